This design comes from an exercise in tuning for small area on the open sky130 flow, not from production work.
In this exercise RTL edits were held to simulation tests only and were not proved equivalent to the original.
Order is by start time. A run may have started before the one above it ended, and the first run may already hold edits.
Not every run is shown, and edits may drop behaviour that the tests do not exercise.
Power is estimated from default activity; no workload was simulated.

==> design/flow/design.v <==
module address_mem_encoder  #(  
        parameter int unsigned output_width = 5,
        parameter int unsigned input_width  = 32
    )(   
        input   logic                       clock, reset, we, clear,
        input   logic [input_width-1:0]     addr_in,
        output  logic [output_width-1:0]    addr_out,
        output  logic                       not_selected, address_conflict, free_space
    );
    logic                          init, end_init;
    logic [output_width-1:0]       pos, start_ptr, end_ptr;
    logic [output_width-1:0]       pos_vector[2**output_width-1:0];
    logic [output_width:0]         pos_start_ptr, pos_end_ptr;
    wire  [2**output_width-1:0]    sel_vector;
    wire  [2**output_width-2:0]    conflict_vector, sel;
    logic [2**output_width-1:0]    used_vector;
    wire  [2**output_width-1:0]    addr_out_comb[2**output_width-1:0];
    logic [input_width-1:0]        task_lookup_reg[2**output_width-1:0];
    assign start_ptr    = pos_start_ptr[output_width-1:0];
    assign end_ptr      = pos_end_ptr[output_width-1:0];
    assign pos          = pos_vector[start_ptr];
    assign end_init     = &end_ptr;
    always_ff @(posedge clock) 
        if (reset) begin
            used_vector                 <= 1'd0;
            init                        <= 1'd1;
            pos_start_ptr               <= {output_width{1'd0}};
            pos_end_ptr                 <= {output_width{1'd0}};
        end
        else if (we & free_space & ~init) begin
            used_vector[pos]            <= 1'd1;
            task_lookup_reg[pos]        <= addr_in;
            pos_start_ptr               <= pos_start_ptr + 1'd1; 
        end
        else if (clear & ~init & ~not_selected & ~address_conflict) begin
            used_vector[addr_out]       <= 1'd0;
            task_lookup_reg[addr_out]   <= {input_width{1'd0}};
            pos_vector[end_ptr]         <= addr_out;
            pos_end_ptr                 <= pos_end_ptr + 1'd1;
        end
        else if (init) begin
            init                        <= ~end_init;
            pos_vector[end_ptr]         <= pos_end_ptr[output_width-1:0];
            pos_end_ptr                 <= pos_end_ptr + 1'd1;
            task_lookup_reg[end_ptr]    <= {input_width{1'd0}};
        end
            assign sel_vector[0]    = used_vector[0] & (addr_in == task_lookup_reg[0]);
            assign addr_out_comb[0] = {output_width{1'd0}};
            genvar i;
            generate
            for(i=0; i < 2**output_width-1; i=i+1)
                begin
                    assign sel[i]               = used_vector[i+1] && (addr_in == task_lookup_reg[i+1]);
                    assign sel_vector[i+1]      = sel[i] | sel_vector[i];
                    assign addr_out_comb[i+1]   = addr_out_comb[i] | (sel[i] ? i+1 : {output_width{1'd0}});
                    assign conflict_vector[i]   = sel_vector[i] & sel[i];
                end
            endgenerate
    assign addr_out             = addr_out_comb[2**output_width-1];
    assign not_selected         = ~|sel_vector;
    assign address_conflict     = |conflict_vector;
    assign free_space           = ~&used_vector;
endmodule 
==> design/flow/run.sh <==
#!/bin/bash
# synth_recipe.tcl (not shown) runs the flow's synth.tcl, then flattens the netlist and writes it again
# the make line also repeats each setting of config.mk as NAME=value (left out here)
make -C /OpenROAD-flow-scripts/flow DESIGN_CONFIG=/design/flow/config.mk WORK_HOME=/design/flow/orfs CLKGATE_MAP_FILE= SYNTH_SCRIPT=/design/flow/synth_recipe.tcl finish
==> design/flow/config.mk <==
export PLATFORM = sky130hd
export DESIGN_NAME = address_mem_encoder
export DESIGN_NICKNAME = address_mem_encoder
export VERILOG_FILES = /design/flow/design.v
export SDC_FILE = /design/flow/constraint.sdc
export NUM_CORES = 4
export LEC_CHECK = 0
export CAP_MARGIN = 20
export CORE_MARGIN = 2
export CORE_UTILIZATION = 45
export PLACE_DENSITY = 0.6
export SETUP_SLACK_MARGIN = 0.15
export SLEW_MARGIN = 20
==> design/flow/constraint.sdc <==
create_clock -name core_clock -period 5.5 [get_ports {clock}]
set_input_delay 1.1000 -clock core_clock [delete_from_list [all_inputs] [get_ports {clock}]]
set_output_delay 1.1000 -clock core_clock [all_outputs]
set_load 0.01 [all_outputs]
==> results of run 1 <==
==> worst max path at each step <==
stage                start                       to  slack, ns  cells past startpoint
2_1_floorplan   addr_in[9]   task_lookup_reg[17][0]      -0.08                     16
3_3_place_gp   addr_in[18]  task_lookup_reg[26][17]      -0.47                     21
3_5_place_dp   addr_in[18]  task_lookup_reg[26][17]      -0.46                     21
4_1_cts         addr_in[3]         address_conflict      -0.08                     15
5_1_grt         addr_in[2]         address_conflict       0.09                     16
6_report        addr_in[7]              addr_out[4]       0.15                     13
==> final cells by class <==
type / count / area share, %
inverters: 26 / 0.147
clock inverters: 74 / 1.00
clock buffers: 167 / 5.45
multi-input cells: 1915 / 24.8
repair buffers: 608 / 10.6
flip-flops and latches: 1232 / 55.1
well taps: 1536 / 2.90
diodes: 1 / 0.00378
==> timing repair <==
item,CTS,global route
gates resized for setup,35,16
setup endpoints to repair,7,5
buffers inserted,18,8
pin swaps,12,11
==> Yosys cell counts, types with 9 or more instances <==
cell type | n | area, sq um
nand3_1 | 64 | 320
nand2_1 | 47 | 176
a211oi_1 | 15 | 113
o21bai_1 | 12 | 90.1
xor2_1 | 935 | 8190
nor2_1 | 56 | 210
nor2b_1 | 39 | 244
buf_4 | 69 | 518
buf_6 | 34 | 383
nor3_1 | 58 | 290
edfxtp_1 | 1184 | 35600
or3_1 | 22 | 138
xnor2_1 | 98 | 858
inv_1 | 26 | 97.6
buf_1 | 10 | 37.5
nand4_1 | 69 | 432
mux4_2 | 50 | 1130
dfxtp_1 | 48 | 961
ha_1 | 12 | 150
nor4_1 | 235 | 1470
buf_2 | 31 | 155
a31oi_1 | 12 | 75.1
or2_2 | 9 | 56.3
and3_1 | 40 | 250
a21oi_1 | 35 | 175
clkbuf_1 | 22 | 82.6
==> metal layers <==
| layer | wire length [microns] | vias up | part of all wire (%) |
|---|---|---|---|
| li1 | - | 13600 | - |
| met1 | 72400 | 16800 | 40 |
| met2 | 85300 | 1890 | 47 |
| met3 | 17400 | 289 | 9.7 |
| met4 | 5650 | 2 | 3.1 |
| met5 | 15 | - | 0.0083 |
==> where the power goes <==
group	internal, mW	switching [mW]	leakage, nW
Sequential	10.4	0.0338	11.2
Combinational	0.665	1.14	10.2
Clock	5.13	3.70	2.08
==> per-stage QoR <==
stage          std cells  setup TNS [ns]  instance area, sq um  hold slack (ns)  setup slack, ns
6_report            5559               0                 66300            0.547            0.153
5_1_grt             5558               0                 66300            0.572           0.0927
4_1_cts             5550         -0.0777                 66100            0.558          -0.0777
3_5_place_dp        5291         -578.07                 61500            0.553           -0.457
3_3_place_gp        5291         -552.35                 61500            0.527           -0.468
2_1_floorplan       3342          -21.90                 54100            0.485          -0.0819
==> kinds of logic after synthesis <==
logic type	share of synthesized area (%)
fa+ha+maj	0.304
mux	2.31
flops	68.7
simple gates	7.52
buf+inv	2.51
xor+xnor	17.0
compound gates	1.63
==> critical path, cell delays in order <==
cell	delay, ns
buf_2	0.15
buf_4	0.20
buf_12	0.17
xor2_1	0.31
nor4_1	0.09
buf_4	0.14
nand4_1	0.14
or4_4	0.21
buf_4	0.13
nand4_1	0.13
nor4_2	0.59
inv_1	0.25
clkdlybuf4s50_1	0.58
==> reports/metrics.csv, run 1 <==
metric,value,unit
status,no timing/DRC/antenna violations,
YS warnings,1,
Hold Path Depth,2,
FP Rows,126,
"most common cell after layout, fill and taps aside",edfxtp_1,
chip height,348,microns
grt total ovfl,0,
total power,21.0,mW
Worst R2R Start,task_lookup_reg[7][23],
clock sink count,1232,
met2 usage,47.8,%
hold_sp,pos_start_ptr[4],
H-tree Lvls,4,
syn nets,3390,
WL final,181000,microns
Max IR drop VDD,314,uV
GPL Wtd Cong,0.940,
total CTS buffers,134,
initial DRC count,4686,
Worst Path Max Fanout,9,
clk latency of the worst-skew pair,0.75,ns
TritonRoute pass-1 iters,6,
via count,32600,
"Setup violations, final",0,
Rel. slew slack,44.8,%
Post-Syn Instances,3342,
Async SR Flop Fraction,0,%
first-pass GRT wire length,251000,microns
DIE WIDTH,348,microns
"EDFF count, synth",1184,
GR Util All Layers,29.9,%
Slew @ Worst Pin,0.826,ns
CTS tree,yes,
dpl hpwl,120000,microns
Worst-path clk slew,0.06,ns
GR peak layer,met2,
CP Capture Type,primary output,
worst reg2reg path depth,19,
initial antenna violation count,18,
die area,0.121,sq mm
Core ar.,0.118,sq mm
final core occ,56.4,%
"commonest cells after routing, fill and taps aside","edfxtp_1 (1,184), xor2_1 (933), buf_4 (366)",
vias per cell,5.86,
average instance area after synthesis,15.9,sq um
ys flop type,edfxtp_1,
register area,0.0365,sq mm
Critical Path RT,4.40,ns
leakage,23.5,nW
DRC,0,
Max Slew Vio Count,0,
R2R setup slack,0.71,ns
grt met1 use,41.9,%
MaxCap Viol Count,0,
cts hold-fix bufs,0,
CP arrival,4.25,ns
number of global-route vias before repair,32200,
min cycle time layout,5.35,ns
fmax,187,MHz
post-synthesis sequential area ratio,68.7,%
reg2reg end,task_lookup_reg[19][27],
Final period util,97.2,%
P&R area growth vs syn,24.7,%
Clock Path Buffers,3,
Final Hold Viols,0,
WS Path Type,in2out,
multi-input logic area,0.0164,sq mm
Initial Utilization,45.2,%
PD cells,318,mW/mm^2
max reg flops,1024,
clk root buf,clkbuf_16,
Mapped Area,0.0531,sq mm
met3 usage,4.79,%
Nets,3965,
largest net degree at the start of global routing,41,
Yosys reg bits,1232,
Netlist cell types,73,
worst min-delay path category,reg2reg,
clock skew,0.0279,ns
RSZ-0062 raised after global routing,yes,
# IOs,44,
I/O Buffers,43,
Routed WL per cell,32.5,microns
CP startpoint kind,input pin,
share of cells above drive strength 1,25.0,%
ANT nets after route,0,
fillcell total,9139,
==> inputs of run 2 (changes only) <==
==> design/flow/design.v (replaced) <==
module address_mem_encoder  #(
        parameter int unsigned output_width = 5,
        parameter int unsigned input_width  = 32
    )(
        input   logic                       clock, reset, we, clear,
        input   logic [input_width-1:0]     addr_in,
        output  logic [output_width-1:0]    addr_out,
        output  logic                       not_selected, address_conflict, free_space
    );
    localparam int unsigned N = 2**output_width;
    logic                       init;
    logic [output_width-1:0]    start_ptr, end_ptr;
    logic [N-1:0]               used;
    logic [output_width-1:0]    seq [N-1:0];
    logic [input_width-1:0]     data[N-1:0];
    logic [N-1:0]               sel, head, wsel, csel;
    logic                       do_write, do_clear;
    genvar i;
    generate
        for (i = 0; i < N; i = i + 1) begin : g_cmp
            assign sel[i]  = used[i] & (addr_in == data[i]);
            assign head[i] = ~used[i] & (seq[i] == start_ptr);
        end
    endgenerate
    logic [N-1:0] any_l [output_width:0];
    logic [N-1:0] mul_l [output_width:0];
    assign any_l[0] = sel;
    assign mul_l[0] = '0;
    genvar l, k;
    generate
        for (l = 0; l < output_width; l = l + 1) begin : g_lvl
            for (k = 0; k < (N >> (l+1)); k = k + 1) begin : g_node
                assign any_l[l+1][k] = any_l[l][2*k] | any_l[l][2*k+1];
                assign mul_l[l+1][k] = mul_l[l][2*k] | mul_l[l][2*k+1] |
                                       (any_l[l][2*k] & any_l[l][2*k+1]);
            end
            for (k = (N >> (l+1)); k < N; k = k + 1) begin : g_pad
                assign any_l[l+1][k] = 1'b0;
                assign mul_l[l+1][k] = 1'b0;
            end
        end
    endgenerate
    always_comb begin
        addr_out = '0;
        for (int j = 0; j < N; j = j + 1)
            if (sel[j]) addr_out = addr_out | j[output_width-1:0];
    end
    assign not_selected     = ~any_l[output_width][0];
    assign address_conflict = mul_l[output_width][0];
    assign free_space       = ~&used;
    assign do_write = we & ~init & free_space;
    assign do_clear = clear & ~init & ~do_write & ~not_selected & ~address_conflict;
    assign wsel     = head & {N{we & ~init}};
    assign csel     = sel  & {N{do_clear}};
    always_ff @(posedge clock)
        if (reset) begin
            init      <= 1'b1;
            start_ptr <= '0;
            end_ptr   <= '0;
        end else begin
            if (init) begin
                init    <= ~&end_ptr;
                end_ptr <= end_ptr + 1'b1;
            end else if (do_clear)
                end_ptr <= end_ptr + 1'b1;
            if (do_write)
                start_ptr <= start_ptr + 1'b1;
        end
    always_ff @(posedge clock)
        used <= reset ? '0 : ((used | wsel) & ~csel);
    logic [output_width-1:0] seq_d;
    logic [N-1:0]            seq_keep, seq_load;
    assign seq_keep = ~used & {N{~reset}};
    assign seq_load = csel | {N{reset}};
    generate
        for (i = 0; i < N; i = i + 1) begin : g_seq
            logic [output_width-1:0] ld;
            assign ld = reset ? i[output_width-1:0] : end_ptr;
            always_ff @(posedge clock)
                seq[i] <= (seq[i] & {output_width{seq_keep[i]}}) |
                          (ld     & {output_width{seq_load[i]}});
        end
    endgenerate
    generate
        for (i = 0; i < N; i = i + 1) begin : g_data
            always_ff @(posedge clock)
                data[i] <= (data[i] & {input_width{used[i]}}) |
                           (addr_in & {input_width{wsel[i]}});
        end
    endgenerate
endmodule
==> reports/metrics.csv, run 2 <==
metric,value,unit
clock sink count,1227,
Nets,5084,
H-tree Lvls,4,
"commonest cells after routing, fill and taps aside","dfxtp_1 (1,222), a22o_1 (1,020), xnor2_1 (947)",
Async SR Flop Fraction,0,%
ys flop type,dfxtp_1,
number of diodes,0,
CP bufs+invs,7,
die area,0.120,sq mm
Worst Path Max Fanout,26,
TritonRoute pass-1 iters,6,
top-count cell post-synth,dfxtp_1,
"EDFF count, synth",0,
Worst path max stage delay,0.58,ns
ANT nets after route,0,
Final period util,96.3,%
Final WS setup,0.203,ns
dpl hpwl,106000,microns
total CTS buffers,133,
placed inst area,0.0564,sq mm
register area,0.0246,sq mm
status,no timing/DRC/antenna violations,
PD cells,315,mW/mm^2
clk root buf,clkbuf_16,
leakage,21.6,nW
Crit path top cell by count,buf_4,
fillcell total,10300,
initial antenna violation count,0,
Area contributors post-synth,"dfxtp_1 (47%), a22o_1 (17%), xnor2_1 (16%)",
Netlist cell types,49,
Core ar.,0.116,sq mm
Mapped Area,0.0528,sq mm
GPL Wtd Cong,0.848,
DRC,0,
"Setup violations, final",0,
P&R area growth vs syn,15.6,%
average instance area after synthesis,10.6,sq um
I/O Buffers,43,
Critical Path Slowest Stage Cell,clkdlybuf4s50_1,
Synth top area share,46.5,%
clk latency of the worst-skew pair,0.76,ns
Routed WL per cell,24.7,microns
largest area contributor in the netlist,dfxtp_1,
DIE WIDTH,346,microns
chip height,346,microns
Max Slew Vio Count,0,
fmax,189,MHz
Crit path max-delay family,buffers and inverters,
WS Path Type,in2out,
cts hold-fix bufs,0,
Clock Path Buffers,3,
YS warnings,5,
via count,39100,
"most common cell after layout, fill and taps aside",dfxtp_1,
CTS tree,yes,
Max IR drop VDD,289,uV
GR Util All Layers,26.9,%
setup_tns,0,ns
vias per cell,5.87,
CP startpoint kind,input pin,
cells along the critical path,buf_4 -> buf_12 -> xor2_1 -> nor2_1 -> nand4_1 -> buf_4 -> nand4_1 -> buf_4 -> buf_4 -> or4_4 -> buf_4 -> nor2_1 -> clkdlybuf4s50_1,
worst min-delay path category,reg2reg,
WL final,165000,microns
post-synthesis sequential area ratio,46.5,%
largest net degree at the start of global routing,116,
post-route cell area,0.0610,sq mm
Critical Path RT,4.40,ns
Final Hold Viols,0,
# IOs,44,
Initial Utilization,45.4,%
FP Rows,125,
CP arrival,4.20,ns
initial DRC count,3328,
Yosys reg bits,1227,
total power,19.2,mW
Post-synth top cells,"dfxtp_1 (1,227), a22o_1 (1,020), xnor2_1 (947)",
MaxCap Viol Count,0,
CP Capture Type,primary output,
max reg flops,1024,
Post-Syn Instances,5002,
RSZ-0062 raised after global routing,no,
clock skew,0.0303,ns
multi-input logic area,0.0256,sq mm
share of cells above drive strength 1,14.0,%
grt total ovfl,0,
number of global-route vias before repair,37600,
first-pass GRT wire length,248000,microns
syn nets,5041,
Rel. slew slack,33.5,%
min cycle time layout,5.30,ns
Slew @ Worst Pin,0.990,ns
Worst-path clk slew,0.05,ns
"worst slack, placed",-0.229,ns
==> run 2: cell count changes after synthesis, moves of 51 or more <==
cell,delta
edfxtp_1,-1184
dfxtp_1,+1179
a22o_1,+1020
xnor2_1,+849
xor2_1,-708
clkbuf_1,+350
nand4_1,+183
nor4_1,-128
o21ai_0,+83
nor2_1,+78
a21oi_1,+51
==> run 2: final timing paths <==
path                            startpoint           end  slack, ns  depth (start not counted)
worst max register to register    used[11]    seq[14][0]       1.60                         11
worst min-delay path            seq[12][4]    seq[12][4]       0.49                          2
worst max-delay path            addr_in[3]  not_selected       0.20                         13
worst min register to register  seq[12][4]    seq[12][4]       0.49                          2
==> run 2: metal layers <==
metal | wire length (microns) | GRT usage (%) | vias to the layer above
met5 | 0 | 0 | -
met4 | 5280 | 9.18 | 0
met3 | 8410 | 3.50 | 295
met2 | 77100 | 44.0 | 1094
met1 | 74200 | 36.6 | 19600
li1 | - | - | 18100
==> run 2: cell type report <==
cell class	instances	share of cell area, %
clock buffer	195	6.43
sequential	1227	40.3
clock inverter	43	0.883
inverter	50	0.307
tap	1524	3.12
multi-input combinational	3203	41.9
timing repair buffer	430	7.07
==> run 2: kinds of logic after synthesis <==
family	after synthesis	synth area share, %
flip-flops	1227	46.5
multiplexers	3	0.0569
adder cells (fa/ha/maj)	3	0.0711
XOR/XNOR	1177	19.6
AO/OA/AOI/OAI	1302	20.3
AND/OR/NAND/NOR	718	7.93
buffers and inverters	572	5.53
==> run 2: repair_timing <==
action                     CTS  global route
setup endpoints to repair    4             2
buffers inserted             2             5
pin swaps                    1             5
resized for setup            5            14
==> run 2: worst reg2reg max path, delay by kind of cell, from the launching register on <==
family | cells | cell delay, ns
buffers and inverters | 3 | 0.90
DFF | 1 | 0.32
AOI/OAI and AO/OA | 2 | 0.34
and+or+nand+nor | 6 | 2.28
==> run 2: stage by stage <==
step	hold slack [ns]	std cells	util [%]
final	0.486	6672	52.5
after global routing	0.501	6672	52.5
after floorplan	0.452	5002	-
after detailed placement	0.470	6427	48.5
after CTS	0.481	6667	52.4
after global placement	0.465	6427	48.5
==> run 2: where the power goes <==
| part | total (mW) | leakage, nW | internal, mW | switching (mW) |
|---|---|---|---|---|
| sequential | 8.89 | 9.88 | 8.89 | 0.00178 |
| clock | 9.18 | 2.21 | 5.43 | 3.75 |
| combinational | 1.14 | 9.55 | 0.441 | 0.699 |
==> inputs of run 3 (changes only) <==
==> design/flow/config.mk (replaced) <==
export PLATFORM = sky130hd
export DESIGN_NAME = address_mem_encoder
export DESIGN_NICKNAME = address_mem_encoder
export VERILOG_FILES = /design/flow/design.v
export SDC_FILE = /design/flow/constraint.sdc
export NUM_CORES = 4
export LEC_CHECK = 0
export CAP_MARGIN = 0
export CORE_MARGIN = 2
export CORE_UTILIZATION = 65
export CTS_BUF_LIST = sky130_fd_sc_hd__clkbuf_4
export PLACE_DENSITY = 0.8
export SETUP_SLACK_MARGIN = 0.05
export SLEW_MARGIN = 0
==> reports/metrics.csv, run 3 <==
metric,value,unit
"EDFF count, synth",0,
vias per cell,6.40,
initial DRC count,4365,
R2R setup slack,0.95,ns
"commonest cells after routing, fill and taps aside","dfxtp_1 (1,214), a22o_1 (1,020), xnor2_1 (947)",
clk root buf,clkbuf_4,
chip height,289,microns
Routed WL per cell,24.0,microns
dpl hpwl,96300,microns
Critical Path RT,4.40,ns
DIE WIDTH,289,microns
total CTS buffers,324,
Max IR drop VDD,201,uV
final std cells w/o fill,6406,
status,no timing/DRC/antenna violations,
max reg flops,1024,
"Setup violations, final",0,
MaxCap Viol Count,0,
I/O Buffers,43,
DRC,0,
part of the power in combinational logic,6.1,%
GPL Wtd Cong,0.903,
ANT nets after route,0,
share of cells above drive strength 1,17.1,%
clk latency of the worst-skew pair,1.25,ns
Final Hold Viols,0,
first-pass GRT wire length,237000,microns
Reg power frac,50.8,%
TritonRoute pass-1 iters,5,
PD cells,298,mW/mm^2
sw power,4.29,mW
Netlist cell types,49,
Async SR Flop Fraction,0,%
average instance area after synthesis,10.6,sq um
Area contributors post-synth,"dfxtp_1 (47%), a22o_1 (17%), xnor2_1 (16%)",
placed inst area,0.0548,sq mm
Nets,5185,
post-route cell area,0.0587,sq mm
largest area contributor in the netlist,dfxtp_1,
min cycle time layout,5.44,ns
YS warnings,5,
Core ar.,0.0804,sq mm
leakage,21.1,nW
grt total ovfl,0,
initial antenna violation count,2,
largest net degree at the start of global routing,130,
Worst-path clk slew,0.06,ns
WL final,153000,microns
Initial Utilization,65.6,%
clock sink count,1227,
Rel. slew slack,27.2,%
via count,41000,
top-count cell post-synth,dfxtp_1,
# IOs,44,
fillcell total,5618,
number of global-route vias before repair,40000,
clock share of power,43.2,%
ys flop type,dfxtp_1,
Synth top area share,46.5,%
FP Rows,104,
placed cells,5879,
CTS tree,yes,
"most common cell after layout, fill and taps aside",dfxtp_1,
total power,17.5,mW
post-synthesis sequential area ratio,46.5,%
Worst Path Max Fanout,4,
fmax,184,MHz
Post-synth top cells,"dfxtp_1 (1,227), a22o_1 (1,020), xnor2_1 (947)",
Post-Syn Instances,5002,
GR Util All Layers,36.5,%
RSZ-0062 raised after global routing,yes,
WS Path Type,reg2out,
H-tree Lvls,5,
worst min-delay path category,in2reg,
Slew @ Worst Pin,1.08,ns
syn nets,5041,
Mapped Area,0.0528,sq mm
Yosys reg bits,1227,
Clock Path Buffers,4,
P_int,13.2,mW
clock skew,0.123,ns
CP startpoint kind,flip-flop,
CP Capture Type,primary output,
Final period util,98.8,%
CP arrival,4.34,ns
Max Slew Vio Count,0,
die area,0.0835,sq mm
Net Sw Frac,24.5,%
P&R area growth vs syn,11.2,%
==> run 3: cell counts after synthesis <==
Identical to the previous run, type by type.
==> run 3: worst paths after layout <==
check | from | end | cells past startpoint
max | data[18][2] | address_conflict | 11
min reg2reg | seq[18][0] | seq[18][0] | 2
min | addr_in[17] | data[23][17] | 2
max reg2reg | used[12] | seq[6][4] | 9
==> run 3: power by group through the flow <==
stage          clock (mW)  combinational [mW]  sequential (mW)
2_1_floorplan           0               0.674             9.09
3_3_place_gp            0                1.02             9.09
3_5_place_dp            0                1.03             9.09
4_1_cts              7.64                1.04             8.88
5_1_grt              8.12                1.10             8.88
6_report             7.55                1.06             8.88
==> run 3: routing by layer <==
metal	vias to the layer above	global-route usage, %	wire, microns
met5	-	0	0
met4	0	21.6	9160
met3	457	6.72	12400
met2	1919	57.5	70100
met1	20200	46.9	61800
li1	18400	-	-
==> run 3: per-stage QoR <==
stage	setup TNS, ns	util (%)	setup slack [ns]	hold slack [ns]
detailed placement	-0.0175	68.2	-0.0175	0.468
global route	-0.0233	73.0	-0.0233	0.194
floorplan	0	-	1.31	0.452
global placement	0	68.2	0.00770	0.464
finish	0	73.0	0.0645	0.256
CTS	0	72.9	0.0636	0.172
==> run 3: area by class of cell <==
cell class                      count  area (sq um)  share of cell area [%]
Antenna cell                        8          20.0                  0.0341
Clock buffer                      470          3530                    6.01
Clock inverter                     48           228                   0.388
Inverter                           50           188                   0.320
Multi-Input combinational cell   3203         25600                    43.5
Sequential cell                  1227         24600                    41.9
Tap cell                         1060          1330                    2.26
Timing Repair Buffer              340          3260                    5.56
==> run 3: timing repair <==
action                                  CTS  global route
hold buffers                              0             0
pin swaps                                 3             2
buffers inserted                          0             1
resized for setup                        15             9
endpoints found under the setup margin    4             1
==> run 3: cell families (layout without fill, tap and decap cells) <==
family,Yosys count,count (layout),synth area share [%]
mux,3,3,0.0569
fa+ha+maj,3,3,0.0711
compound gates,1302,1302,20.3
xor+xnor,1177,1177,19.6
flops,1227,1227,46.5
simple gates,718,718,7.93
buf+inv,572,908,5.53
other cells,0,8,0
==> run 3: critical path, stage by stage, from the launching register on <==
cell and delay (ns):
dfxtp_4 0.39, xor2_1 0.16, nor4_2 0.32, buf_4 0.17, nand4_1 0.32, or4_4 0.60
a22oi_1 0.23, nor4_1 0.10, o2111ai_1 0.15, nor2_2 0.12, nand2_1 0.07, clkdlybuf4s50_1 0.53
==> inputs of run 4 (changes only) <==
--- a/design/flow/config.mk
+++ b/design/flow/config.mk
@@ -7,8 +7,8 @@
 export LEC_CHECK = 0
 export CAP_MARGIN = 0
 export CORE_MARGIN = 2
-export CORE_UTILIZATION = 65
+export CORE_UTILIZATION = 45
 export CTS_BUF_LIST = sky130_fd_sc_hd__clkbuf_4
-export PLACE_DENSITY = 0.8
+export PLACE_DENSITY = 0.6
 export SETUP_SLACK_MARGIN = 0.05
 export SLEW_MARGIN = 0
==> reports/metrics.csv, run 4 <==
metric,value,unit
wire length on met2,78300,microns
PD cells,298,mW/mm^2
CP arrival,4.29,ns
P&R area growth vs syn,14.6,%
Post-synth top cells,"dfxtp_1 (1,227), a22o_1 (1,020), xnor2_1 (947)",
die area,0.120,sq mm
leakage,21.8,nW
"commonest cells after routing, fill and taps aside","dfxtp_1 (1,222), a22o_1 (1,020), xnor2_1 (947)",
post-route cell area,0.0605,sq mm
CP Capture Type,primary output,
worst reg2reg path depth,11,
total CTS buffers,340,
Nets,5285,
number of global-route vias before repair,39300,
WS Path Type,in2out,
Slew @ Worst Pin,0.990,ns
initial DRC count,3196,
CP startpoint kind,input pin,
Crit path max-delay family,buffers and inverters,
Area contributors post-synth,"dfxtp_1 (47%), a22o_1 (17%), xnor2_1 (16%)",
syn nets,5041,
multi-input logic area,0.0255,sq mm
share of cells above drive strength 1,18.5,%
ys flop type,dfxtp_1,
Critical Path Slowest Stage Cell,clkdlybuf4s50_1,
I/O Buffers,43,
largest area contributor in the netlist,dfxtp_1,
cells along the critical path,buf_4 -> buf_12 -> xnor2_1 -> nand4_1 -> nor4_1 -> nand4_1 -> buf_4 -> nand4_1 -> buf_4 -> or4_4 -> buf_4 -> nor2_1 -> clkdlybuf4s50_1,
Mapped Area,0.0528,sq mm
final core occ,52.1,%
Yosys reg bits,1227,
GPL Wtd Cong,0.848,
clock skew,0.0697,ns
chip height,346,microns
Initial Utilization,45.4,%
setup_tns,0,ns
Critical Path RT,4.40,ns
top-count cell post-synth,dfxtp_1,
average instance area after synthesis,10.6,sq um
Crit path top cell by count,buf_4,
Final WS setup,0.113,ns
Hold Path Depth,2,
post-synthesis sequential area ratio,46.5,%
dpl hpwl,106000,microns
placed inst area,0.0564,sq mm
CP bufs+invs,6,
fillcell total,10700,
clk latency of the worst-skew pair,1.22,ns
hold_sp,addr_in[14],
DRC,0,
R2R setup slack,1.61,ns
Final period util,98.0,%
Worst Path Max Fanout,17,
initial antenna violation count,2,
"Setup violations, final",0,
Clock Path Buffers,4,
Max Slew Vio Count,0,
Final Hold Viols,0,
WL final,167000,microns
clk root buf,clkbuf_4,
max reg flops,1024,
"worst slack, placed",-0.229,ns
Rel. slew slack,33.5,%
register area,0.0246,sq mm
total power,18.0,mW
min cycle time layout,5.39,ns
vias per cell,5.79,
DIE WIDTH,346,microns
reg2reg end,seq[30][0],
FP Rows,125,
Synth top area share,46.5,%
fmax,186,MHz
M1 WL,73900,microns
MaxCap Viol Count,0,
Post-Syn Instances,5002,
"most common cell after layout, fill and taps aside",dfxtp_1,
worst min-delay path category,in2reg,
GR Util All Layers,27.2,%
CTS tree,yes,
met3 wire len,9200,microns
Max IR drop VDD,253,uV
status,no timing/DRC/antenna violations,
Hold Path End,data[19][14],
ANT nets after route,0,
Async SR Flop Fraction,0,%
first-pass GRT wire length,251000,microns
grt total ovfl,0,
largest net degree at the start of global routing,116,
Worst-path clk slew,0.06,ns
TritonRoute pass-1 iters,5,
Core ar.,0.116,sq mm
Worst R2R Start,used[11],
Routed WL per cell,23.9,microns
RSZ-0062 raised after global routing,no,
via count,40500,
YS warnings,5,
top sig layer,met4,
H-tree Lvls,5,
"EDFF count, synth",0,
# IOs,44,
Worst path max stage delay,0.58,ns
Netlist cell types,49,
clock sink count,1227,
==> run 4: cells by family after synthesis <==
logic type,after synthesis,synth area share (%)
fa+ha+maj,3,0.0711
xor+xnor,1177,19.6
buf+inv,572,5.53
simple gates,718,7.93
flops,1227,46.5
compound gates,1302,20.3
mux,3,0.0569
==> run 4: through the flow <==
step / hold slack (ns) / instances
6_report: 0.186 / 6993
5_1_grt: 0.132 / 6993
4_1_cts: 0.0626 / 6987
3_5_place_dp: 0.470 / 6427
3_3_place_gp: 0.465 / 6427
2_1_floorplan: 0.452 / 5002
==> run 4: how the worst max path moves through the flow <==
stage	start	to	slack, ns	cells past startpoint
global route	addr_in[26]	not_selected	0.06	13
detailed placement	addr_in[6]	address_conflict	-0.23	12
floorplan	addr_in[23]	address_conflict	1.31	12
CTS	addr_in[29]	not_selected	0.05	12
finish	addr_in[26]	not_selected	0.11	13
global placement	addr_in[6]	address_conflict	-0.23	12
==> run 4: layout make-up <==
class | count | share of cell area (%)
antenna | 6 | 0.0248
clock buffer | 497 | 6.17
clock inverter | 62 | 0.484
inverter | 50 | 0.310
multi-input combinational | 3203 | 42.2
sequential | 1227 | 40.6
tap | 1524 | 3.15
timing repair buffer | 424 | 7.03
==> run 4: routing by layer <==
metal,vias up,global-route usage [%]
met1,20100,36.0
li1,18700,-
met4,0,11.1
met2,1344,44.3
met5,-,0
met3,318,4.18
==> run 4: where the power goes <==
part	switching [mW]	internal [mW]
clock network	3.79	4.19
logic	0.699	0.440
registers	0.00175	8.88
==> run 4: timing repair <==
action                                  4_1_cts  5_1_grt
buffers inserted                              1        0
gates resized for setup                       6        2
hold endpoints to repair                      0        0
endpoints found under the setup margin        4        1
hold buffers                                  0        0
pin swaps                                     4        0
==> run 4: worst register-to-register path: cells and delay by family (launching register included) <==
| kind | cells | cell delay (ns) |
|---|---|---|
| AND/OR/NAND/NOR | 6 | 2.23 |
| AO/OA/AOI/OAI | 2 | 0.33 |
| buffers and inverters | 3 | 0.90 |
| flip-flops | 1 | 0.32 |
==> inputs of run 5 (changes only) <==
--- a/design/flow/design.v
+++ b/design/flow/design.v
@@ -7,11 +7,11 @@
         output  logic [output_width-1:0]    addr_out,
         output  logic                       not_selected, address_conflict, free_space
     );
-    localparam int unsigned N = 2**output_width;
+    localparam int unsigned N  = 2**output_width;
+    localparam int unsigned SW = output_width;
     logic                       init;
-    logic [output_width-1:0]    start_ptr, end_ptr;
+    logic [SW-1:0]              start_ptr, end_ptr;
     logic [N-1:0]               used;
-    logic [output_width-1:0]    seq [N-1:0];
     logic [input_width-1:0]     data[N-1:0];
     logic [N-1:0]               sel, head, wsel, csel;
     logic                       do_write, do_clear;
@@ -19,7 +19,7 @@
     generate
         for (i = 0; i < N; i = i + 1) begin : g_cmp
             assign sel[i]  = used[i] & (addr_in == data[i]);
-            assign head[i] = ~used[i] & (seq[i] == start_ptr);
+            assign head[i] = ~used[i] & (data[i][SW-1:0] == start_ptr);
         end
     endgenerate
     logic [N-1:0] any_l [output_width:0];
@@ -68,24 +68,26 @@
         end
     always_ff @(posedge clock)
         used <= reset ? '0 : ((used | wsel) & ~csel);
-    logic [output_width-1:0] seq_d;
-    logic [N-1:0]            seq_keep, seq_load;
-    assign seq_keep = ~used & {N{~reset}};
-    assign seq_load = csel | {N{reset}};
-    generate
-        for (i = 0; i < N; i = i + 1) begin : g_seq
-            logic [output_width-1:0] ld;
-            assign ld = reset ? i[output_width-1:0] : end_ptr;
-            always_ff @(posedge clock)
-                seq[i] <= (seq[i] & {output_width{seq_keep[i]}}) |
-                          (ld     & {output_width{seq_load[i]}});
-        end
-    endgenerate
+    logic [SW-1:0] lo_bus, lo_bus0, lo_bus1;
+    logic [N-1:0]  lo_keep, lo_load;
+    assign lo_bus  = do_write ? addr_in[SW-1:0] : end_ptr;
+    assign lo_bus0 = lo_bus & {SW{~reset}};
+    assign lo_bus1 = lo_bus | {SW{reset}};
+    assign lo_load = wsel | csel | {N{reset}};
+    assign lo_keep = ~{N{reset}} & ~(used & csel) & ~(~used & wsel);
     generate
         for (i = 0; i < N; i = i + 1) begin : g_data
+            logic [SW-1:0] bus;
+            for (k = 0; k < SW; k = k + 1) begin : g_bit
+                assign bus[k] = ((i >> k) & 1) ? lo_bus1[k] : lo_bus0[k];
+            end
             always_ff @(posedge clock)
-                data[i] <= (data[i] & {input_width{used[i]}}) |
-                           (addr_in & {input_width{wsel[i]}});
+                data[i][input_width-1:SW] <=
+                    (data[i][input_width-1:SW] & {(input_width-SW){used[i]}}) |
+                    (addr_in[input_width-1:SW] & {(input_width-SW){wsel[i]}});
+            always_ff @(posedge clock)
+                data[i][SW-1:0] <= (data[i][SW-1:0] & {SW{lo_keep[i]}}) |
+                                   (bus & {SW{lo_load[i]}});
         end
     endgenerate
 endmodule
--- a/design/flow/config.mk
+++ b/design/flow/config.mk
@@ -7,8 +7,7 @@
 export LEC_CHECK = 0
 export CAP_MARGIN = 0
 export CORE_MARGIN = 2
-export CORE_UTILIZATION = 45
-export CTS_BUF_LIST = sky130_fd_sc_hd__clkbuf_4
-export PLACE_DENSITY = 0.6
+export CORE_UTILIZATION = 70
+export PLACE_DENSITY = 0.85
 export SETUP_SLACK_MARGIN = 0.05
 export SLEW_MARGIN = 0
==> reports/metrics.csv, run 5 <==
metric,value,unit
Initial Utilization,70.4,%
Max IR drop VDD,437,uV
GPL Wtd Cong,1.04,
I/O Buffers,43,
Slew @ Worst Pin,1.28,ns
simple-gate share of the synthesized area,11.8,%
worst min-delay path category,reg2reg,
largest area contributor in the netlist,dfxtp_1,
Post-Synth XOR/XNOR Area,20.3,%
Nets,5108,
Reg power frac,44.6,%
placed cells,5919,
total power,17.3,mW
Mapped Area,0.0511,sq mm
TritonRoute pass-1 iters,6,
Synth Area in Compound Gates,20.0,%
number of global-route vias before repair,42000,
Net Sw Frac,24.0,%
Worst Path Max Fanout,21,
final std cells w/o fill,6118,
dpl hpwl,118000,microns
min cycle time layout,5.36,ns
chip height,274,microns
mux share of post-synthesis cell area,0.118,%
vias per cell,7.16,
Critical Path RT,4.40,ns
Final Hold Viols,0,
initial antenna violation count,1,
"commonest cells after routing, fill and taps aside","dfxtp_1 (1,061), a22o_1 (867), xor2_1 (599)",
placed inst area,0.0536,sq mm
"Setup violations, final",0,
Netlist cell types,70,
max reg flops,1024,
"most common cell after layout, fill and taps aside",dfxtp_1,
clock share of power,47.4,%
fmax,187,MHz
Yosys reg bits,1067,
CP arrival,4.26,ns
Post-Syn Instances,5043,
DIE WIDTH,274,microns
Worst-path clk slew,0.06,ns
final core occ,79.4,%
grt total ovfl,0,
Rel. slew slack,13.7,%
GR Util All Layers,46.5,%
MaxCap Viol Count,0,
ANT nets after route,0,
CP startpoint kind,input pin,
setup_tns,0,ns
via count,43800,
Area contributors post-synth,"dfxtp_1 (42%), a22o_1 (15%), xor2_1 (10%)",
largest net degree at the start of global routing,61,
clk root buf,clkbuf_16,
sw power,4.17,mW
clk latency of the worst-skew pair,0.69,ns
"EDFF count, synth",0,
syn nets,5082,
FP Rows,99,
status,no timing/DRC/antenna violations,
Async SR Flop Fraction,0,%
Max Slew Vio Count,0,
clock sink count,1067,
P_int,13.2,mW
main combinational cell family by area after synthesis,XOR/XNOR gates,
part of the power in combinational logic,7.9,%
Synth top area share,41.8,%
first-pass GRT wire length,265000,microns
initial DRC count,5490,
share of cells above drive strength 1,13.1,%
average instance area after synthesis,10.1,sq um
H-tree Lvls,3,
DRC,0,
# IOs,44,
RSZ-0062 raised after global routing,no,
die area,0.0752,sq mm
clock skew,0.0324,ns
WS Path Type,in2out,
P&R area growth vs syn,12.9,%
total CTS buffers,107,
Routed WL per cell,29.3,microns
ys flop type,dfxtp_1,
post-synthesis sequential area ratio,41.8,%
leakage,21.7,nW
CTS tree,yes,
Post-synth top cells,"dfxtp_1 (1,067), a22o_1 (867), xor2_1 (599)",
Clock Path Buffers,3,
post-route cell area,0.0577,sq mm
YS warnings,4,
Core ar.,0.0726,sq mm
CP Capture Type,primary output,
top-count cell post-synth,dfxtp_1,
adder-cell share of the synthesized area,0.0735,%
PD cells,301,mW/mm^2
Final period util,97.4,%
WL final,179000,microns
==> run 5: layer usage <==
| metal | global-route usage (%) | vias to the layer above | part of all wire, % |
|---|---|---|---|
| met2 | 68.5 | 3022 | 42 |
| met3 | 11.9 | 788 | 13 |
| met4 | 25.6 | 2 | 6.6 |
| met5 | 0 | - | 0.0067 |
| met1 | 62.2 | 21300 | 39 |
| li1 | - | 18700 | - |
==> run 5: cells by family (layout without fill, tap and decap cells) <==
family / count (synthesis) / in the layout
simple gates: 1000 / 1000
xor+xnor: 1184 / 1184
flops: 1067 / 1067
buf+inv: 586 / 699
mux: 6 / 6
compound gates: 1197 / 1197
fa+ha+maj: 3 / 3
other cells: 0 / 3
==> run 5: worst paths after layout <==
check / from / end / slack (ns) / cells past startpoint
hold / removal: data[9][3] / data[9][3] / 0.49 / 2
setup reg to reg: used[15] / used[13] / 1.09 / 8
setup / recovery: addr_in[27] / address_conflict / 0.14 / 12
hold reg to reg: data[9][3] / data[9][3] / 0.49 / 2
==> run 5: critical path, stage by stage <==
cell             delay (ns)
buf_4                  0.31
buf_12                 0.27
xor2_1                 0.14
nor4_1                 0.31
nand4_1                0.13
or4_1                  0.69
o22ai_1                0.33
nor4_1                 0.13
nand2_1                0.08
nor3_1                 0.07
nand2_1                0.14
clkdlybuf4s50_1        0.56
==> run 5: cell type report <==
cell class	count	area [sq um]
inverters	114	428
multi-input cells	3390	26900
flip-flops and latches	1067	21400
repair buffers	389	3810
well taps	959	1200
clock buffers	139	3020
diodes	3	7.51
clock inverters	57	918
fillers	4602	14900
==> run 5: per-stage QoR <==
step                      worst slack (ns)  hold WS (ns)
after global placement              0.0720         0.470
after global routing                0.0652         0.512
after CTS                           0.0830         0.492
after detailed placement            0.0929         0.483
final                                0.142         0.493
after floorplan                       1.42         0.460
==> run 5: power groups by stage <==
stage	clock (mW)	combinational (mW)	sequential (mW)
floorplan	0	0.786	7.90
global placement	0	1.28	7.90
detailed placement	0	1.29	7.90
CTS	8.18	1.31	7.73
global route	8.52	1.40	7.73
finish	8.22	1.38	7.73
==> run 5: what timing repair did <==
action,CTS,global route
hold buffers,0,0
setup buffers,0,0
endpoints found under the setup margin,0,3
gates resized for setup,0,18
endpoints found under the hold margin,0,0
==> inputs of run 6 (changes only) <==
--- a/design/flow/config.mk
+++ b/design/flow/config.mk
@@ -8,6 +8,8 @@
 export CAP_MARGIN = 0
 export CORE_MARGIN = 2
 export CORE_UTILIZATION = 70
+export CTS_CLUSTER_DIAMETER = 100
+export CTS_CLUSTER_SIZE = 30
 export PLACE_DENSITY = 0.85
 export SETUP_SLACK_MARGIN = 0.05
 export SLEW_MARGIN = 0
==> reports/metrics.csv, run 6 <==
metric,value,unit
"worst slack, placed",0.0929,ns
"Setup violations, final",0,
top-count cell post-synth,dfxtp_1,
first-pass GRT wire length,256000,microns
"EDFF count, synth",0,
Final period util,97.7,%
vias per cell,7.17,
CP Capture Type,primary output,
chip height,274,microns
initial DRC count,5558,
DIE WIDTH,274,microns
Core ar.,0.0726,sq mm
Netlist cell types,70,
ANT nets after route,0,
WL final,173000,microns
# IOs,44,
cells along the critical path,buf_4 -> buf_12 -> xor2_1 -> nor4_1 -> nand4_1 -> or4_1 -> o22ai_1 -> nor4_1 -> nand2_1 -> nor3_1 -> nand2_1 -> clkdlybuf4s50_1,
post-synthesis sequential area ratio,41.8,%
Final Hold Viols,0,
Final WS setup,0.126,ns
Crit path max-delay family,simple AND/OR/NAND/NOR gates,
fmax,186,MHz
Async SR Flop Fraction,0,%
multi-input logic area,0.0269,sq mm
setup_tns,0,ns
PD cells,238,mW/mm^2
CP arrival,4.27,ns
Hold Path Depth,2,
syn nets,5082,
YS warnings,4,
Mapped Area,0.0511,sq mm
register area,0.0214,sq mm
clock skew,0.0510,ns
average instance area after synthesis,10.1,sq um
R2R setup slack,1.25,ns
"most common cell after layout, fill and taps aside",dfxtp_1,
clock sink count,1067,
reg2reg end,used[13],
Clock Path Buffers,3,
dpl hpwl,118000,microns
Yosys reg bits,1067,
Critical Path RT,4.40,ns
max reg flops,1024,
Hold Path End,data[9][3],
P&R area growth vs syn,7.38,%
placed inst area,0.0536,sq mm
worst reg2reg path depth,8,
share of cells above drive strength 1,10.8,%
Synth top area share,41.8,%
GR Util All Layers,44.9,%
largest net degree at the start of global routing,61,
CP startpoint kind,input pin,
Worst path max stage delay,0.69,ns
FP Rows,99,
worst min-delay path category,reg2reg,
TritonRoute pass-1 iters,8,
Critical Path Slowest Stage Cell,or4_1,
grt total ovfl,0,
Max IR drop VDD,322,uV
initial antenna violation count,3,
status,no timing/DRC/antenna violations,
hold_sp,data[9][3],
total CTS buffers,42,
via count,42800,
Max Slew Vio Count,0,
CTS tree,yes,
DRC,0,
Post-Syn Instances,5043,
min cycle time layout,5.37,ns
Area contributors post-synth,"dfxtp_1 (42%), a22o_1 (15%), xor2_1 (10%)",
final std cells w/o fill,5975,
CP bufs+invs,3,
Post-synth top cells,"dfxtp_1 (1,067), a22o_1 (867), xor2_1 (599)",
Rel. slew slack,15.6,%
I/O Buffers,43,
Worst-path clk slew,0.10,ns
die area,0.0752,sq mm
Initial Utilization,70.4,%
Worst R2R Start,used[15],
Crit path depth,12,
clk latency of the worst-skew pair,0.67,ns
total power,13.0,mW
post-route cell area,0.0549,sq mm
GPL Wtd Cong,1.04,
Slew @ Worst Pin,1.26,ns
largest area contributor in the netlist,dfxtp_1,
RSZ-0062 raised after global routing,no,
Nets,5043,
WS Path Type,in2out,
placed cells,5919,
ys flop type,dfxtp_1,
fillcell total,5124,
H-tree Lvls,2,
Fin Hold WS,0.499,ns
leakage,20.4,nW
final core occ,75.6,%
MaxCap Viol Count,0,
Worst Path Max Fanout,21,
clk root buf,clkbuf_16,
Routed WL per cell,29.0,microns
"commonest cells after routing, fill and taps aside","dfxtp_1 (1,061), a22o_1 (867), xor2_1 (599)",
number of global-route vias before repair,40500,
## run 6: cell types whose count changed in the layout (fill, tap and decap cells not counted), moves of 2 or more
| cell | previous run | this run |
|---|---|---|
| clkinvlp_4 | 7 | 1 |
| clkbuf_8 | 20 | 2 |
| clkbuf_1 | 12 | 1 |
| bufinv_16 | 24 | 0 |
| clkinv_2 | 22 | 2 |
| clkbuf_16 | 109 | 43 |
| clkinv_4 | 2 | 0 |
## run 6: layout make-up
class / instances / share of cell area, %
Inverter: 114 / 0.780
Sequential cell: 1067 / 38.9
Antenna cell: 4 / 0.0182
Tap cell: 959 / 2.19
Clock inverter: 7 / 0.109
Clock buffer: 45 / 1.99
Multi-Input combinational cell: 3390 / 49.0
Timing Repair Buffer: 389 / 6.93
## run 6: cell families (layout without fill, tap and decap cells)
kind of cell / count (synthesis) / count (layout) / share of synthesized area [%]
multiplexers: 6 / 6 / 0.118
other: 0 / 4 / 0
buffers and inverters: 586 / 555 / 5.96
AO/OA/AOI/OAI: 1197 / 1197 / 20.0
AND/OR/NAND/NOR: 1000 / 1000 / 11.8
XOR/XNOR: 1184 / 1184 / 20.3
flip-flops: 1067 / 1067 / 41.8
adder cells (fa/ha/maj): 3 / 3 / 0.0735
## run 6: layer usage
layer  GRT usage (%)  wire length (microns)
met4            21.6                   9690
met1            62.1                  68900
met5               0                     13
met2            66.6                  73000
met3            9.65                  21900
## run 6: worst max path at each step
stage,startpoint,to
after floorplan,addr_in[15],address_conflict
after global placement,addr_in[6],address_conflict
after detailed placement,addr_in[6],address_conflict
after CTS,addr_in[6],address_conflict
after global routing,addr_in[14],address_conflict
final,addr_in[27],address_conflict
## run 6: what timing repair did
item | in CTS | in global routing
setup buffers | 0 | 0
resized for setup | 0 | 14
endpoints found under the setup margin | 0 | 3
hold buffers | 0 | 0
## run 6: tightest hold or removal path: stages (launching register included)
cell       delay, ns
dfxtp_1         0.35
inv_1           0.06
a2bb2oi_1       0.05
## run 6: power breakdown
group,switching (mW),internal [mW],leakage [nW]
Combinational,0.916,0.450,11.2
Clock,2.48,1.46,0.567
Sequential,0.00227,7.73,8.60
==> inputs of run 7 (changes only) <==
--- a/design/flow/config.mk
+++ b/design/flow/config.mk
@@ -8,8 +8,8 @@
 export CAP_MARGIN = 0
 export CORE_MARGIN = 2
 export CORE_UTILIZATION = 70
-export CTS_CLUSTER_DIAMETER = 100
-export CTS_CLUSTER_SIZE = 30
+export CTS_CLUSTER_DIAMETER = 80
+export CTS_CLUSTER_SIZE = 24
 export PLACE_DENSITY = 0.85
 export SETUP_SLACK_MARGIN = 0.05
 export SLEW_MARGIN = 0
==> reports/metrics.csv, run 7 <==
metric,value,unit
status,no timing/DRC/antenna violations,
Async SR Flop Fraction,0,%
Yosys reg bits,1067,
postcts setup bufs,0,
Slew @ Worst Pin,1.27,ns
Max IR drop VDD,350,uV
Critical Path RT,4.40,ns
MaxCap Viol Count,0,
Worst-path clk slew,0.09,ns
hold_sp,data[10][1],
clk root buf,clkbuf_16,
CTS tree,yes,
Area contributors post-synth,"dfxtp_1 (42%), a22o_1 (15%), xor2_1 (10%)",
Nets,5053,
Core ar.,0.0726,sq mm
RSZ-0062 raised after global routing,no,
GR Util All Layers,45.1,%
CP arrival,4.27,ns
TritonRoute pass-1 iters,6,
Initial Utilization,70.4,%
top-count cell post-synth,dfxtp_1,
largest area contributor in the netlist,dfxtp_1,
total CTS buffers,52,
Netlist cell types,70,
reg2reg end,used[14],
Mapped Area,0.0511,sq mm
ANT nets after route,0,
ys flop type,dfxtp_1,
"Setup violations, final",0,
via count,43000,
worst reg2reg path depth,8,
leakage,20.5,nW
WS Path Type,in2out,
largest net degree at the start of global routing,61,
syn nets,5082,
Max Slew Vio Count,0,
# IOs,44,
clock skew,0.0343,ns
Final period util,97.7,%
WL final,175000,microns
Worst R2R Start,used[15],
vias per cell,7.18,
min cycle time layout,5.37,ns
DRC,0,
FP Rows,99,
P&R area growth vs syn,8.08,%
Routed WL per cell,29.2,microns
Clock Path Buffers,3,
setup_tns,0,ns
I/O Buffers,43,
average instance area after synthesis,10.1,sq um
Worst Path Max Fanout,15,
PD cells,247,mW/mm^2
fmax,186,MHz
Post-synth top cells,"dfxtp_1 (1,067), a22o_1 (867), xor2_1 (599)",
H-tree Lvls,2,
Worst Setup SP,addr_in[14],
YS warnings,4,
Synth top area share,41.8,%
"EDFF count, synth",0,
die area,0.0752,sq mm
R2R setup slack,1.25,ns
max reg flops,1024,
Post-Syn Instances,5043,
number of global-route vias before repair,40700,
"most common cell after layout, fill and taps aside",dfxtp_1,
dpl hpwl,118000,microns
clock sink count,1067,
DIE WIDTH,274,microns
worst min-delay path category,reg2reg,
first-pass GRT wire length,258000,microns
CP startpoint kind,input pin,
CP Capture Type,primary output,
post-synthesis sequential area ratio,41.8,%
GPL Wtd Cong,1.04,
final core occ,76.1,%
chip height,274,microns
"commonest cells after routing, fill and taps aside","dfxtp_1 (1,061), a22o_1 (867), xor2_1 (599)",
Hold Path Depth,2,
Rel. slew slack,14.6,%
Hold Path End,data[10][1],
share of cells above drive strength 1,11.0,%
grt total ovfl,0,
Final Hold Viols,0,
clk latency of the worst-skew pair,0.66,ns
total power,13.6,mW
initial DRC count,5472,
initial antenna violation count,4,
## run 7: routing by layer
metal / global-route usage [%] / vias up / part of all wire (%) / wire length, microns
met2: 67.0 / 2792 / 42 / 72900
met1: 61.7 / 21000 / 39 / 68700
met3: 10.3 / 666 / 13 / 22400
li1: - / 18500 / - / -
met4: 22.6 / 6 / 6.1 / 10600
met5: 0 / - / 0.023 / 41
## run 7: what timing repair did
action | 4_1_cts | 5_1_grt
resized for setup | 0 | 13
endpoints found under the setup margin | 0 | 3
hold buffers | 0 | 0
## run 7: logic make-up (layout without fill, tap and decap cells)
kind of cell	after synthesis	count (layout)	share of synthesized area, %
xor+xnor	1184	1184	20.3
buf+inv	586	568	5.96
fa+ha+maj	3	3	0.0735
flops	1067	1067	41.8
other cells	0	2	0
compound gates	1197	1197	20.0
simple gates	1000	1000	11.8
mux	6	6	0.118
## run 7: report_power, final
group / switching [mW] / internal [mW] / total [mW]
logic: 0.918 / 0.449 / 1.37
clock network: 2.59 / 1.96 / 4.55
registers: 0.00234 / 7.72 / 7.72
total: 3.51 / 10.1 / 13.6
## run 7: worst max path at each step
stage,to,slack (ns),depth (start not counted)
after floorplan,address_conflict,1.42,11
after global placement,address_conflict,0.07,13
after detailed placement,address_conflict,0.09,12
after CTS,address_conflict,0.08,12
after global routing,address_conflict,0.05,13
final,address_conflict,0.13,13
## run 7: critical path: stages
cell and delay [ns]:
buf_4 0.38, buf_12 0.24, buf_4 0.19, xor2_1 0.23, nor4_1 0.08, nand4_1 0.08, or3_1 0.30, o22ai_1 0.12
nor4_1 0.38, nand2_1 0.09, nor3_1 0.34, nand2_1 0.19, clkdlybuf4s50_1 0.52
## run 7: layout make-up
class,instances,area (sq um)
clock inverter,9,170
antenna,2,5.00
sequential,1067,21400
timing repair buffer,389,3790
inverter,114,428
clock buffer,56,1350
fill,5082,17400
multi-input combinational,3390,26900
tap,959,1200
## run 7: through the flow
stage | setup slack [ns] | hold WS (ns) | cell area (sq um) | instances
floorplan | 1.42 | 0.460 | 51100 | 5043
global placement | 0.0720 | 0.470 | 53600 | 5919
detailed placement | 0.0929 | 0.483 | 53600 | 5919
CTS | 0.0825 | 0.496 | 55200 | 5984
global route | 0.0548 | 0.520 | 55200 | 5984
finish | 0.126 | 0.499 | 55200 | 5986
==> inputs of run 8 (changes only) <==
==> design/flow/flow/run.sh (new file) <==
#!/bin/bash
set -euo pipefail
bash standard.sh \
  "CTS_ARGS=-sink_clustering_enable -repair_clock_nets -dont_use_dummy_load -sink_clustering_size 24 -sink_clustering_max_diameter 80" \
  "BUFFER_PORTS_ARGS=-buffer_cell sky130_fd_sc_hd__buf_2" \
  finish > flow_make.log 2>&1
==> design/flow/standard.sh (new file) <==
#!/bin/bash
# synth_recipe.tcl (not shown) runs the flow's synth.tcl, then flattens the netlist and writes it again
# the make line also repeats each setting of config.mk as NAME=value (left out here)
make -C /OpenROAD-flow-scripts/flow DESIGN_CONFIG=/design/flow/config.mk WORK_HOME=/design/flow/orfs CLKGATE_MAP_FILE= SYNTH_SCRIPT=/design/flow/synth_recipe.tcl "${@:-finish}"
--- a/design/flow/config.mk
+++ b/design/flow/config.mk
@@ -7,9 +7,7 @@
 export LEC_CHECK = 0
 export CAP_MARGIN = 0
 export CORE_MARGIN = 2
-export CORE_UTILIZATION = 70
-export CTS_CLUSTER_DIAMETER = 80
-export CTS_CLUSTER_SIZE = 24
+export CORE_UTILIZATION = 68
 export PLACE_DENSITY = 0.85
 export SETUP_SLACK_MARGIN = 0.05
 export SLEW_MARGIN = 0
removed: design/flow/run.sh
==> reports/metrics.csv, run 8 <==
metric,value,unit
status,no timing/DRC/antenna violations,
CP startpoint kind,input pin,
placed cells,5825,
clock sink count,1067,
via count,41900,
placed inst area,0.0527,sq mm
total CTS buffers,51,
"Setup violations, final",0,
MaxCap Viol Count,0,
total power,13.1,mW
first-pass GRT wire length,242000,microns
top-count cell post-synth,dfxtp_1,
Hold Path Depth,1,
syn nets,5082,
largest area contributor in the netlist,dfxtp_1,
Reg power frac,58.9,%
chip height,278,microns
P&R area growth vs syn,5.70,%
Area contributors post-synth,"dfxtp_1 (42%), a22o_1 (15%), xor2_1 (10%)",
max reg flops,1024,
WL final,160000,microns
postcts setup bufs,0,
"commonest cells after routing, fill and taps aside","dfxtp_1 (1,062), a22o_1 (867), xor2_1 (599)",
number of global-route vias before repair,39800,
Final period util,95.0,%
H-tree Lvls,2,
"most common cell after layout, fill and taps aside",dfxtp_1,
clock skew,0.0560,ns
ANT nets after route,0,
DIE WIDTH,278,microns
Routed WL per cell,27.3,microns
average instance area after synthesis,10.1,sq um
clock share of power,31.4,%
grt total ovfl,0,
register area,0.0214,sq mm
Clock Path Buffers,3,
Nets,4948,
clk root buf,clkbuf_16,
Initial Utilization,68.6,%
Mapped Area,0.0511,sq mm
Async SR Flop Fraction,0,%
cts hold-fix bufs,0,
Netlist cell types,70,
WS Path Type,in2out,
Worst Path Max Fanout,35,
CTS tree,yes,
sw power,3.33,mW
fmax,191,MHz
leakage,19.9,nW
YS warnings,4,
GR Util All Layers,40.1,%
"EDFF count, synth",0,
ys flop type,dfxtp_1,
multi-input logic area,0.0269,sq mm
DRC,0,
CP arrival,4.13,ns
die area,0.0773,sq mm
RSZ-0062 raised after global routing,no,
GPL Wtd Cong,1.03,
TritonRoute pass-1 iters,8,
dpl hpwl,107000,microns
Worst-path clk slew,0.05,ns
Post-Syn Instances,5043,
worst min-delay path category,reg2reg,
fillcell total,5233,
Post-synth top cells,"dfxtp_1 (1,067), a22o_1 (867), xor2_1 (599)",
part of the power in combinational logic,9.7,%
PD cells,243,mW/mm^2
vias per cell,7.13,
post-route cell area,0.0540,sq mm
I/O Buffers,43,
Yosys reg bits,1067,
Max IR drop VDD,270,uV
initial DRC count,5812,
Synth top area share,41.8,%
Slew @ Worst Pin,1.36,ns
post-cts sizing count,0,
FP Rows,100,
initial antenna violation count,5,
worst reg2reg path depth,10,
Net Sw Frac,25.4,%
CP Capture Type,primary output,
final std cells w/o fill,5877,
min cycle time layout,5.23,ns
post-synthesis sequential area ratio,41.8,%
Final Hold Viols,0,
share of cells above drive strength 1,9.07,%
largest net degree at the start of global routing,51,
clk latency of the worst-skew pair,0.66,ns
setup_tns,0,ns
Core ar.,0.0744,sq mm
Rel. slew slack,9.28,%
# IOs,44,
P_int,9.78,mW
Critical Path RT,4.40,ns
Max Slew Vio Count,0,
-- run 8: through the flow --
stage	setup WS (ns)	hold slack (ns)	utilization (%)
finish	0.272	0.500	72.5
global route	0.226	0.517	72.5
CTS	0.461	0.500	72.5
detailed placement	0.470	0.485	70.8
global placement	0.445	0.473	70.8
floorplan	1.42	0.460	-
-- run 8: final timing paths --
check,from,slack [ns],to
setup / recovery,addr_in[6],0.27,not_selected
hold / removal,data[8][29],0.50,data[8][29]
setup reg to reg,data[4][0],1.72,used[27]
hold reg to reg,data[8][29],0.50,data[8][29]
-- run 8: kinds of logic (layout without fill, tap and decap cells) --
family | after synthesis | after routing | synth area share [%]
multiplexers | 6 | 6 | 0.118
AO/OA/AOI/OAI | 1197 | 1197 | 20.0
flip-flops | 1067 | 1067 | 41.8
other | 0 | 1 | 0
AND/OR/NAND/NOR | 1000 | 1000 | 11.8
adder cells (fa/ha/maj) | 3 | 3 | 0.0735
buffers and inverters | 586 | 450 | 5.96
XOR/XNOR | 1184 | 1184 | 20.3
-- run 8: power groups by stage --
| stage | Clock (mW) | Combinational, mW | Sequential, mW |
|---|---|---|---|
| after global routing | 4.37 | 1.29 | 7.73 |
| final | 4.12 | 1.27 | 7.72 |
| after detailed placement | 0 | 1.21 | 7.90 |
| after CTS | 4.09 | 1.22 | 7.72 |
| after floorplan | 0 | 0.786 | 7.90 |
| after global placement | 0 | 1.19 | 7.90 |
-- run 8: cell type report --
type                       instances  area share, %
antenna                            1        0.00463
clock buffer                      51           2.36
inverter                         114          0.792
multi-input combinational       3390           49.8
sequential                      1067           39.6
tap                              969           2.25
timing repair buffer             285           5.24
-- run 8: worst max-delay path, cell delays in order --
cell and delay (ns):
buf_4 0.64, buf_4 0.33, xor2_1 0.30, nor4_1 0.09
nand4_1 0.10, or3_1 0.22, nand2_1 0.14, nor3_1 0.47
nand2_1 0.11, nor2_1 0.37, buf_2 0.22
-- run 8: routing by layer --
metal | vias up | GRT usage (%) | wire length (microns)
li1 | 18200 | - | -
met1 | 20200 | 54.9 | 62100
met2 | 2760 | 58.8 | 66300
met3 | 684 | 8.80 | 21500
met4 | 6 | 22.1 | 10400
met5 | - | 0 | 46
==> inputs of run 9 (changes only) <==
--- a/design/flow/design.v
+++ b/design/flow/design.v
@@ -13,13 +13,18 @@
     logic [SW-1:0]              start_ptr, end_ptr;
     logic [N-1:0]               used;
     logic [input_width-1:0]     data[N-1:0];
-    logic [N-1:0]               sel, head, wsel, csel;
+    logic [N-1:0]               sel, head, wsel, csel, hi_keep;
+    logic [input_width-1:0]     diff[N-1:0];
     logic                       do_write, do_clear;
     genvar i;
     generate
         for (i = 0; i < N; i = i + 1) begin : g_cmp
-            assign sel[i]  = used[i] & (addr_in == data[i]);
-            assign head[i] = ~used[i] & (data[i][SW-1:0] == start_ptr);
+            address_mem_encoder_diff #(.W(input_width)) u_diff (
+                .a(addr_in), .b(data[i]), .d(diff[i]));
+            address_mem_encoder_match #(.W(input_width)) u_sel (
+                .x(diff[i]), .en(used[i]), .m(sel[i]));
+            address_mem_encoder_head #(.W(SW)) u_head (
+                .q(data[i][SW-1:0]), .p(start_ptr), .used(used[i]), .h(head[i]));
         end
     endgenerate
     logic [N-1:0] any_l [output_width:0];
@@ -74,6 +79,7 @@
     assign lo_bus0 = lo_bus & {SW{~reset}};
     assign lo_bus1 = lo_bus | {SW{reset}};
     assign lo_load = wsel | csel | {N{reset}};
+    assign hi_keep = used & ~csel;
     assign lo_keep = ~{N{reset}} & ~(used & csel) & ~(~used & wsel);
     generate
         for (i = 0; i < N; i = i + 1) begin : g_data
@@ -81,13 +87,53 @@
             for (k = 0; k < SW; k = k + 1) begin : g_bit
                 assign bus[k] = ((i >> k) & 1) ? lo_bus1[k] : lo_bus0[k];
             end
+            logic [input_width-1:SW] hi_d;
+            address_mem_encoder_hold #(.W(input_width-SW)) u_hi (
+                .q(data[i][input_width-1:SW]), .keep(hi_keep[i]),
+                .x(diff[i][input_width-1:SW]), .load(wsel[i]), .d(hi_d));
             always_ff @(posedge clock)
-                data[i][input_width-1:SW] <=
-                    (data[i][input_width-1:SW] & {(input_width-SW){used[i]}}) |
-                    (addr_in[input_width-1:SW] & {(input_width-SW){wsel[i]}});
+                data[i][input_width-1:SW] <= hi_d;
+            logic [SW-1:0] lo_d;
+            address_mem_encoder_hold #(.W(SW)) u_lo (
+                .q(data[i][SW-1:0]), .keep(lo_keep[i]),
+                .x(bus), .load(lo_load[i]), .d(lo_d));
             always_ff @(posedge clock)
-                data[i][SW-1:0] <= (data[i][SW-1:0] & {SW{lo_keep[i]}}) |
-                                   (bus & {SW{lo_load[i]}});
+                data[i][SW-1:0] <= lo_d;
         end
     endgenerate
 endmodule
+module address_mem_encoder_diff #(
+        parameter int unsigned W = 32
+    )(
+        input  logic [W-1:0] a, b,
+        output logic [W-1:0] d
+    );
+    assign d = a ^ b;
+endmodule
+module address_mem_encoder_hold #(
+        parameter int unsigned W = 32
+    )(
+        input  logic [W-1:0] q, x,
+        input  logic         keep, load,
+        output logic [W-1:0] d
+    );
+    assign d = (q & {W{keep}}) | (x & {W{load}});
+endmodule
+module address_mem_encoder_match #(
+        parameter int unsigned W = 32
+    )(
+        input  logic [W-1:0] x,
+        input  logic         en,
+        output logic         m
+    );
+    assign m = en & ~|x;
+endmodule
+module address_mem_encoder_head #(
+        parameter int unsigned W = 5
+    )(
+        input  logic [W-1:0] q, p,
+        input  logic         used,
+        output logic         h
+    );
+    assign h = ~used & (q == p);
+endmodule
--- a/design/flow/config.mk
+++ b/design/flow/config.mk
@@ -9,5 +9,7 @@
 export CORE_MARGIN = 2
 export CORE_UTILIZATION = 68
 export PLACE_DENSITY = 0.85
-export SETUP_SLACK_MARGIN = 0.05
+export SETUP_SLACK_MARGIN = 0.15
 export SLEW_MARGIN = 0
+export SYNTH_HIERARCHICAL = 1
+export SYNTH_MINIMUM_KEEP_SIZE = 0
==> reports/metrics.csv, run 9 <==
metric,value,unit
clock sink count,1067,
CTS tree,yes,
Mapped Area,0.0497,sq mm
TritonRoute pass-1 iters,8,
DRC,0,
grt total ovfl,0,
Rel. slew slack,15.7,%
postcts setup bufs,0,
Routed WL per cell,24.7,microns
MaxCap Viol Count,0,
Worst-path clk slew,0.07,ns
Core ar.,0.0727,sq mm
Critical Path RT,4.40,ns
DIE WIDTH,274,microns
R2R setup slack,1.40,ns
Slew @ Worst Pin,1.26,ns
"commonest cells after routing, fill and taps aside","dfxtp_1 (1,062), xor2_1 (1,059), a22o_1 (800)",
worst min-delay path category,reg2reg,
Initial Utilization,68.4,%
share of cells above drive strength 1,16.8,%
max reg flops,1024,
CP arrival,3.99,ns
ys flop type,dfxtp_1,
Netlist cell types,44,
min cycle time layout,5.09,ns
cells along the critical path,buf_2 -> buf_12 -> buf_4 -> xor2_1 -> nor4_2 -> nand4_1 -> nor3_2 -> nor4_1 -> buf_4 -> a22oi_1 -> nor2_1 -> o211ai_1 -> buf_4 -> buf_2,
clk latency of the worst-skew pair,0.65,ns
initial DRC count,3288,
# IOs,44,
final core occ,71.8,%
Critical Path End,address_conflict,
die area,0.0753,sq mm
Final Hold Viols,0,
Critical Path Slowest Stage Cell,nor3_2,
Synth top area share,43.0,%
Worst R2R Start,data[10][1],
clk root buf,clkbuf_16,
number of global-route vias before repair,34600,
Crit path max-delay family,simple AND/OR/NAND/NOR gates,
post-cts sizing count,0,
Clock Path Buffers,3,
"EDFF count, synth",0,
dpl hpwl,81900,microns
FP Rows,99,
Worst Setup SP,addr_in[10],
WS Path Type,in2out,
fmax,197,MHz
leakage,22.1,nW
"most common cell after layout, fill and taps aside",dfxtp_1,
Max IR drop VDD,342,uV
Post-synth top cells,"dfxtp_1 (1,067), xor2_1 (1,059), a22o_1 (800)",
average instance area after synthesis,11.5,sq um
Crit path top cell by count,buf_4,
clock skew,0.0435,ns
via count,35500,
Hold Path Depth,1,
initial antenna violation count,0,
vias per cell,6.68,
total CTS buffers,52,
Worst Path Max Fanout,29,
Nets,4396,
Post-Syn Instances,4336,
Yosys reg bits,1067,
Worst path max stage delay,0.52,ns
H-tree Lvls,2,
I/O Buffers,43,
CP Capture Type,primary output,
placed inst area,0.0509,sq mm
WL final,131000,microns
CP startpoint kind,input pin,
Max Slew Vio Count,0,
Area contributors post-synth,"dfxtp_1 (43%), xor2_1 (19%), a22o_1 (14%)",
setup_tns,0,ns
post-synthesis sequential area ratio,43.0,%
post-route cell area,0.0522,sq mm
PD cells,255,mW/mm^2
GPL Wtd Cong,0.997,
P&R area growth vs syn,4.97,%
largest area contributor in the netlist,dfxtp_1,
largest net degree at the start of global routing,84,
first-pass GRT wire length,202000,microns
RSZ-0062 raised after global routing,no,
Crit path depth,14,
top-count cell post-synth,dfxtp_1,
CP bufs+invs,6,
"Setup violations, final",0,
syn nets,4375,
chip height,274,microns
cts hold-fix bufs,0,
Final period util,92.5,%
worst reg2reg path depth,14,
reg2reg end,data[0][10],
number of diodes,0,
status,no timing/DRC/antenna violations,
YS warnings,14,
ANT nets after route,0,
GR Util All Layers,34.2,%
Async SR Flop Fraction,0,%
## run 9: report_power, final
part           total [mW]  internal [mW]  switching, mW
clock                4.13           1.69           2.45
combinational        1.24          0.450          0.787
sequential           7.92           7.81          0.107
## run 9: worst min path at each step
stage	start	end	slack, ns
2_1_floorplan	data[0][11]	data[0][11]	0.48
3_3_place_gp	data[14][20]	data[14][20]	0.48
3_5_place_dp	data[26][28]	data[26][28]	0.49
4_1_cts	data[4][12]	data[4][12]	0.51
5_1_grt	data[17][28]	data[17][28]	0.52
6_report	data[25][27]	data[25][27]	0.51
## run 9: worst register-to-register path, cell delays in order, from the launching register on
cell      delay (ns)
dfxtp_1         0.35
xor2_1          0.17
nor4_2          0.34
nand4_1         0.15
nor3_2          0.59
nor4_1          0.19
buf_4           0.19
a22oi_1         0.20
nor2_1          0.06
o211ai_1        0.16
buf_4           0.16
nor2_4          0.05
buf_12          0.17
a21boi_2        0.94
a22o_2          0.33
## run 9: per-stage QoR
| step | setup slack, ns | hold slack (ns) | power [mW] | instances |
|---|---|---|---|---|
| global placement | 0.343 | 0.485 | 9.27 | 5262 |
| global route | 0.329 | 0.516 | 13.7 | 5314 |
| CTS | 0.523 | 0.507 | 13.3 | 5314 |
| finish | 0.411 | 0.505 | 13.3 | 5314 |
| detailed placement | 0.337 | 0.490 | 9.30 | 5262 |
| floorplan | 1.33 | 0.475 | 8.76 | 4336 |
## run 9: cell type report
type / count / area [sq um]
clock buffers: 52 / 1300
fillers: 5099 / 20500
inverters: 1 / 3.75
multi-input cells: 3017 / 26100
flip-flops and latches: 1067 / 21400
well taps: 959 / 1200
repair buffers: 218 / 2260
## run 9: routing by layer
metal	GRT usage [%]	share of wire, %
met3	5.00	8.3
met1	47.1	42
met5	0	0
met2	54.0	45
met4	13.7	4.5
## run 9: kinds of logic after synthesis
group / synth area share, %
flops: 43.0
fa+ha+maj: 0.0755
xor+xnor: 20.9
simple gates: 9.94
buf+inv: 4.88
compound gates: 21.1
mux: 0.121
==> inputs of run 10 (changes only) <==
--- a/design/flow/design.v
+++ b/design/flow/design.v
@@ -13,10 +13,10 @@
     logic [SW-1:0]              start_ptr, end_ptr;
     logic [N-1:0]               used;
     logic [input_width-1:0]     data[N-1:0];
-    logic [N-1:0]               sel, head, wsel, csel, hi_keep;
+    logic [N-1:0]               sel, head, wsel, csel, hi_keep, lo_keep, lo_load;
     logic [input_width-1:0]     diff[N-1:0];
     logic                       do_write, do_clear;
-    genvar i;
+    genvar i, k, l;
     generate
         for (i = 0; i < N; i = i + 1) begin : g_cmp
             address_mem_encoder_diff #(.W(input_width)) u_diff (
@@ -31,7 +31,6 @@
     logic [N-1:0] mul_l [output_width:0];
     assign any_l[0] = sel;
     assign mul_l[0] = '0;
-    genvar l, k;
     generate
         for (l = 0; l < output_width; l = l + 1) begin : g_lvl
             for (k = 0; k < (N >> (l+1)); k = k + 1) begin : g_node
@@ -73,32 +72,29 @@
         end
     always_ff @(posedge clock)
         used <= reset ? '0 : ((used | wsel) & ~csel);
+    assign hi_keep = used & ~csel;
     logic [SW-1:0] lo_bus, lo_bus0, lo_bus1;
-    logic [N-1:0]  lo_keep, lo_load;
     assign lo_bus  = do_write ? addr_in[SW-1:0] : end_ptr;
     assign lo_bus0 = lo_bus & {SW{~reset}};
     assign lo_bus1 = lo_bus | {SW{reset}};
     assign lo_load = wsel | csel | {N{reset}};
-    assign hi_keep = used & ~csel;
-    assign lo_keep = ~{N{reset}} & ~(used & csel) & ~(~used & wsel);
+    assign lo_keep = ~lo_load;
     generate
         for (i = 0; i < N; i = i + 1) begin : g_data
-            logic [SW-1:0] bus;
-            for (k = 0; k < SW; k = k + 1) begin : g_bit
-                assign bus[k] = ((i >> k) & 1) ? lo_bus1[k] : lo_bus0[k];
+            logic [input_width-1:0] d, x;
+            for (k = 0; k < input_width; k = k + 1) begin : g_bit
+                if (k < SW) begin : g_lo
+                    assign x[k] = ((i >> k) & 1) ? lo_bus1[k] : lo_bus0[k];
+                    address_mem_encoder_hold u_hold (
+                        .q(data[i][k]), .keep(lo_keep[i]), .x(x[k]), .load(lo_load[i]), .d(d[k]));
+                end else begin : g_hi
+                    assign x[k] = diff[i][k];
+                    address_mem_encoder_hold u_hold (
+                        .q(data[i][k]), .keep(hi_keep[i]), .x(x[k]), .load(wsel[i]), .d(d[k]));
+                end
             end
-            logic [input_width-1:SW] hi_d;
-            address_mem_encoder_hold #(.W(input_width-SW)) u_hi (
-                .q(data[i][input_width-1:SW]), .keep(hi_keep[i]),
-                .x(diff[i][input_width-1:SW]), .load(wsel[i]), .d(hi_d));
             always_ff @(posedge clock)
-                data[i][input_width-1:SW] <= hi_d;
-            logic [SW-1:0] lo_d;
-            address_mem_encoder_hold #(.W(SW)) u_lo (
-                .q(data[i][SW-1:0]), .keep(lo_keep[i]),
-                .x(bus), .load(lo_load[i]), .d(lo_d));
-            always_ff @(posedge clock)
-                data[i][SW-1:0] <= lo_d;
+                data[i] <= d;
         end
     endgenerate
 endmodule
@@ -110,14 +106,11 @@
     );
     assign d = a ^ b;
 endmodule
-module address_mem_encoder_hold #(
-        parameter int unsigned W = 32
-    )(
-        input  logic [W-1:0] q, x,
-        input  logic         keep, load,
-        output logic [W-1:0] d
+module address_mem_encoder_zero4 (
+        input  logic [3:0] x,
+        output logic       z
     );
-    assign d = (q & {W{keep}}) | (x & {W{load}});
+    assign z = ~|x;
 endmodule
 module address_mem_encoder_match #(
         parameter int unsigned W = 32
@@ -126,7 +119,14 @@
         input  logic         en,
         output logic         m
     );
-    assign m = en & ~|x;
+    logic [W/4-1:0] z;
+    genvar g;
+    generate
+        for (g = 0; g < W/4; g = g + 1) begin : g_z
+            address_mem_encoder_zero4 u_z (.x(x[4*g +: 4]), .z(z[g]));
+        end
+    endgenerate
+    assign m = en & &z;
 endmodule
 module address_mem_encoder_head #(
         parameter int unsigned W = 5
@@ -137,3 +137,9 @@
     );
     assign h = ~used & (q == p);
 endmodule
+module address_mem_encoder_hold (
+        input  logic q, x, keep, load,
+        output logic d
+    );
+    assign d = (q & keep) | (x & load);
+endmodule
==> design/flow/flow/run.sh (replaced) <==
#!/bin/bash
set -euo pipefail
bash standard.sh \
  "ABC_LOAD_IN_FF=1" \
  "CTS_ARGS=-sink_clustering_enable -repair_clock_nets -dont_use_dummy_load -sink_clustering_size 24 -sink_clustering_max_diameter 80" \
  "BUFFER_PORTS_ARGS=-buffer_cell sky130_fd_sc_hd__buf_2" \
  finish > flow_make.log 2>&1
==> reports/metrics.csv, run 10 <==
metric,value,unit
status,no timing/DRC/antenna violations,
syn nets,4151,
Reg power frac,60.4,%
Core ar.,0.0669,sq mm
ys flop type,dfxtp_1,
Critical Path End,address_conflict,
PD cells,263,mW/mm^2
chip height,264,microns
"EDFF count, synth",0,
die area,0.0695,sq mm
YS warnings,14,
clock skew,0.0423,ns
R2R setup slack,1.20,ns
cts hold-fix bufs,0,
leakage,21.4,nW
P_int,9.90,mW
reg2reg end,data[31][30],
H-tree Lvls,2,
DIE WIDTH,264,microns
MaxCap Viol Count,0,
Initial Utilization,68.5,%
WS Path Type,in2out,
WL final,122000,microns
number of diodes,0,
Synth top area share,46.6,%
Final period util,93.8,%
Post-synth top cells,"dfxtp_1 (1,067), xor2_1 (1,059), a22o_1 (1,024)",
Fin Hold WS,0.502,ns
Hold Path Depth,1,
initial antenna violation count,1,
worst reg2reg path depth,13,
Async SR Flop Fraction,0,%
CP arrival,4.06,ns
"most common cell after layout, fill and taps aside",dfxtp_1,
Area contributors post-synth,"dfxtp_1 (47%), xor2_1 (20%), a22o_1 (20%)",
TritonRoute pass-1 iters,6,
I/O Buffers,43,
worst min-delay path category,reg2reg,
dpl hpwl,77100,microns
part of the power in combinational logic,8.7,%
Netlist cell types,40,
largest area contributor in the netlist,dfxtp_1,
Critical Path RT,4.40,ns
Clock Path Buffers,3,
multi-input logic area,0.0243,sq mm
clk root buf,clkbuf_16,
Max Slew Vio Count,0,
Nets,4315,
clock sink count,1067,
ANT nets after route,0,
Worst R2R Start,data[27][17],
CP Capture Type,primary output,
GR Util All Layers,34.3,%
Rel. slew slack,13.8,%
clock share of power,30.9,%
max reg flops,1024,
average instance area after synthesis,11.1,sq um
number of global-route vias before repair,34000,
fillcell total,4567,
via count,34900,
vias per cell,6.78,
RSZ-0062 raised after global routing,no,
total CTS buffers,51,
CP startpoint kind,input pin,
post-synthesis sequential area ratio,46.6,%
register area,0.0214,sq mm
DRC,0,
Max IR drop VDD,293,uV
Slew @ Worst Pin,1.29,ns
grt total ovfl,0,
"commonest cells after routing, fill and taps aside","dfxtp_1 (1,062), xor2_1 (1,059), a22o_1 (1,024)",
min cycle time layout,5.16,ns
Mapped Area,0.0458,sq mm
top-count cell post-synth,dfxtp_1,
Routed WL per cell,23.8,microns
GPL Wtd Cong,0.948,
postcts setup bufs,0,
CTS tree,yes,
Yosys reg bits,1067,
# IOs,44,
Post-Syn Instances,4112,
share of cells above drive strength 1,6.29,%
Worst Setup SP,addr_in[16],
fmax,194,MHz
initial DRC count,3493,
sw power,3.21,mW
P&R area growth vs syn,8.65,%
Final Hold Viols,0,
Worst Path Max Fanout,32,
Worst-path clk slew,0.05,ns
first-pass GRT wire length,192000,microns
largest net degree at the start of global routing,92,
setup_tns,0,ns
Net Sw Frac,24.5,%
FP Rows,95,
"Setup violations, final",0,
clk latency of the worst-skew pair,0.65,ns
post-cts sizing count,0,
run 10: cell types whose count changed after synthesis, moves of 64 or more:
cell and delta:
a22o_1 +224, a22o_2 -224, buf_6 -192, nor4_1 +158, nor4_2 -94, nor3_1 +64
nor3_2 -64
run 10: Yosys stat by module, one instance, submodules excluded, excerpt:
module / area (sq um) / flip-flops and latches
address_mem_encoder: 23900 / 1067
address_mem_encoder_zero4: 6.26 / 0
address_mem_encoder_hold: 8.76 / 0
run 10: kinds of logic after synthesis:
kind of cell | Yosys count | share of synthesized area [%]
muxes | 6 | 0.131
xor gates and xnor gates | 1188 | 22.7
AOI/OAI and AO/OA | 1182 | 22.2
DFF | 1067 | 46.6
and+or+nand+nor | 606 | 7.67
buffers and inverters | 60 | 0.603
adders and majority gates | 3 | 0.0819
run 10: worst min-delay path by stage:
stage                       from            to
finish              data[12][15]  data[12][15]
global route        data[12][30]  data[12][30]
CTS                 data[12][17]  data[12][17]
detailed placement  data[17][22]  data[17][22]
global placement    data[15][10]  data[15][10]
floorplan            data[0][10]   data[0][10]
run 10: area by class of cell:
cell class                 count  share of cell area (%)
multi-input combinational   2985                    48.8
sequential                  1067                    42.9
timing repair buffer         170                    3.48
clock buffer                  51                    2.56
tap                          873                    2.19
inverter                       1                 0.00754
run 10: power groups by stage:
| stage | logic (mW) | clock network (mW) | registers (mW) |
|---|---|---|---|
| floorplan | 0.610 | 0 | 8.07 |
| global placement | 1.07 | 0 | 8.09 |
| detailed placement | 1.10 | 0 | 8.09 |
| CTS | 1.11 | 4.08 | 7.91 |
| global route | 1.21 | 4.36 | 7.93 |
| finish | 1.14 | 4.05 | 7.92 |
run 10: metal layers:
| metal | vias to the layer above | GRT usage (%) | routed length [microns] |
|---|---|---|---|
| met1 | 17200 | 49.2 | 54200 |
| met4 | 0 | 12.2 | 4360 |
| li1 | 15900 | - | - |
| met5 | - | 0 | 0 |
| met2 | 1481 | 52.8 | 53700 |
| met3 | 316 | 4.84 | 10000 |
run 10: per-stage QoR:
stage / cells / setup WS [ns] / total power [mW] / util [%] / cell area [sq um]
after floorplan: 4112 / 0.497 / 8.68 / - / 45800
after global placement: 5096 / 0.368 / 9.16 / 72.5 / 48500
after detailed placement: 5096 / 0.292 / 9.19 / 72.5 / 48500
after CTS: 5147 / 0.459 / 13.1 / 74.4 / 49800
after global routing: 5147 / 0.287 / 13.5 / 74.4 / 49800
final: 5147 / 0.343 / 13.1 / 74.4 / 49800
run 10: worst max-delay path, stage by stage:
cell      delay [ns]
buf_2           0.10
buf_12          0.30
xor2_1          0.15
nor4_1          0.40
nand4_1         0.16
nor3_1          0.58
nor4_2          0.18
nand4_1         0.18
buf_4           0.14
nor2_1          0.05
o211ai_1        0.39
buf_2           0.28
==> inputs of run 11 (changes only) <==
--- a/design/flow/config.mk
+++ b/design/flow/config.mk
@@ -7,8 +7,8 @@
 export LEC_CHECK = 0
 export CAP_MARGIN = 0
 export CORE_MARGIN = 2
-export CORE_UTILIZATION = 68
-export PLACE_DENSITY = 0.85
+export CORE_UTILIZATION = 76
+export PLACE_DENSITY = 0.9
 export SETUP_SLACK_MARGIN = 0.15
 export SLEW_MARGIN = 0
 export SYNTH_HIERARCHICAL = 1
==> reports/metrics.csv, run 11 <==
metric,value,unit
placed inst area,0.0483,sq mm
Critical Path RT,4.40,ns
number of diodes,0,
postcts setup bufs,0,
WS Path Type,in2out,
Final WS setup,0.265,ns
Clock Path Buffers,3,
# IOs,44,
clk latency of the worst-skew pair,0.65,ns
syn nets,4151,
largest net degree at the start of global routing,77,
first-pass GRT wire length,198000,microns
"commonest cells after routing, fill and taps aside","dfxtp_1 (1,062), xor2_1 (1,059), a22o_1 (1,024)",
reg2reg end,data[13][21],
PD cells,265,mW/mm^2
Netlist cell types,40,
CTS tree,yes,
WL final,128000,microns
ys flop type,dfxtp_1,
clock skew,0.0411,ns
"Setup violations, final",0,
via count,35800,
Initial Utilization,76.4,%
final core occ,82.7,%
clk root buf,clkbuf_16,
I/O Buffers,43,
Core ar.,0.0600,sq mm
MaxCap Viol Count,0,
placed cells,4993,
min cycle time layout,5.24,ns
die area,0.0623,sq mm
Worst R2R Start,data[13][21],
status,no timing/DRC/antenna violations,
total CTS buffers,51,
Worst Setup SP,addr_in[20],
fmax,191,MHz
"worst slack, placed",0.0141,ns
fillcell total,3524,
DIE WIDTH,250,microns
FP Rows,90,
Yosys reg bits,1067,
"EDFF count, synth",0,
Rel. slew slack,12.8,%
GPL Wtd Cong,0.951,
RSZ-0062 raised after global routing,no,
Final Hold Viols,0,
Async SR Flop Fraction,0,%
DRC,0,
Routed WL per cell,25.3,microns
max reg flops,1024,
initial antenna violation count,1,
Critical Path End,address_conflict,
Post-Syn Instances,4112,
share of cells above drive strength 1,6.05,%
grt total ovfl,0,
R2R setup slack,1.12,ns
worst reg2reg path depth,14,
Worst-path clk slew,0.06,ns
cts hold-fix bufs,0,
setup_tns,0,ns
final std cells w/o fill,5044,
Max IR drop VDD,230,uV
Slew @ Worst Pin,1.30,ns
Fin Hold WS,0.503,ns
post-route cell area,0.0496,sq mm
Nets,4303,
CP startpoint kind,input pin,
Final period util,95.2,%
TritonRoute pass-1 iters,5,
top-count cell post-synth,dfxtp_1,
vias per cell,7.09,
YS warnings,14,
CP Capture Type,primary output,
largest area contributor in the netlist,dfxtp_1,
P&R area growth vs syn,8.25,%
clock sink count,1067,
"most common cell after layout, fill and taps aside",dfxtp_1,
leakage,21.4,nW
chip height,250,microns
Post-synth top cells,"dfxtp_1 (1,067), xor2_1 (1,059), a22o_1 (1,024)",
ANT nets after route,0,
initial DRC count,3680,
total power,13.1,mW
worst min-delay path category,reg2reg,
Mapped Area,0.0458,sq mm
post-cts sizing count,0,
average instance area after synthesis,11.1,sq um
post-synthesis sequential area ratio,46.6,%
Synth top area share,46.6,%
CP arrival,4.14,ns
GR Util All Layers,39.8,%
Area contributors post-synth,"dfxtp_1 (47%), xor2_1 (20%), a22o_1 (20%)",
Worst Path Max Fanout,17,
Max Slew Vio Count,0,
number of global-route vias before repair,35400,
H-tree Lvls,2,
dpl hpwl,80200,microns
[run 11: changes by cell type in the layout (fill, tap and decap cells not counted), sizes merged]
cell	before	now
buf	170	157
clkbuf	51	52
[run 11: layout make-up]
| type | count | area [sq um] | area share, % |
|---|---|---|---|
| multi-input cells | 2985 | 24300 | 49.0 |
| flip-flops and latches | 1067 | 21400 | 43.1 |
| repair buffers | 158 | 1660 | 3.34 |
| clock buffers | 51 | 1280 | 2.57 |
| well taps | 782 | 978 | 1.97 |
| inverters | 1 | 3.75 | 0.00757 |
[run 11: worst min path at each step]
stage | from | end | slack, ns | cells after the start
2_1_floorplan | data[0][10] | data[0][10] | 0.48 | 1
3_3_place_gp | data[21][10] | data[21][10] | 0.48 | 1
3_5_place_dp | data[16][28] | data[16][28] | 0.49 | 1
4_1_cts | data[1][31] | data[1][31] | 0.51 | 1
5_1_grt | data[5][5] | data[5][5] | 0.52 | 1
6_report | data[2][13] | data[2][13] | 0.50 | 1
[run 11: modules after synthesis, one instance, submodules excluded, a selection]
module	cell area [sq um]	copies in the design	cells inside	flops+latches
address_mem_encoder	23900	1	1456	1067
address_mem_encoder_hold	8.76	1024	1	0
address_mem_encoder_zero4	6.26	256	1	0
[run 11: per-layer routing]
metal  wire (microns)  up-vias  GRT usage (%)
met2            57200     1819           63.7
li1                 -    15900              -
met1            51300    17600           53.2
met5                7        -              0
met3            12900      445           6.83
met4             6160        2           17.5
[run 11: logic make-up (layout without fill, tap and decap cells)]
family | after synthesis | count (layout) | synth area share [%]
muxes | 6 | 6 | 0.131
and+or+nand+nor | 606 | 606 | 7.67
adders and majority gates | 3 | 3 | 0.0819
buffers and inverters | 60 | 210 | 0.603
DFF | 1067 | 1067 | 46.6
AOI/OAI and AO/OA | 1182 | 1182 | 22.2
xor gates and xnor gates | 1188 | 1188 | 22.7
[run 11: power by group]
part	leakage [nW]	internal, mW	switching [mW]
sequential	8.63	7.81	0.106
combinational	12.1	0.431	0.739
clock	0.628	1.66	2.38
total	21.4	9.90	3.23
[run 11: worst max-delay path: stages]
cell,delay [ns]
buf_2,0.30
buf_12,0.24
xor2_1,0.12
nor4_1,0.48
nand3_1,0.14
nor3_1,0.67
buf_4,0.31
o22ai_1,0.10
nand4_1,0.09
nor4_1,0.06
o211ai_1,0.08
buf_4,0.21
buf_2,0.20
==> inputs of run 12 (changes only) <==
--- a/design/flow/config.mk
+++ b/design/flow/config.mk
@@ -7,8 +7,9 @@
 export LEC_CHECK = 0
 export CAP_MARGIN = 0
 export CORE_MARGIN = 2
-export CORE_UTILIZATION = 76
-export PLACE_DENSITY = 0.9
+export CORE_UTILIZATION = 68
+export GPL_TIMING_DRIVEN = 0
+export PLACE_DENSITY = 0.85
 export SETUP_SLACK_MARGIN = 0.15
 export SLEW_MARGIN = 0
 export SYNTH_HIERARCHICAL = 1
==> reports/metrics.csv, run 12 <==
metric,value,unit
fmax,190,MHz
max reg flops,1024,
leakage,21.3,nW
via count,34900,
number of global-route vias before repair,34400,
DIE WIDTH,264,microns
WS Path Type,in2out,
FP Rows,95,
Async SR Flop Fraction,0,%
ANT nets after route,0,
CP bufs+invs,4,
GR Util All Layers,34.1,%
Routed WL per cell,23.7,microns
MaxCap Viol Count,0,
"Setup violations, final",0,
grt total ovfl,0,
share of cells above drive strength 1,5.74,%
Initial Utilization,68.5,%
min cycle time layout,5.26,ns
Final Hold Viols,0,
"worst slack, placed",-2.27,ns
Yosys reg bits,1067,
Net Sw Frac,24.4,%
Worst-path clk slew,0.04,ns
largest net degree at the start of global routing,34,
Max IR drop VDD,334,uV
GPL Wtd Cong,0.977,
Area contributors post-synth,"dfxtp_1 (47%), xor2_1 (20%), a22o_1 (20%)",
average instance area after synthesis,11.1,sq um
Netlist cell types,40,
Worst path max stage delay,0.43,ns
RSZ-0062 raised after global routing,no,
YS warnings,14,
Synth Area in Compound Gates,22.2,%
CP startpoint kind,input pin,
Fin Hold WS,0.502,ns
total power,13.0,mW
Mapped Area,0.0458,sq mm
cells along the critical path,buf_6 -> xor2_1 -> nor4_1 -> nand4_1 -> nor3_1 -> clkbuf_2 -> nor4_2 -> nand4_1 -> nor2_1 -> o211ai_1 -> clkbuf_2 -> buf_2,
PD cells,262,mW/mm^2
Critical Path RT,4.40,ns
Clock Path Buffers,3,
final std cells w/o fill,5129,
wire length on met2,53200,microns
chip height,264,microns
mux share of post-synthesis cell area,0.131,%
Synth top area share,46.6,%
Post-Synth XOR/XNOR Area,22.7,%
part of the power in combinational logic,8.2,%
sw power,3.18,mW
DRC,0,
CP arrival,4.16,ns
clock share of power,31.0,%
clock skew,0.0654,ns
Nets,4295,
post-synthesis sequential area ratio,46.6,%
Rel. slew slack,8.06,%
P&R area growth vs syn,8.32,%
largest area contributor in the netlist,dfxtp_1,
Final period util,95.6,%
placed cells,5070,
die area,0.0695,sq mm
M1 WL,52900,microns
Post-synth top cells,"dfxtp_1 (1,067), xor2_1 (1,059), a22o_1 (1,024)",
Post-Syn Instances,4112,
ys flop type,dfxtp_1,
"EDFF count, synth",0,
worst min-delay path category,reg2reg,
Crit path max-delay family,simple AND/OR/NAND/NOR gates,
"commonest cells after routing, fill and taps aside","dfxtp_1 (1,062), xor2_1 (1,059), a22o_1 (1,024)",
cts hold-fix bufs,0,
syn nets,4151,
CP Capture Type,primary output,
P_int,9.84,mW
H-tree Lvls,2,
I/O Buffers,43,
Core ar.,0.0669,sq mm
simple-gate share of the synthesized area,7.67,%
Slew @ Worst Pin,1.38,ns
fillcell total,4596,
Max Slew Vio Count,0,
status,no timing/DRC/antenna violations,
first-pass GRT wire length,192000,microns
top sig layer,met5,
Final WS setup,0.241,ns
clock sink count,1067,
vias per cell,6.81,
main combinational cell family by area after synthesis,XOR/XNOR gates,
Critical Path Slowest Stage Cell,buf_6,
TritonRoute pass-1 iters,5,
CTS tree,yes,
initial DRC count,3507,
adder-cell share of the synthesized area,0.0819,%
met3 wire len,10200,microns
Reg power frac,60.8,%
top-count cell post-synth,dfxtp_1,
"most common cell after layout, fill and taps aside",dfxtp_1,
# IOs,44,
total CTS buffers,51,
clk root buf,clkbuf_16,
dpl hpwl,74500,microns
clk latency of the worst-skew pair,0.67,ns
Worst Path Max Fanout,32,
initial antenna violation count,3,
WL final,122000,microns
==> run 12: cell counts after synthesis <==
No cell type changed its count.
==> run 12: power groups by stage <==
stage | registers, mW | clock network, mW | logic, mW
floorplan | 8.07 | 0 | 0.610
global placement | 8.09 | 0 | 0.979
detailed placement | 8.09 | 0 | 1.01
CTS | 7.91 | 4.08 | 1.04
global route | 7.93 | 4.34 | 1.14
finish | 7.92 | 4.04 | 1.06
==> run 12: cells by family (layout without fill, tap and decap cells) <==
family	after synthesis	in the layout
buffers and inverters	60	202
AO/OA/AOI/OAI	1182	1182
other	0	2
multiplexers	6	6
adder cells (fa/ha/maj)	3	3
XOR/XNOR	1188	1188
AND/OR/NAND/NOR	606	606
flip-flops	1067	1067
==> run 12: worst reg2reg max path, cell delays in order (launching register included) <==
cell and delay (ns):
dfxtp_1 0.36, xor2_1 0.18, nor4_1 0.54, nand3_1 0.25, nor3_4 0.25, buf_12 0.15
nor4_2 0.07, nand4_1 0.30, nor2_1 0.20, or4b_4 0.56, nor2_1 0.14, buf_2 0.20
clkbuf_2 0.63, a21boi_2 0.32, buf_8 0.24, a22o_1 0.24
==> run 12: per-layer routing <==
layer  vias to the layer above  track usage (%)
met3                       382             5.50
li1                      15900                -
met2                      1500             52.6
met5                         -                0
met1                     17200             47.7
met4                         2             14.3
==> run 12: repair_timing <==
item                                    4_1_cts  5_1_grt
endpoints found under the setup margin     1065       49
pin swaps                                     1        3
buffers inserted                              2        4
resized for setup                            80       17
==> run 12: path summary, 6_finish.rpt <==
kind,endpoint,startpoint,slack (ns),cells past startpoint
setup reg to reg,data[3][9],data[24][0],0.79,15
setup / recovery,address_conflict,addr_in[19],0.24,12
hold reg to reg,data[1][10],data[1][10],0.50,1
hold / removal,data[1][10],data[1][10],0.50,1
==> run 12: cell type report <==
class | count | area (sq um) | area share, %
Sequential cell | 1067 | 21400 | 43.0
Timing Repair Buffer | 91 | 1200 | 2.42
Clock buffer | 51 | 1280 | 2.57
Tap cell | 873 | 1090 | 2.20
Inverter | 1 | 3.75 | 0.00756
Buffer | 59 | 278 | 0.560
Antenna cell | 2 | 5.00 | 0.0101
Multi-Input combinational cell | 2985 | 24400 | 49.2
==> run 12: stage by stage <==
stage	setup TNS (ns)	utilization, %	area, sq um
after detailed placement	-1934.07	71.6	47900
after global routing	0	74.2	49600
final	0	74.2	49600
after global placement	-2592.65	70.4	47100
after CTS	0	74.0	49500
after floorplan	0	-	45800
==> run 12: Yosys stat by module, one instance, submodules excluded, excerpt <==
module	cell area (sq um)	copies in the design	cells inside
address_mem_encoder	23900	1	1456
address_mem_encoder_hold	8.76	1024	1
address_mem_encoder_zero4	6.26	256	1
==> inputs of run 13 (changes only) <==
==> design/flow/flow/run.sh (replaced) <==
#!/bin/bash
set -euo pipefail
bash standard.sh \
  "ABC_LOAD_IN_FF=1" \
  "BUFFER_PORTS_ARGS=-buffer_cell sky130_fd_sc_hd__buf_2" \
  "PRE_RESIZE_TCL=$PWD/flow/upsize_inputs.tcl" \
  "CTS_ARGS=-sink_clustering_enable -repair_clock_nets -dont_use_dummy_load -sink_clustering_size 24 -sink_clustering_max_diameter 80" \
  finish > flow_make.log 2>&1
==> design/flow/flow/upsize_inputs.tcl (new file) <==
# Before repair_design: give each addr_in port buffer (which drives a lookup
# bit of every slot) a stronger cell, so that it drives the net alone.
foreach port [get_ports addr_in*] {
  set net [get_nets -of_objects $port]
  foreach pin [get_pins -of_objects $net -filter "direction == input"] {
    set inst [get_cells -of_objects $pin]
    if {[get_property $inst ref_name] eq "sky130_fd_sc_hd__buf_2"} {
      replace_cell $inst sky130_fd_sc_hd__buf_8
    }
  }
}
==> reports/metrics.csv, run 13 <==
metric,value,unit
Stopped at,placement repair (3_4_place_resized),
I/O Buffers,43,
top-count cell post-synth,dfxtp_1,
FP Rows,95,
Area contributors post-synth,"dfxtp_1 (47%), xor2_1 (20%), a22o_1 (20%)",
Post-synth top cells,"dfxtp_1 (1,067), xor2_1 (1,059), a22o_1 (1,024)",
largest area contributor in the netlist,dfxtp_1,
ys flop type,dfxtp_1,
Synth top area share,46.6,%
DIE WIDTH,264,microns
Yosys reg bits,1067,
post-synthesis sequential area ratio,46.6,%
GPL Wtd Cong,0.977,
Mapped Area,0.0458,sq mm
YS warnings,14,
syn nets,4151,
Async SR Flop Fraction,0,%
chip height,264,microns
Initial Utilization,68.5,%
Netlist cell types,40,
status,did not finish,
average instance area after synthesis,11.1,sq um
error msg,[ERROR STA-0100] unsupported object type Port.,
"EDFF count, synth",0,
# IOs,44,
Post-Syn Instances,4112,
## run 13: cell counts after synthesis
No cell type changed its count.
## run 13: power by group through the flow
stage | Sequential, mW | Combinational (mW) | Clock, mW
2_1_floorplan | 8.07 | 0.610 | 0
3_3_place_gp | 8.09 | 0.979 | 0
## run 13: per-module statistics from Yosys (local to each module, per instance), a selection
module / cell area [sq um] / copies in the design / cells inside
address_mem_encoder_hold: 8.76 / 1024 / 1
address_mem_encoder_zero4: 6.26 / 256 / 1
address_mem_encoder: 23900 / 1 / 1456
## run 13: logic make-up after synthesis
logic type	share of synthesized area (%)
compound gates	22.2
xor+xnor	22.7
fa+ha+maj	0.0819
buf+inv	0.603
flops	46.6
mux	0.131
simple gates	7.67
## run 13: worst min path at each step
stage	start	to	slack, ns	cells past startpoint
after global placement	data[10][30]	data[10][30]	0.49	1
after floorplan	data[0][10]	data[0][10]	0.48	1
## run 13: metrics by stage
step	worst slack (ns)	std cells	TNS [ns]	hold slack [ns]
floorplan	0.497	4112	0	0.475
global placement	-2.90	5028	-2592.65	0.485
==> inputs of run 14 (changes only) <==
==> design/flow/flow/upsize_inputs.tcl (replaced) <==
# Before repair_design: give each addr_in port buffer (which drives a lookup
# bit of every slot) a stronger cell, so that it drives the net alone.
foreach bterm [[ord::get_db_block] getBTerms] {
  if {![string match {addr_in*} [$bterm getName]]} { continue }
  foreach iterm [[$bterm getNet] getITerms] {
    set inst [$iterm getInst]
    if {[[$inst getMaster] getName] eq "sky130_fd_sc_hd__buf_2"} {
      replace_cell [get_cells [$inst getName]] sky130_fd_sc_hd__buf_8
    }
  }
}
==> reports/metrics.csv, run 14 <==
metric,value,unit
Core ar.,0.0669,sq mm
max reg flops,1024,
P_int,9.85,mW
CTS tree,yes,
Yosys reg bits,1067,
clk latency of the worst-skew pair,0.65,ns
leakage,21.4,nW
Reg power frac,60.7,%
part of the power in combinational logic,8.3,%
Area contributors post-synth,"dfxtp_1 (47%), xor2_1 (20%), a22o_1 (20%)",
# IOs,44,
H-tree Lvls,2,
GPL Wtd Cong,0.977,
syn nets,4151,
dpl hpwl,74700,microns
post-synthesis sequential area ratio,46.6,%
clock sink count,1067,
Synth top area share,46.6,%
Net Sw Frac,24.4,%
reg2reg end,data[3][8],
total CTS buffers,51,
Worst Path Max Fanout,32,
total power,13.0,mW
clock skew,0.0470,ns
fmax,191,MHz
Async SR Flop Fraction,0,%
Post-Syn Instances,4112,
initial DRC count,3781,
Nets,4295,
final std cells w/o fill,5129,
Clock Path Buffers,3,
Hold Path Depth,1,
"Setup violations, final",0,
GR Util All Layers,34.3,%
Worst R2R Start,data[22][1],
YS warnings,14,
I/O Buffers,43,
R2R setup slack,0.77,ns
Worst-path clk slew,0.06,ns
largest net degree at the start of global routing,34,
FP Rows,95,
hold_sp,data[22][8],
Slew @ Worst Pin,1.38,ns
Critical Path RT,4.40,ns
status,no timing/DRC/antenna violations,
vias per cell,6.81,
CP startpoint kind,input pin,
largest area contributor in the netlist,dfxtp_1,
"commonest cells after routing, fill and taps aside","dfxtp_1 (1,062), xor2_1 (1,059), a22o_1 (1,024)",
die area,0.0695,sq mm
cts hold-fix bufs,0,
clock share of power,31.0,%
worst reg2reg path depth,15,
min cycle time layout,5.23,ns
Final Hold Viols,0,
placed cells,5070,
TritonRoute pass-1 iters,6,
worst min-delay path category,reg2reg,
clk root buf,clkbuf_16,
Post-synth top cells,"dfxtp_1 (1,067), xor2_1 (1,059), a22o_1 (1,024)",
average instance area after synthesis,11.1,sq um
Final period util,95.2,%
Final WS setup,0.266,ns
CP Capture Type,primary output,
P&R area growth vs syn,8.54,%
chip height,264,microns
grt total ovfl,0,
fillcell total,4564,
Initial Utilization,68.5,%
via count,34900,
Routed WL per cell,24.0,microns
WL final,123000,microns
PD cells,262,mW/mm^2
initial antenna violation count,4,
number of global-route vias before repair,34500,
Max Slew Vio Count,0,
WS Path Type,in2out,
ys flop type,dfxtp_1,
"worst slack, placed",-1.52,ns
MaxCap Viol Count,0,
"EDFF count, synth",0,
first-pass GRT wire length,192000,microns
RSZ-0062 raised after global routing,no,
Max IR drop VDD,270,uV
DIE WIDTH,264,microns
ANT nets after route,0,
"most common cell after layout, fill and taps aside",dfxtp_1,
share of cells above drive strength 1,5.71,%
top-count cell post-synth,dfxtp_1,
Mapped Area,0.0458,sq mm
Netlist cell types,40,
Rel. slew slack,7.96,%
CP arrival,4.13,ns
Hold Path End,data[22][8],
sw power,3.19,mW
DRC,0,
-- run 14: Yosys stat by module (local to each module, per instance), a selection --
module | flip-flops and latches | cells inside | copies in the design | area (sq um)
address_mem_encoder_hold | 0 | 1 | 1024 | 8.76
address_mem_encoder_zero4 | 0 | 1 | 256 | 6.26
address_mem_encoder | 1067 | 1456 | 1 | 23900
-- run 14: cells by family (layout without fill, tap and decap cells) --
| family | count (synthesis) | in the layout | share of synthesized area (%) |
|---|---|---|---|
| mux | 6 | 6 | 0.131 |
| xor+xnor | 1188 | 1188 | 22.7 |
| compound gates | 1182 | 1182 | 22.2 |
| flops | 1067 | 1067 | 46.6 |
| fa+ha+maj | 3 | 3 | 0.0819 |
| simple gates | 606 | 606 | 7.67 |
| other cells | 0 | 2 | 0 |
| buf+inv | 60 | 202 | 0.603 |
-- run 14: through the flow --
step	cell area, sq um	TNS [ns]	utilization, %	hold slack, ns
after detailed placement	48300	-1141.52	72.1	0.490
after floorplan	45800	0	-	0.475
after global placement	47100	-2592.65	70.4	0.485
final	49700	0	74.3	0.504
after CTS	49600	0	74.1	0.506
after global routing	49700	0	74.3	0.523
-- run 14: timing repair --
action,CTS,global route
setup buffers,0,6
pin swaps,0,4
resized for setup,15,7
setup endpoints to repair,904,134
-- run 14: layout make-up --
class / instances / area, sq um / share of cell area [%]
Sequential cell: 1067 / 21400 / 43.0
Inverter: 1 / 3.75 / 0.00755
Antenna cell: 2 / 5.00 / 0.0101
Tap cell: 873 / 1090 / 2.20
Buffer: 59 / 278 / 0.558
Clock buffer: 51 / 1280 / 2.57
Timing Repair Buffer: 91 / 1300 / 2.61
Multi-Input combinational cell: 2985 / 24400 / 49.1
-- run 14: routing by layer --
metal  track usage [%]  share of wire [%]  vias to the layer above
met4              14.5                4.1                        6
met2              53.1                 44                     1523
li1                  -                  -                    15900
met5                 0              0.024                        -
met1              47.2                 43                    17100
met3              6.13                8.8                      364
-- run 14: how the worst max path moves through the flow --
stage,start,to,slack (ns),cells past startpoint
2_1_floorplan,addr_in[25],data[0][10],0.50,13
3_3_place_gp,addr_in[13],data[5][11],-2.90,14
3_5_place_dp,addr_in[0],data[3][8],-1.52,15
4_1_cts,addr_in[0],address_conflict,0.15,11
5_1_grt,addr_in[17],address_conflict,0.14,11
6_report,addr_in[9],address_conflict,0.27,11
-- run 14: worst max-delay path: stages --
cell and delay, ns:
buf_8 0.37, xor2_1 0.18, nor4_1 0.35, nand2_1 0.19
nor3_4 0.50, nor4_1 0.16, nand4_1 0.30, nor2_1 0.10
o211ai_1 0.31, clkbuf_2 0.30, buf_2 0.21
-- run 14: power by group through the flow --
stage	clock [mW]	sequential, mW	combinational, mW
after floorplan	0	8.07	0.610
after global placement	0	8.09	0.979
after detailed placement	0	8.09	1.03
after CTS	4.07	7.91	1.05
after global routing	4.33	7.93	1.15
final	4.04	7.92	1.08
==> inputs of run 15 (changes only) <==
==> design/flow/flow/run.sh (replaced) <==
#!/bin/bash
set -euo pipefail
bash standard.sh \
  "ABC_LOAD_IN_FF=1" \
  "CTS_ARGS=-sink_clustering_enable -repair_clock_nets -dont_use_dummy_load -sink_clustering_size 16 -sink_clustering_max_diameter 60 -buf_list sky130_fd_sc_hd__clkbuf_8" \
  "BUFFER_PORTS_ARGS=-buffer_cell sky130_fd_sc_hd__buf_2" \
  finish > flow_make.log 2>&1
removed: design/flow/flow/upsize_inputs.tcl
==> reports/metrics.csv, run 15 <==
metric,value,unit
vias per cell,6.79,
ANT nets after route,0,
Yosys reg bits,1067,
Slew @ Worst Pin,1.42,ns
Post-synth top cells,"dfxtp_1 (1,067), xor2_1 (1,059), a22o_1 (1,024)",
total CTS buffers,79,
cts hold-fix bufs,0,
Mapped Area,0.0458,sq mm
Post-Syn Instances,4112,
min cycle time layout,5.34,ns
TritonRoute pass-1 iters,12,
Worst-path clk slew,0.05,ns
I/O Buffers,43,
CP startpoint kind,input pin,
cells along the critical path,buf_6 -> xor2_1 -> nor4_1 -> nand4_1 -> nor3_4 -> nor4_2 -> nand4_1 -> nor2_1 -> o211ai_1 -> clkbuf_2 -> buf_2,
DIE WIDTH,264,microns
clock skew,0.0766,ns
share of cells above drive strength 1,6.31,%
Clock Path Buffers,3,
average instance area after synthesis,11.1,sq um
MaxCap Viol Count,0,
Worst path max stage delay,0.49,ns
via count,35000,
Final period util,97.0,%
GR Util All Layers,34.2,%
initial antenna violation count,2,
post-synthesis sequential area ratio,46.6,%
number of global-route vias before repair,34500,
die area,0.0695,sq mm
Crit path max-delay family,simple AND/OR/NAND/NOR gates,
Routed WL per cell,23.6,microns
leakage,21.3,nW
H-tree Lvls,3,
RSZ-0062 raised after global routing,no,
GPL Wtd Cong,0.977,
clock share of power,29.1,%
"most common cell after layout, fill and taps aside",dfxtp_1,
largest net degree at the start of global routing,34,
Worst R2R Start,data[22][1],
P_int,9.48,mW
Hold Path End,data[1][12],
Final Hold Viols,0,
reg2reg end,data[3][9],
# IOs,44,
P&R area growth vs syn,7.88,%
initial DRC count,3429,
Netlist cell types,40,
Fin Hold WS,0.501,ns
chip height,264,microns
WL final,122000,microns
PD cells,256,mW/mm^2
Synth top area share,46.6,%
final core occ,73.9,%
"commonest cells after routing, fill and taps aside","dfxtp_1 (1,062), xor2_1 (1,059), a22o_1 (1,024)",
worst reg2reg path depth,15,
Async SR Flop Fraction,0,%
YS warnings,14,
syn nets,4151,
worst min-delay path category,reg2reg,
Hold Path Depth,1,
Initial Utilization,68.5,%
Crit path top cell by count,nand4_1,
status,no timing/DRC/antenna violations,
"EDFF count, synth",0,
grt total ovfl,0,
Critical Path RT,4.40,ns
Reg power frac,62.5,%
Max Slew Vio Count,0,
part of the power in combinational logic,8.4,%
Net Sw Frac,25.2,%
Nets,4322,
first-pass GRT wire length,191000,microns
max reg flops,1024,
post-route cell area,0.0494,sq mm
CP bufs+invs,3,
Worst Path Max Fanout,32,
clock sink count,1067,
FP Rows,95,
CTS tree,yes,
clk root buf,clkbuf_8,
placed inst area,0.0479,sq mm
CP Capture Type,primary output,
top-count cell post-synth,dfxtp_1,
largest area contributor in the netlist,dfxtp_1,
Rel. slew slack,5.09,%
ys flop type,dfxtp_1,
hold_sp,data[1][12],
CP arrival,4.24,ns
R2R setup slack,0.74,ns
fmax,187,MHz
sw power,3.19,mW
WS Path Type,in2out,
dpl hpwl,74500,microns
Area contributors post-synth,"dfxtp_1 (47%), xor2_1 (20%), a22o_1 (20%)",
Max IR drop VDD,265,uV
DRC,0,
Critical Path Slowest Stage Cell,nor3_4,
clk latency of the worst-skew pair,0.72,ns
"Setup violations, final",0,
Core ar.,0.0669,sq mm
==> run 15: layer usage <==
layer  track usage (%)  wire length [microns]  vias to the layer above
li1                  -                      -                    15900
met1              47.8                  53500                    17200
met2              52.6                  53400                     1516
met3              5.84                   9840                      380
met4              13.5                   5130                        0
met5                 0                      0                        -
==> run 15: power by group through the flow <==
stage / combinational (mW) / clock (mW) / sequential (mW)
detailed placement: 1.01 / 0 / 8.09
floorplan: 0.610 / 0 / 8.07
global route: 1.14 / 3.99 / 7.93
global placement: 0.979 / 0 / 8.09
finish: 1.06 / 3.69 / 7.92
CTS: 1.04 / 3.73 / 7.91
==> run 15: cell families (layout without fill, tap and decap cells) <==
group | after synthesis | after routing | share of synthesized area [%]
xor+xnor | 1188 | 1188 | 22.7
compound gates | 1182 | 1182 | 22.2
flops | 1067 | 1067 | 46.6
simple gates | 606 | 606 | 7.67
buf+inv | 60 | 229 | 0.603
mux | 6 | 6 | 0.131
fa+ha+maj | 3 | 3 | 0.0819
other cells | 0 | 3 | 0
==> run 15: Yosys stat by module, one instance, submodules excluded, excerpt <==
| module | cells | flops+latches | copies in the design | cell area [sq um] |
|---|---|---|---|---|
| address_mem_encoder_zero4 | 1 | 0 | 256 | 6.26 |
| address_mem_encoder | 1456 | 1067 | 1 | 23900 |
| address_mem_encoder_hold | 1 | 0 | 1024 | 8.76 |
==> run 15: per-stage QoR <==
stage          setup TNS [ns]  std cells  power, mW  worst slack (ns)
2_1_floorplan               0       4112       8.68             0.497
3_3_place_gp         -2592.65       5028       9.07             -2.90
3_5_place_dp         -1934.07       5070       9.10             -2.27
4_1_cts                     0       5151       12.7             0.153
5_1_grt                     0       5155       13.1             0.127
6_report                    0       5157       12.7             0.164
==> run 15: layout make-up <==
| cell class | count | area, sq um |
|---|---|---|
| multi-input cells | 2985 | 24400 |
| flip-flops and latches | 1067 | 21400 |
| fillers | 4664 | 17500 |
| repair buffers | 90 | 1190 |
| well taps | 873 | 1090 |
| clock buffers | 79 | 1090 |
| plain buffers | 59 | 278 |
| diodes | 3 | 7.51 |
| inverters | 1 | 3.75 |
==> run 15: worst max path at each step <==
stage | startpoint | to | depth (start not counted) | slack (ns)
finish | addr_in[19] | address_conflict | 11 | 0.16
global placement | addr_in[13] | data[5][11] | 14 | -2.90
detailed placement | addr_in[13] | data[3][9] | 15 | -2.27
CTS | addr_in[8] | address_conflict | 11 | 0.15
floorplan | addr_in[25] | data[0][10] | 13 | 0.50
global route | addr_in[13] | address_conflict | 12 | 0.13
==> run 15: what timing repair did <==
item                       4_1_cts  5_1_grt
pin swaps                        1        3
resized for setup               79       16
buffers inserted                 2        3
setup endpoints to repair     1064        1

==> separate check: timing with driven ports <==
How much do the figures lean on ideal ports? The routed layouts below were timed once more, with nothing changed but the port constraints. Step 1, drivers: a clkbuf_16 drives clock and a buf_2 each remaining input, both assumed. Step 2 moves the port delays by t, midway between the first and last clock arrival at a register: inputs arrive t later, outputs are due t later. That takes back most of the time a late clock gives input paths. Slacks: ideal ports / drivers / drivers and shift; pairs: ideal ports / drivers.
run	t (ns)	setup slack, ns	hold slack, ns	worst register clock-pin slew, ns	worst data-port slew with drivers (ns)
run 1	0.816	0.153 / 0.121 / -0.444	0.547 / 0.547 / 0.547	0.06 / 0.06	0.07
run 2	0.826	0.203 / 0.175 / 0.175	0.486 / 0.486 / 0.486	0.06 / 0.06	0.07
run 3	1.244	0.065 / 0.000 / 0.157	0.256 / 0.216 / 0.478	0.08 / 0.08	0.05
run 4	1.268	0.113 / 0.088 / 0.088	0.186 / 0.149 / 0.481	0.08 / 0.08	0.06
run 5	0.740	0.142 / 0.106 / 0.106	0.493 / 0.493 / 0.493	0.07 / 0.07	0.04
run 6	0.712	0.126 / 0.097 / 0.097	0.499 / 0.499 / 0.499	0.12 / 0.12	0.05
run 7	0.717	0.126 / 0.098 / 0.098	0.499 / 0.499 / 0.499	0.10 / 0.10	0.04
run 8	0.704	0.272 / 0.245 / 0.245	0.500 / 0.500 / 0.500	0.10 / 0.10	0.15
run 9	0.702	0.411 / 0.391 / 0.171	0.505 / 0.505 / 0.505	0.10 / 0.10	0.07
run 10	0.697	0.343 / 0.317 / 0.022	0.502 / 0.502 / 0.502	0.10 / 0.10	0.06
run 11	0.699	0.265 / 0.244 / -0.142	0.503 / 0.503 / 0.503	0.10 / 0.10	0.06
run 12	0.699	0.241 / 0.154 / -0.428	0.502 / 0.502 / 0.502	0.11 / 0.11	0.10
run 14	0.691	0.266 / 0.187 / -0.384	0.504 / 0.504 / 0.504	0.10 / 0.10	0.10
run 15	0.741	0.164 / 0.107 / -0.463	0.501 / 0.501 / 0.501	0.11 / 0.11	0.10
With both steps, setup timing fails in 5 of these runs, where it was met with ideal ports. The setup slack of run 12, which loses most, moves by -0.087 ns with the drivers and by -0.669 ns with both steps.
